From an optimization exercise on the open Yosys and OpenROAD flow, aimed at small area; shortcuts taken in it are not production practice. Function was checked by simulation only, so behaviour that the tests miss may differ from the original. Runs are listed by start time; runs that overlapped did not see each other's results, and the first one shown may already differ from the original design. Some runs may be left out. An edit can pass the tests and still lose a function that they never use. Power figures rest on the tool's default switching activity, not on a simulated workload.

### flow/run.sh
#!/bin/bash
# synth_recipe.tcl (not shown) runs the flow's synth.tcl, then flattens the netlist and writes it again
# the make line also repeats each setting of config.mk as NAME=value (left out here)
make -C /OpenROAD-flow-scripts/flow DESIGN_CONFIG=/design/flow/config.mk WORK_HOME=/design/flow/orfs CLKGATE_MAP_FILE= SYNTH_SCRIPT=/design/flow/synth_recipe.tcl finish
### flow/config.mk
export PLATFORM = sky130hd
export DESIGN_NAME = snn_rgb
export DESIGN_NICKNAME = snn_rgb
export VERILOG_FILES = /design/flow/design.v
export SDC_FILE = /design/flow/constraint.sdc
export NUM_CORES = 4
export LEC_CHECK = 0
export CAP_MARGIN = 20
export CORE_MARGIN = 2
export CORE_UTILIZATION = 40
export SLEW_MARGIN = 20
### flow/constraint.sdc
create_clock -name core_clock -period 10.0 [get_ports {clk}]
set_input_delay 2.0000 -clock core_clock [delete_from_list [all_inputs] [get_ports {clk}]]
set_output_delay 2.0000 -clock core_clock [all_outputs]
set_load 0.01 [all_outputs]
### flow/design.v
module gen_input (
    input clk,
    input reset,
    input [7:0] r_st,
    input [7:0] g_st,
    input [7:0] b_st,
    output r_sp,
    output g_sp,
    output b_sp
);
reg [7:0] lfsr_r, lfsr_g, lfsr_b;
function [7:0] lfsr_next;
    input [7:0] s;
    begin
        lfsr_next = {1'b0, s[7:1]} ^ (s[0] ? 8'hB8 : 8'h00);
    end
endfunction
always @(posedge clk) begin
    if (reset) begin
        lfsr_r <= 8'h01;
        lfsr_g <= 8'h5A;
        lfsr_b <= 8'hC3;
    end else begin
        lfsr_r <= lfsr_next(lfsr_r);
        lfsr_g <= lfsr_next(lfsr_g);
        lfsr_b <= lfsr_next(lfsr_b);
    end
end
assign r_sp = (lfsr_r < r_st);
assign g_sp = (lfsr_g < g_st);
assign b_sp = (lfsr_b < b_st);
endmodule
module neuron (input[31:0] w_0 ,w_1, w_2, w_3, w_4, w_5, w_6, bias, v_th,
   input clk,
   input reset,
   input sp_0,
   input sp_1,
   input sp_2,
   input sp_3,
   input sp_4,
   input sp_5,
   input sp_6,
   input neuron_reset,
   output reg spike_out);
reg [31:0] tmp_sum_0;
reg [31:0] tmp_sum_1;
reg [31:0] tmp_sum_2;
reg [31:0] tmp_sum_3;
reg [31:0] tmp_sum_4;
reg [31:0] tmp_sum_5;
reg [31:0] tmp_sum_6;
reg [31:0] tmp_sum_b_0;
reg [31:0] tmp_sum_1_2;
reg [31:0] tmp_sum_3_4;
reg [31:0] tmp_sum_5_6;
reg [31:0] tmp_sum_b_0_1_2;
reg [31:0] tmp_sum_3_4_5_6;
reg [31:0] sum;
reg [31:0] voltage;
always @(posedge clk) begin
  if (reset) begin
    tmp_sum_0 <= 0;
    tmp_sum_1 <= 0;
    tmp_sum_2 <= 0;
    tmp_sum_3 <= 0;
    tmp_sum_4 <= 0;
    tmp_sum_5 <= 0;
    tmp_sum_6 <= 0;
    tmp_sum_b_0 <= 0;
    tmp_sum_1_2 <= 0;
    tmp_sum_3_4 <= 0;
    tmp_sum_5_6 <= 0;
    tmp_sum_b_0_1_2 <= 0;
    tmp_sum_3_4_5_6 <= 0;
    sum <= 0;
    voltage <= 0;
    spike_out <= 1'b0;
  end else begin
    tmp_sum_0 <= (sp_0) ? w_0 : 0;
    tmp_sum_1 <= (sp_1) ? w_1 : 0;
    tmp_sum_2 <= (sp_2) ? w_2 : 0;
    tmp_sum_3 <= (sp_3) ? w_3 : 0;
    tmp_sum_4 <= (sp_4) ? w_4 : 0;
    tmp_sum_5 <= (sp_5) ? w_5 : 0;
    tmp_sum_6 <= (sp_6) ? w_6 : 0;
    tmp_sum_b_0 <= bias + tmp_sum_0;
    tmp_sum_1_2 <= tmp_sum_1 + tmp_sum_2;
    tmp_sum_3_4 <= tmp_sum_3 + tmp_sum_4;
    tmp_sum_5_6 <= tmp_sum_5 + tmp_sum_6;
    tmp_sum_b_0_1_2 <= tmp_sum_b_0 + tmp_sum_1_2;
    tmp_sum_3_4_5_6 <= tmp_sum_3_4 + tmp_sum_5_6;
    sum <= tmp_sum_b_0_1_2 + tmp_sum_3_4_5_6;
    voltage <= voltage + sum; 
    if ($signed(voltage) > $signed(v_th)) begin
      voltage <= voltage - v_th;
      spike_out <= 1'b1;
    end else begin
      spike_out <= 1'b0;
    end
    if (neuron_reset) begin
      voltage <= 0;
    end
  end
end
endmodule
module snn_rgb (
    input clk,                      
    input reset_n,                    
    input [2:0] enable_in,            
    input [7:0] r_in,                 
    input [7:0] g_in,                 
    input [7:0] b_in,                 
    output reg [7:0] r_out,
    output reg [7:0] g_out,
    output reg [7:0] b_out
);
reg reset;                            
reg [7:0] r_0, g_0, b_0;              
reg r_out_1, g_out_1, b_out_1;   
wire h_0, h_1, h_2, h_3, h_4, h_5, h_6, out_0, out_1;   
wire r_sp, g_sp, b_sp;                                  
wire res_ly_1;              
wire res_ly_2;              
reg [7:0] step;              
reg [7:0] num_out0_sp;   
reg [7:0] num_out1_sp;
parameter v_th = 500;         
parameter n_sp_to_activate = 60;   
parameter w_0_n0 = 8;
parameter w_1_n0 = 37;
parameter w_2_n0 = 141;
parameter bias_n0 = 69;
parameter w_0_n1 = 44;
parameter w_1_n1 = 25;
parameter w_2_n1 = -73;
parameter bias_n1 = 124;
parameter w_0_n2 = 20;
parameter w_1_n2 = -39;
parameter w_2_n2 = -23;
parameter bias_n2 = 8;
parameter w_0_n3 = 137;
parameter w_1_n3 = 72;
parameter w_2_n3 = -113;
parameter bias_n3 = 20;
parameter w_0_n4 = 7;
parameter w_1_n4 = 45;
parameter w_2_n4 = -37;
parameter bias_n4 = -25;
parameter w_0_n5 = 81;
parameter w_1_n5 = 33;
parameter w_2_n5 = 55;
parameter bias_n5 = -57;
parameter w_0_n6 = -89;
parameter w_1_n6 = 0;
parameter w_2_n6 = 132;
parameter bias_n6 = 33;
parameter w_0_n7 = 196;
parameter w_1_n7 = 295;
parameter w_2_n7 = 74;
parameter w_3_n7 = -275;
parameter w_4_n7 =110;
parameter w_5_n7 = -178;
parameter w_6_n7 = 349;
parameter bias_n7 = 57;
parameter w_0_n8 = -255;
parameter w_1_n8 = 57;
parameter w_2_n8 = -171;
parameter w_3_n8 = 497;
parameter w_4_n8 = -108;
parameter w_5_n8 = 9;
parameter w_6_n8 = -386;
parameter bias_n8 = 92;
gen_input pseudo_random_inst (
    .clk(clk),
    .reset(reset),
    .r_st(r_in),
    .g_st(g_in),
    .b_st(b_in),
    .r_sp(r_sp),
    .g_sp(g_sp),
    .b_sp(b_sp)
);
neuron hidden0_inst (
    .w_0(w_0_n0),
    .w_1(w_1_n0),
    .w_2(w_2_n0),
    .w_3(32'd0),
    .w_4(32'd0),
    .w_5(32'd0),
    .w_6(32'd0),
    .bias(bias_n0),
    .v_th(v_th),
    .clk(clk),
    .reset(reset),
    .sp_0(r_sp),
    .sp_1(g_sp),
    .sp_2(b_sp),
    .sp_3(1'b0),
    .sp_4(1'b0),
    .sp_5(1'b0),
    .sp_6(1'b0),
    .neuron_reset(res_ly_1),
    .spike_out(h_0)
);
neuron hidden1_inst (
    .w_0(w_0_n1),
    .w_1(w_1_n1),
    .w_2(w_2_n1),
    .w_3(32'd0),
    .w_4(32'd0),
    .w_5(32'd0),
    .w_6(32'd0),
    .bias(bias_n1),
    .v_th(v_th),
    .clk(clk),
    .reset(reset),
    .sp_0(r_sp),
    .sp_1(g_sp),
    .sp_2(b_sp),
    .sp_3(1'b0),
    .sp_4(1'b0),
    .sp_5(1'b0),
    .sp_6(1'b0),
    .neuron_reset(res_ly_1),
    .spike_out(h_1)
);
neuron hidden2_inst (
    .w_0(w_0_n2),
    .w_1(w_1_n2),
    .w_2(w_2_n2),
    .w_3(32'd0),
    .w_4(32'd0),
    .w_5(32'd0),
    .w_6(32'd0),
    .bias(bias_n2),
    .v_th(v_th),
    .clk(clk),
    .reset(reset),
    .sp_0(r_sp),
    .sp_1(g_sp),
    .sp_2(b_sp),
    .sp_3(1'b0),
    .sp_4(1'b0),
    .sp_5(1'b0),
    .sp_6(1'b0),
    .neuron_reset(res_ly_1),
    .spike_out(h_2)
);
neuron hidden3_inst (
    .w_0(w_0_n3),
    .w_1(w_1_n3),
    .w_2(w_2_n3),
    .w_3(32'd0),
    .w_4(32'd0),
    .w_5(32'd0),
    .w_6(32'd0),
    .bias(bias_n3),
    .v_th(v_th),
    .clk(clk),
    .reset(reset),
    .sp_0(r_sp),
    .sp_1(g_sp),
    .sp_2(b_sp),
    .sp_3(1'b0),
    .sp_4(1'b0),
    .sp_5(1'b0),
    .sp_6(1'b0),
    .neuron_reset(res_ly_1),
    .spike_out(h_3)
);
neuron hidden4_inst (
    .w_0(w_0_n4),
    .w_1(w_1_n4),
    .w_2(w_2_n4),
    .w_3(32'd0),
    .w_4(32'd0),
    .w_5(32'd0),
    .w_6(32'd0),
    .bias(bias_n4),
    .v_th(v_th),
    .clk(clk),
    .reset(reset),
    .sp_0(r_sp),
    .sp_1(g_sp),
    .sp_2(b_sp),
    .sp_3(1'b0),
    .sp_4(1'b0),
    .sp_5(1'b0),
    .sp_6(1'b0),
    .neuron_reset(res_ly_1),
    .spike_out(h_4)
);
neuron hidden5_inst (
    .w_0(w_0_n5),
    .w_1(w_1_n5),
    .w_2(w_2_n5),
    .w_3(32'd0),
    .w_4(32'd0),
    .w_5(32'd0),
    .w_6(32'd0),
    .bias(bias_n5),
    .v_th(v_th),
    .clk(clk),
    .reset(reset),
    .sp_0(r_sp),
    .sp_1(g_sp),
    .sp_2(b_sp),
    .sp_3(1'b0),
    .sp_4(1'b0),
    .sp_5(1'b0),
    .sp_6(1'b0),
    .neuron_reset(res_ly_1),
    .spike_out(h_5)
);
neuron hidden6_inst (
    .w_0(w_0_n6),
    .w_1(w_1_n6),
    .w_2(w_2_n6),
    .w_3(32'd0),
    .w_4(32'd0),
    .w_5(32'd0),
    .w_6(32'd0),
    .bias(bias_n6),
    .v_th(v_th),
    .clk(clk),
    .reset(reset),
    .sp_0(r_sp),
    .sp_1(g_sp),
    .sp_2(b_sp),
    .sp_3(1'b0),
    .sp_4(1'b0),
    .sp_5(1'b0),
    .sp_6(1'b0),
    .neuron_reset(res_ly_1),
    .spike_out(h_6)
);
neuron output0 (
    .w_0(w_0_n7),
    .w_1(w_1_n7),
    .w_2(w_2_n7),
    .w_3(w_3_n7),
    .w_4(w_4_n7),
    .w_5(w_5_n7),
    .w_6(w_6_n7),
    .bias(bias_n7),
    .v_th(v_th),
    .clk(clk),
    .reset(reset),
    .sp_0(h_0),
    .sp_1(h_1),
    .sp_2(h_2),
    .sp_3(h_3),
    .sp_4(h_4),
    .sp_5(h_5),
    .sp_6(h_6),
    .neuron_reset(res_ly_2),
    .spike_out(out_0)
);
neuron output1 (
    .w_0(w_0_n8),
    .w_1(w_1_n8),
    .w_2(w_2_n8),
    .w_3(w_3_n8),
    .w_4(w_4_n8),
    .w_5(w_5_n8),
    .w_6(w_6_n8),
    .bias(bias_n8),
    .v_th(v_th),
    .clk(clk),
    .reset(reset),
    .sp_0(h_0),
    .sp_1(h_1),
    .sp_2(h_2),
    .sp_3(h_3),
    .sp_4(h_4),
    .sp_5(h_5),
    .sp_6(h_6),
    .neuron_reset(res_ly_2),
    .spike_out(out_1)
);
always @(posedge clk) begin
    reset <= ~reset_n;
end
always @(posedge clk) begin
    if (reset)
        step <= 8'd0;
    else
        step <= step + 1'b1;
end
assign res_ly_1 = (step == 8'd255);
assign res_ly_2 = (step == 8'd5);
always @(posedge clk) begin
  if (reset) begin
    num_out0_sp <= 8'd0;
    num_out1_sp <= 8'd0;
    r_out_1 <= 1'b0;
    g_out_1 <= 1'b0;
    b_out_1 <= 1'b0;
    r_out <= 8'd0;
    g_out <= 8'd0;
    b_out <= 8'd0;
  end else begin
    if (out_0) begin
        num_out0_sp <= num_out0_sp + 1'b1;
    end
    if (out_1) begin
        num_out1_sp <= num_out1_sp + 1'b1;
    end
    if (res_ly_2) begin
        if (num_out0_sp >= n_sp_to_activate) begin
            r_out_1 <= 1'b0;
            g_out_1 <= 1'b0;
            b_out_1 <= 1'b1;
        end else if (num_out1_sp >= n_sp_to_activate) begin
            r_out_1 <= 1'b1;
            g_out_1 <= 1'b1;
            b_out_1 <= 1'b0;
        end else begin
            r_out_1 <= 1'b0;
            g_out_1 <= 1'b0;
            b_out_1 <= 1'b0;
        end
        num_out0_sp <= 1'b0;
        num_out1_sp <= 1'b0;
    end
    r_out <= {r_out_1, r_out_1, r_out_1, r_out_1, r_out_1, r_out_1, r_out_1, r_out_1};
    g_out <= {g_out_1, g_out_1, g_out_1, g_out_1, g_out_1, g_out_1, g_out_1, g_out_1};
    b_out <= {b_out_1, b_out_1, b_out_1, b_out_1, b_out_1, b_out_1, b_out_1, b_out_1};
  end
end
endmodule
==> impl_metrics.csv, run 1 <==
group,metric,value,unit
run_status,outcome,"complete, no violations",
placement,portBuffers,49,
timing,slew_headroom,30.24,%
power,p_comb_share,36.8,%
critical_path,slowest_delay,0.63,ns
logic_synthesis,synthFlopType,"dfxtp_1",
logic_synthesis,mappedNetlistNets,5959,
clock_tree,clock_path_buffers,3,
drt,avgViaCountPerCell,5.236,
timing,post-route-period-util,38.72,%
placement,pre_cts_slack,5.585,ns
critical_path,crit_type,"reg2out",
drt,drtPass1Iterations,5,
logic_synthesis,synth_area_leader_cell,"dfxtp_1",
power,ir_drop,0.1204,mV
critical_path,crit_path_end_kind,"output port",
clock_tree,root_buffer,"clkbuf_16",
drt,routedWlPerCell,14.68,um
power,p_sw_share,37.38,%
clock_tree,cts_hold_buf,0,
grt,track_usage,17.16,%
critical_path,cpLargestDelayFamily,"buffers and inverters",
clock_tree,cts_tree,"built",
critical_path,start_kind,"register",
floorplanning,boundaryPins,53,
run,drv_cap,0,
critical_path,cp.depth,1,
clock_tree,cts_setup_buffers,0,
critical_path,rr_worst_depth,11,
finish,fin_util,44.39,%
finish,fillers,11480,
clock_tree,cts-htree-levels,3,
logic_synthesis,avgSynthCellArea,8.513,um^2
timing,worst_pin_slew,1.046,ns
floorplanning,start_util,40.12,%
logic_synthesis,synthesis.area,46440,um^2
min_path,hold_path.class,"reg2reg",
power,cellLeakagePower,0.02222,uW
floorplanning,die_w,344.7,um
floorplanning,die_height,344.7,um
timing,tns,0,ns
logic_synthesis,yosysUniqueCellTypes,87,
power,power_density,243.9,nW/um^2
logic_synthesis,synthArstFlopShare,0,%
timing,setup_violations,0,
finish,nets,5927,
critical_path,critPathMaxFanout,16,
logic_synthesis,synth_edf_count,0,
critical_path,slowest_stage,"clkdlybuf4s50_1",
clock_tree,cts_sinks,816,
timing,post-route-min-period,3.872,ns
grt,grt_pass1_wl,172200,um
timing,rsz0062_at_grt,"no",
finish,diodes,0,
logic_synthesis,ys_warn_count,3,
drt,num_vias,36730,
clock_tree,insertion_delay,0.66,ns
clock_tree,cts_buffers,92,
min_path,hold_depth,1,
timing,slew_violations,0,
finish,area_growth,10.63,%
floorplanning,rows,125,
timing,fin_worst_skew,0.02448,ns
grt,grt_max_degree,193,
timing,finalWorstSetupSlack,6.128,ns
critical_path,cp.buffers_inverters,1,
critical_path,r2r_setup_slack,6.19,ns
logic_synthesis,yosys_register_bits,816,
placement,hpwl,73480,um
logic_synthesis,synth.top_cells.by_area,"dfxtp_1, ha_1, xnor2_1",
timing,max_freq,0.2582,GHz
placement,place_area,48270,um^2
finish,drive_above_1_share,4.462,%
drt,drt_iter0_drc,1981,
critical_path,crit_required,8.00,ns
power,power,12530,uW
clock_tree,ctsResizeCount,0,
placement,gp_congestion,0.8439,
grt,first_global_vias,34740,
logic_synthesis,yosysSeqAreaShare,35.18,%
finish,finalInstanceArea,51380,um^2
drt,antenna_left,0,
timing,hold_violations,0,
drt,drc_errors,0,
floorplanning,dieArea,118800,um^2
power,clockPowerShare,27.4,%
power,intPower,7847,uW
logic_synthesis,syn_inst,5455,
power,p_seq_share,35.7,%
critical_path,arrival,1.87,ns
grt,antenna_found_initial,0,
floorplanning,coreArea,115700,um^2
logic_synthesis,yosysTopAreaCellShare,35.18,%
clock_tree,clk_pin_slew,0.06,ns
critical_path,cp_cell_sequence,"clkdlybuf4s50_1",
grt,grt_overflow,0,
drt,routed_wirelength,103000,um
power,p_switching,4683,uW
-- placed cells by master, fill, tap and decap left out, drive strengths merged, types with 19 or more instances in the layout --
master | synthesis | layout
dfxtp | 816 | 816
nor2 | 678 | 678
a21oi | 462 | 462
ha | 442 | 442
nand2 | 342 | 342
xnor2 | 309 | 309
nor2b | 277 | 277
o21ai | 255 | 255
xor2 | 243 | 243
inv | 180 | 185
a211oi | 141 | 141
a21o | 137 | 137
nor3 | 130 | 130
clkbuf | 177 | 124
nand3 | 82 | 82
nand2b | 72 | 72
a31oi | 52 | 52
or3 | 51 | 51
nand4 | 49 | 49
clkdlybuf4s50 | 0 | 49
and3 | 44 | 44
nor4 | 44 | 44
o21a | 42 | 42
fa | 33 | 33
o21bai | 32 | 32
and2 | 29 | 29
buf | 27 | 29
or2 | 28 | 28
o31ai | 27 | 27
or4 | 26 | 26
clkinv | 1 | 24
a211o | 19 | 19
o22ai | 19 | 19
-- power by group through the flow --
stage          logic (uW)  clock network [uW]  registers (uW)
2_1_floorplan        3760                   0            4350
4_1_cts              4630                3540            4480
3_3_place_gp         4520                   0            4540
5_1_grt              5250                3680            4570
6_report             4610                3440            4480
3_5_place_dp         4600                   0            4540
-- cell usage after synthesis, types with 43 or more instances --
cell type,number
a211oi_1,140
a21o_1,137
a21oi_1,462
a31oi_1,52
and3_1,44
clkbuf_1,176
dfxtp_1,816
ha_1,442
inv_1,180
nand2_1,342
nand2b_1,72
nand3_1,82
nand4_1,49
nor2_1,677
nor2b_1,277
nor3_1,130
nor4_1,43
o21ai_0,244
or3_1,49
xnor2_1,309
xor2_1,243
-- path summary, 6_finish.rpt --
check / from / end
worst max-delay path: g_out[0]$_SDFF_PP0_ / r_out[5]
worst min register to register: hidden1_inst.spike_out$_SDFF_PP0_ / output1.tmp_sum_1[4]$_SDFF_PP0_
worst min-delay path: hidden1_inst.spike_out$_SDFF_PP0_ / output1.tmp_sum_1[4]$_SDFF_PP0_
worst max register to register: hidden6_inst.sum[8]$_SDFF_PP0_ / hidden6_inst.voltage[28]$_SDFF_PP0_
-- metal layers --
layer / wire [um] / GRT usage, % / vias to the layer above
met5: 0 / 0 / -
met4: 1940 / 4.410 / 0
met3: 3455 / 2.127 / 124
met2: 45440 / 27.53 / 487
met1: 52150 / 24.30 / 17080
li1: - / - / 19040
-- stage by stage --
step,std cells,hold WS [ns]
2_1_floorplan,5455,0.3786
3_3_place_gp,6853,0.4154
3_5_place_dp,6853,0.4204
4_1_cts,7015,0.4241
5_1_grt,7015,0.4360
6_report,7015,0.4260
-- final cells by class --
| cell class | count | area, um^2 | share of cell area (%) |
|---|---|---|---|
| Multi-Input combinational cell | 4254 | 28620 | 55.71 |
| Inverter | 181 | 679.4 | 1.322 |
| Clock buffer | 124 | 2664 | 5.185 |
| Sequential cell | 816 | 16340 | 31.80 |
| Tap cell | 1524 | 1907 | 3.712 |
| Clock inverter | 38 | 442.9 | 0.8621 |
| Timing Repair Buffer | 78 | 720.7 | 1.403 |
-- logic make-up after synthesis --
| family | after synthesis | share of synthesized area, % |
|---|---|---|
| AND/OR/NAND/NOR | 1890 | 19.69 |
| XOR/XNOR | 552 | 10.41 |
| multiplexers | 11 | 0.2398 |
| flip-flops | 816 | 35.18 |
| buffers and inverters | 385 | 3.295 |
| adder cells (fa/ha/maj) | 475 | 13.33 |
| AO/OA/AOI/OAI | 1326 | 17.85 |
==> inputs of run 2 (changes only) <==
==> flow/design.v (replaced) <==
module gen_input (
    input clk,
    input reset,
    input [7:0] r_st,
    input [7:0] g_st,
    input [7:0] b_st,
    output r_sp,
    output g_sp,
    output b_sp
);
reg [7:0] s;
wire [7:0] lfsr_g, lfsr_b;
always @(posedge clk) begin
    if (reset)
        s <= 8'h01;
    else
        s <= {1'b0, s[7:1]} ^ (s[0] ? 8'hB8 : 8'h00);
end
assign lfsr_g[0] = s[2] ^ s[6] ^ s[7];
assign lfsr_g[1] = s[0] ^ s[3] ^ s[7];
assign lfsr_g[2] = s[1] ^ s[4];
assign lfsr_g[3] = s[0] ^ s[2] ^ s[5];
assign lfsr_g[4] = s[0] ^ s[1] ^ s[2] ^ s[3] ^ s[7];
assign lfsr_g[5] = s[1] ^ s[3] ^ s[4] ^ s[6] ^ s[7];
assign lfsr_g[6] = s[0] ^ s[4] ^ s[5] ^ s[6];
assign lfsr_g[7] = s[1] ^ s[5] ^ s[6] ^ s[7];
assign lfsr_b[0] = s[0] ^ s[1] ^ s[2] ^ s[3] ^ s[5] ^ s[7];
assign lfsr_b[1] = s[0] ^ s[1] ^ s[2] ^ s[3] ^ s[4] ^ s[6];
assign lfsr_b[2] = s[1] ^ s[2] ^ s[3] ^ s[4] ^ s[5] ^ s[7];
assign lfsr_b[3] = s[2] ^ s[3] ^ s[4] ^ s[5] ^ s[6];
assign lfsr_b[4] = s[1] ^ s[2] ^ s[4] ^ s[6];
assign lfsr_b[5] = s[1];
assign lfsr_b[6] = s[0] ^ s[1] ^ s[3] ^ s[5] ^ s[7];
assign lfsr_b[7] = s[0] ^ s[1] ^ s[2] ^ s[4] ^ s[6];
function less;
    input [7:0] a;
    input [7:0] b;
    integer i;
    reg c;
    begin
        c = 1'b0;
        for (i = 0; i < 8; i = i + 1)
            c = (~a[i] & b[i]) | (~(a[i] ^ b[i]) & c);
        less = c;
    end
endfunction
assign r_sp = less(s, r_st);
assign g_sp = less(lfsr_g, g_st);
assign b_sp = less(lfsr_b, b_st);
endmodule
module neuron #(
    parameter WIDTH = 16,
    parameter FIRE_LSB = 10,
    parameter signed [31:0] W0 = 0,
    parameter signed [31:0] W1 = 0,
    parameter signed [31:0] W2 = 0,
    parameter signed [31:0] BIAS = 0,
    parameter signed [31:0] INIT = 0       
) (
    input clk,
    input reset,
    input clear,
    input sp_0,
    input sp_1,
    input sp_2,
    output fire
);
localparam signed [31:0] V_TH = 500;
localparam signed [31:0] THRESH = (1 << WIDTH) - (1 << FIRE_LSB);
localparam [WIDTH-1:0] X_CLEAR = THRESH - V_TH - 1;
localparam [WIDTH-1:0] X_INIT = INIT + THRESH - V_TH - 1;
reg [WIDTH-1:0] x;
reg [WIDTH-1:0] k;
assign fire = &x[WIDTH-1:FIRE_LSB];
function [WIDTH-1:0] wsum;
    input [2:0] s;
    begin
        wsum = BIAS + (s[0] ? W0 : 0) + (s[1] ? W1 : 0) + (s[2] ? W2 : 0);
    end
endfunction
function [WIDTH-1:0] add_rc;
    input [WIDTH-1:0] a;
    input [WIDTH-1:0] b;
    integer i;
    reg c;
    begin
        c = 1'b0;
        for (i = 0; i < WIDTH; i = i + 1) begin
            add_rc[i] = a[i] ^ b[i] ^ c;
            c = (a[i] & b[i]) | (a[i] & c) | (b[i] & c);
        end
    end
endfunction
always @(*) begin
    if (fire)
        k = -V_TH;
    else
        case ({sp_2, sp_1, sp_0})
            3'd0: k = wsum(3'd0);
            3'd1: k = wsum(3'd1);
            3'd2: k = wsum(3'd2);
            3'd3: k = wsum(3'd3);
            3'd4: k = wsum(3'd4);
            3'd5: k = wsum(3'd5);
            3'd6: k = wsum(3'd6);
            default: k = wsum(3'd7);
        endcase
end
always @(posedge clk) begin
    if (reset)
        x <= X_INIT;
    else if (clear)
        x <= X_CLEAR;
    else
        x <= add_rc(x, k);
end
endmodule
module neuron_out #(
    parameter WIDTH = 18,
    parameter FIRE_LSB = 10,
    parameter signed [31:0] W0 = 0,
    parameter signed [31:0] W1 = 0,
    parameter signed [31:0] W2 = 0,
    parameter signed [31:0] W3 = 0,
    parameter signed [31:0] W4 = 0,
    parameter signed [31:0] W5 = 0,
    parameter signed [31:0] W6 = 0,
    parameter signed [31:0] BIAS = 0,
    parameter signed [31:0] INIT = 0
) (
    input clk,
    input reset,
    input clear,
    input [6:0] sp,
    output fire
);
localparam signed [31:0] V_TH = 500;
localparam signed [31:0] THRESH = (1 << WIDTH) - (1 << FIRE_LSB);
localparam [WIDTH-1:0] X_CLEAR = THRESH - V_TH - 1;
localparam [WIDTH-1:0] X_INIT = INIT + THRESH - V_TH - 1;
reg [WIDTH-1:0] x;
reg [WIDTH-1:0] ka, kb;
wire [WIDTH-1:0] cs_s, cs_c;
assign fire = &x[WIDTH-1:FIRE_LSB];
function [WIDTH-1:0] wsum_a;
    input [3:0] s;
    begin
        wsum_a = BIAS + (s[0] ? W0 : 0) + (s[1] ? W1 : 0) + (s[2] ? W2 : 0) + (s[3] ? W3 : 0);
    end
endfunction
function [WIDTH-1:0] wsum_b;
    input [2:0] s;
    begin
        wsum_b = (s[0] ? W4 : 0) + (s[1] ? W5 : 0) + (s[2] ? W6 : 0);
    end
endfunction
function [WIDTH-1:0] add_rc;
    input [WIDTH-1:0] a;
    input [WIDTH-1:0] b;
    integer i;
    reg c;
    begin
        c = 1'b0;
        for (i = 0; i < WIDTH; i = i + 1) begin
            add_rc[i] = a[i] ^ b[i] ^ c;
            c = (a[i] & b[i]) | (a[i] & c) | (b[i] & c);
        end
    end
endfunction
always @(*) begin
    if (fire)
        ka = -V_TH;
    else
        case (sp[3:0])
            4'd0: ka = wsum_a(4'd0);
            4'd1: ka = wsum_a(4'd1);
            4'd2: ka = wsum_a(4'd2);
            4'd3: ka = wsum_a(4'd3);
            4'd4: ka = wsum_a(4'd4);
            4'd5: ka = wsum_a(4'd5);
            4'd6: ka = wsum_a(4'd6);
            4'd7: ka = wsum_a(4'd7);
            4'd8: ka = wsum_a(4'd8);
            4'd9: ka = wsum_a(4'd9);
            4'd10: ka = wsum_a(4'd10);
            4'd11: ka = wsum_a(4'd11);
            4'd12: ka = wsum_a(4'd12);
            4'd13: ka = wsum_a(4'd13);
            4'd14: ka = wsum_a(4'd14);
            default: ka = wsum_a(4'd15);
        endcase
    if (fire)
        kb = 0;
    else
        case (sp[6:4])
            3'd0: kb = wsum_b(3'd0);
            3'd1: kb = wsum_b(3'd1);
            3'd2: kb = wsum_b(3'd2);
            3'd3: kb = wsum_b(3'd3);
            3'd4: kb = wsum_b(3'd4);
            3'd5: kb = wsum_b(3'd5);
            3'd6: kb = wsum_b(3'd6);
            default: kb = wsum_b(3'd7);
        endcase
end
assign cs_s = x ^ ka ^ kb;
assign cs_c = {(x[WIDTH-2:0] & ka[WIDTH-2:0]) | (x[WIDTH-2:0] & kb[WIDTH-2:0]) | (ka[WIDTH-2:0] & kb[WIDTH-2:0]), 1'b0};
always @(posedge clk) begin
    if (reset)
        x <= X_INIT;
    else if (clear)
        x <= X_CLEAR;
    else
        x <= add_rc(cs_s, cs_c);
end
endmodule
module snn_rgb (
    input clk,
    input reset_n,                    
    input [2:0] enable_in,            
    input [7:0] r_in,                 
    input [7:0] g_in,                 
    input [7:0] b_in,                 
    output [7:0] r_out,
    output [7:0] g_out,
    output [7:0] b_out
);
parameter n_sp_to_activate = 60;   
parameter w_0_n0 = 8;
parameter w_1_n0 = 37;
parameter w_2_n0 = 141;
parameter bias_n0 = 69;
parameter w_0_n1 = 44;
parameter w_1_n1 = 25;
parameter w_2_n1 = -73;
parameter bias_n1 = 124;
parameter w_0_n2 = 20;
parameter w_1_n2 = -39;
parameter w_2_n2 = -23;
parameter bias_n2 = 8;
parameter w_0_n3 = 137;
parameter w_1_n3 = 72;
parameter w_2_n3 = -113;
parameter bias_n3 = 20;
parameter w_0_n4 = 7;
parameter w_1_n4 = 45;
parameter w_2_n4 = -37;
parameter bias_n4 = -25;
parameter w_0_n5 = 81;
parameter w_1_n5 = 33;
parameter w_2_n5 = 55;
parameter bias_n5 = -57;
parameter w_0_n6 = -89;
parameter w_1_n6 = 0;
parameter w_2_n6 = 132;
parameter bias_n6 = 33;
parameter w_0_n7 = 196;
parameter w_1_n7 = 295;
parameter w_2_n7 = 74;
parameter w_3_n7 = -275;
parameter w_4_n7 = 110;
parameter w_5_n7 = -178;
parameter w_6_n7 = 349;
parameter bias_n7 = 57;
parameter w_0_n8 = -255;
parameter w_1_n8 = 57;
parameter w_2_n8 = -171;
parameter w_3_n8 = 497;
parameter w_4_n8 = -108;
parameter w_5_n8 = 9;
parameter w_6_n8 = -386;
parameter bias_n8 = 92;
reg reset;
reg [7:0] step;
wire r_sp, g_sp, b_sp;
wire [6:0] h;
wire out_0, out_1;
always @(posedge clk) begin
    reset <= ~reset_n;
end
function [7:0] inc8;
    input [7:0] a;
    integer i;
    reg c;
    begin
        c = 1'b1;
        for (i = 0; i < 8; i = i + 1) begin
            inc8[i] = a[i] ^ c;
            c = a[i] & c;
        end
    end
endfunction
always @(posedge clk) begin
    if (reset)
        step <= 8'd0;
    else
        step <= inc8(step);
end
wire clear_hidden = (step == 8'd251);
wire clear_output = (step == 8'd252);
wire classify     = (step == 8'd251);
wire show         = (step == 8'd6);
gen_input pseudo_random_inst (
    .clk(clk), .reset(reset),
    .r_st(r_in), .g_st(g_in), .b_st(b_in),
    .r_sp(r_sp), .g_sp(g_sp), .b_sp(b_sp)
);
neuron #(.WIDTH(10), .FIRE_LSB(9), .W0(w_0_n0), .W1(w_1_n0), .W2(w_2_n0), .BIAS(bias_n0), .INIT(bias_n0)) hidden0_inst (
    .clk(clk), .reset(reset), .clear(clear_hidden), .sp_0(r_sp), .sp_1(g_sp), .sp_2(b_sp), .fire(h[0]));
neuron #(.WIDTH(10), .FIRE_LSB(9), .W0(w_0_n1), .W1(w_1_n1), .W2(w_2_n1), .BIAS(bias_n1), .INIT(bias_n1)) hidden1_inst (
    .clk(clk), .reset(reset), .clear(clear_hidden), .sp_0(r_sp), .sp_1(g_sp), .sp_2(b_sp), .fire(h[1]));
neuron #(.WIDTH(14), .FIRE_LSB(11), .W0(w_0_n2), .W1(w_1_n2), .W2(w_2_n2), .BIAS(bias_n2), .INIT(bias_n2)) hidden2_inst (
    .clk(clk), .reset(reset), .clear(clear_hidden), .sp_0(r_sp), .sp_1(g_sp), .sp_2(b_sp), .fire(h[2]));
neuron #(.WIDTH(15), .FIRE_LSB(13), .W0(w_0_n3), .W1(w_1_n3), .W2(w_2_n3), .BIAS(bias_n3), .INIT(bias_n3)) hidden3_inst (
    .clk(clk), .reset(reset), .clear(clear_hidden), .sp_0(r_sp), .sp_1(g_sp), .sp_2(b_sp), .fire(h[3]));
neuron #(.WIDTH(14), .FIRE_LSB(6), .W0(w_0_n4), .W1(w_1_n4), .W2(w_2_n4), .BIAS(bias_n4), .INIT(bias_n4)) hidden4_inst (
    .clk(clk), .reset(reset), .clear(clear_hidden), .sp_0(r_sp), .sp_1(g_sp), .sp_2(b_sp), .fire(h[4]));
neuron #(.WIDTH(14), .FIRE_LSB(10), .W0(w_0_n5), .W1(w_1_n5), .W2(w_2_n5), .BIAS(bias_n5), .INIT(bias_n5)) hidden5_inst (
    .clk(clk), .reset(reset), .clear(clear_hidden), .sp_0(r_sp), .sp_1(g_sp), .sp_2(b_sp), .fire(h[5]));
neuron #(.WIDTH(14), .FIRE_LSB(10), .W0(w_0_n6), .W1(w_1_n6), .W2(w_2_n6), .BIAS(bias_n6), .INIT(bias_n6)) hidden6_inst (
    .clk(clk), .reset(reset), .clear(clear_hidden), .sp_0(r_sp), .sp_1(g_sp), .sp_2(b_sp), .fire(h[6]));
neuron_out #(.WIDTH(15), .FIRE_LSB(11), .W0(w_0_n7), .W1(w_1_n7), .W2(w_2_n7), .W3(w_3_n7), .W4(w_4_n7),
             .W5(w_5_n7), .W6(w_6_n7), .BIAS(bias_n7), .INIT(3 * bias_n7)) output0 (
    .clk(clk), .reset(reset), .clear(clear_output), .sp(h), .fire(out_0));
neuron_out #(.WIDTH(16), .FIRE_LSB(13), .W0(w_0_n8), .W1(w_1_n8), .W2(w_2_n8), .W3(w_3_n8), .W4(w_4_n8),
             .W5(w_5_n8), .W6(w_6_n8), .BIAS(bias_n8), .INIT(3 * bias_n8)) output1 (
    .clk(clk), .reset(reset), .clear(clear_output), .sp(h), .fire(out_1));
reg [5:0] num_out0_sp, num_out1_sp;
wire full0 = (num_out0_sp == n_sp_to_activate);
wire full1 = (num_out1_sp == n_sp_to_activate);
always @(posedge clk) begin
    if (reset || classify) begin
        num_out0_sp <= 6'd0;
        num_out1_sp <= 6'd0;
    end else begin
        if (out_0 && !full0)
            num_out0_sp <= inc8({2'b00, num_out0_sp});
        if (out_1 && !full1)
            num_out1_sp <= inc8({2'b00, num_out1_sp});
    end
end
reg blue_1, yellow_1, blue_q, yellow_q;
always @(posedge clk) begin
    if (reset) begin
        blue_1 <= 1'b0;
        yellow_1 <= 1'b0;
        blue_q <= 1'b0;
        yellow_q <= 1'b0;
    end else begin
        if (classify) begin
            blue_1 <= full0;
            yellow_1 <= !full0 && full1;
        end
        if (show) begin
            blue_q <= blue_1;
            yellow_q <= yellow_1;
        end
    end
end
assign r_out = {8{yellow_q}};
assign g_out = {8{yellow_q}};
assign b_out = {8{blue_q}};
endmodule
==> impl_metrics.csv, run 2 <==
group,metric,value,unit
grt,grtUsageMet1,22.78,%
drt,routed_wirelength,21270,um
critical_path,cp.buffers_inverters,6,
logic_synthesis,synthesis.area,10450,um^2
floorplanning,start_util,40.45,%
finish,fin_util,45.80,%
finish,area_growth,13.22,%
min_path,hold_depth,1,
critical_path,cpLargestDelayFamily,"adder cells",
min_path,holdPathEnd,"step[0]$_SDFF_PP0_",
drt,routedWlPerCell,14.49,um
power,p_comb_share,64.7,%
finish,largest_reg_flops,16,
grt,grt_overflow,0,
logic_synthesis,synth_area_leader_cell,"dfxtp_1",
logic_synthesis,mappedNetlistNets,1317,
floorplanning,die_height,165.6,um
critical_path,arrival,9.83,ns
logic_synthesis,yosys_register_bits,155,
timing,post-route-period-util,95.41,%
logic_synthesis,synthArstFlopShare,0,%
timing,fin_worst_skew,0.01023,ns
floorplanning,coreArea,25840,um^2
power,p_seq_share,21.4,%
finish,drive_above_1_share,7.944,%
critical_path,slowest_delay,0.46,ns
grt,first_global_vias,7279,
floorplanning,die_w,165.6,um
clock_tree,insertion_delay,0.43,ns
finish,mostFrequentLayoutCell,"inv_1",
placement,portBuffers,49,
critical_path,r2r-start,"pseudo_random_inst.s[4]$_SDFF_PP0_",
logic_synthesis,yosysUniqueCellTypes,64,
finish,max_flop_register,"output1.x",
logic_synthesis,avgSynthCellArea,9.580,um^2
critical_path,crit_required,10.29,ns
run_status,outcome,"complete, no violations",
clock_tree,clk_pin_slew,0.06,ns
finish,seq_area,3104,um^2
grt,track_usage,16.66,%
drt,drtPass1Iterations,5,
logic_synthesis,yosysSeqAreaShare,29.69,%
power,power_density,385.7,nW/um^2
drt,avgViaCountPerCell,4.860,
clock_tree,clock_path_buffers,2,
finish,nets,1346,
logic_synthesis,synth.top_cells.by_area,"dfxtp_1, fa_1, ha_1",
clock_tree,cts-htree-levels,4,
clock_tree,root_buffer,"clkbuf_16",
drt,drt_iter0_drc,424,
min_path,hp-start,"step[0]$_SDFF_PP0_",
min_path,hold_path.class,"reg2reg",
critical_path,rr_worst_depth,31,
logic_synthesis,synth_edf_count,0,
grt,grtUsageMet3,3.130,%
logic_synthesis,syn_inst,1091,
placement,dp_cells,1436,
power,p_sw_share,43.44,%
critical_path,start_kind,"primary input",
logic_synthesis,yosysTopAreaCellShare,29.69,%
placement,hpwl,16110,um
power,ir_drop,0.1441,mV
logic_synthesis,ys_warn_count,11,
drt,antenna_left,0,
logic_synthesis,synth_commonest_cells,"inv_1, dfxtp_1, fa_1",
finish,diodes,0,
power,p_switching,1982,uW
finish,most-common-layout-cells,"inv_1, dfxtp_1, fa_1",
timing,setup_violations,0,
finish,largest_registers,"output1.x x16, hidden3_inst.x x15, output0.x x15",
drt,drc_errors,0,
finish,fillers,2454,
timing,slew_headroom,42.04,%
drt,num_vias,7135,
timing,max_freq,0.1048,GHz
clock_tree,cts_hold_buf,0,
grt,grt_use_met2,26.93,%
clock_tree,cts_sinks,155,
clock_tree,cts_buffers,17,
grt,grt_max_degree,55,
power,cellLeakagePower,0.005391,uW
critical_path,crit_path_end_kind,"register",
timing,hold_violations,0,
floorplanning,boundaryPins,53,
floorplanning,dieArea,27440,um^2
critical_path,r2r_end,"hidden5_inst.x[13]$_SDFF_PP1_",
finish,multi_input_area,6395,um^2
clock_tree,ctsResizeCount,0,
grt,gr-max-usage-layer,"met2",
critical_path,cp.depth,29,
power,intPower,2581,uW
power,clockPowerShare,13.9,%
placement,gp_congestion,0.8662,
finish,finalNonFillerCells,1468,
clock_tree,cts_tree,"built",
clock_tree,cts_setup_buffers,0,
grt,grt_pass1_wl,36930,um
run,drv_cap,0,
critical_path,crit_type,"in2reg",
logic_synthesis,synthFlopType,"dfxtp_1",
critical_path,r2r_setup_slack,1.25,ns
grt,antenna_found_initial,0,
timing,tns,0,ns
critical_path,crit_top_cell,"fa_1",
timing,whs,0.4362,ns
timing,post-route-min-period,9.541,ns
logic_synthesis,yosysMostFrequentCell,"inv_1",
timing,rsz0062_at_grt,"no",
critical_path,critPathMaxFanout,4,
critical_path,slowest_stage,"fa_1",
floorplanning,rows,59,
timing,slew_violations,0,
timing,worst_pin_slew,0.8694,ns
[run 2: per-layer routing]
metal	vias up	share of wire (%)
li1	3486	-
met4	0	1.7
met2	163	46
met3	24	4.3
met5	-	0
met1	3462	48
[run 2: power groups by stage]
stage                     combinational [uW]  sequential [uW]  clock, uW
after CTS                               3030              979        654
after global routing                    3560             1000        682
after detailed placement                2990              990          0
after floorplan                         2300              957          0
after global placement                  2880              985          0
final                                   2950              976        634
[run 2: worst max-delay path by stage]
stage,end,slack [ns],start
after floorplan,hidden5_inst.x[13]$_SDFF_PP1_,0.34,b_in[4]
after global placement,hidden5_inst.x[13]$_SDFF_PP1_,-0.02,r_in[1]
after detailed placement,hidden5_inst.x[13]$_SDFF_PP1_,-0.03,r_in[1]
after CTS,hidden5_inst.x[13]$_SDFF_PP1_,0.39,r_in[1]
after global routing,hidden5_inst.x[13]$_SDFF_PP1_,0.01,r_in[1]
final,hidden5_inst.x[13]$_SDFF_PP1_,0.46,b_in[4]
[run 2: cell type report]
class                      count  share of cell area, %
sequential                   155                  26.23
timing repair buffer          83                  6.302
clock buffer                  18                  3.627
inverter                     158                  5.023
tap                          335                  3.542
clock inverter                14                  1.227
multi-input combinational    705                  54.04
[run 2: cell families after synthesis]
logic type	share of synthesized area [%]
flops	29.69
compound gates	8.931
buf+inv	9.302
fa+ha+maj	32.78
xor+xnor	4.370
simple gates	14.64
mux	0.2873
[run 2: per-stage QoR]
stage,instance area [um^2],worst slack (ns),power [uW]
2_1_floorplan,10450,0.3387,3261
3_3_place_gp,11250,-0.02094,3870
3_5_place_dp,11250,-0.03088,3983
4_1_cts,11830,0.3919,4664
5_1_grt,11830,0.01367,5245
6_report,11830,0.4591,4564
==> inputs of run 3 (changes only) <==
--- a/flow/config.mk
+++ b/flow/config.mk
@@ -8,4 +8,5 @@
 export CAP_MARGIN = 20
 export CORE_MARGIN = 2
 export CORE_UTILIZATION = 40
+export CTS_BUF_LIST = sky130_fd_sc_hd__clkbuf_2 sky130_fd_sc_hd__clkbuf_4 sky130_fd_sc_hd__clkbuf_8
 export SLEW_MARGIN = 20
==> impl_metrics.csv, run 3 <==
group,metric,value,unit
run_status,outcome,"complete, no violations",
drt,avgViaCountPerCell,4.827,
drt,drc_errors,0,
drt,drt_iter0_drc,431,
grt,grt_overflow,0,
logic_synthesis,synth_simple_gate_area_share,14.64,%
clock_tree,cts-htree-levels,4,
finish,finalNonFillerCells,1468,
finish,drive_above_1_share,8.032,%
clock_tree,ctsResizeCount,0,
finish,seq_area,3104,um^2
logic_synthesis,synth_top_family_by_area,"adder cells",
critical_path,crit_path_end_kind,"register",
clock_tree,clk_pin_slew,0.08,ns
logic_synthesis,synthArstFlopShare,0,%
placement,place_area,11250,um^2
critical_path,start_kind,"primary input",
timing,post-route-min-period,9.502,ns
drt,drtPass1Iterations,5,
finish,nets,1346,
critical_path,crit_type,"in2reg",
timing,max_freq,0.1052,GHz
critical_path,arrival,9.83,ns
critical_path,startpoint,"b_in[4]",
logic_synthesis,synth_compound_area_share,8.931,%
critical_path,crit_required,10.33,ns
critical_path,r2r_setup_slack,1.25,ns
floorplanning,dieArea,27440,um^2
min_path,hold_depth,1,
finish,diodes,0,
grt,first_global_vias,7269,
critical_path,critPathMaxFanout,4,
drt,routed_wirelength,21160,um
clock_tree,cts_hold_buf,0,
finish,fin_util,45.07,%
floorplanning,rows,59,
power,cellLeakagePower,0.005307,uW
logic_synthesis,ys_warn_count,11,
timing,slew_violations,0,
clock_tree,insertion_delay,0.46,ns
finish,largest_reg_flops,16,
run,drv_cap,0,
logic_synthesis,yosysMostFrequentCell,"inv_1",
drt,num_vias,7086,
clock_tree,cts_buffers,17,
timing,setup_violations,0,
clock_tree,cts_tree,"built",
critical_path,slowest_stage,"fa_1",
min_path,hp-start,"step[0]$_SDFF_PP0_",
logic_synthesis,synthesis.area,10450,um^2
finish,mostFrequentLayoutCell,"inv_1",
timing,post-route-period-util,95.02,%
timing,rsz0062_at_grt,"no",
logic_synthesis,yosysSeqAreaShare,29.69,%
placement,pre_cts_slack,-0.03088,ns
timing,hold_violations,0,
floorplanning,boundaryPins,53,
logic_synthesis,yosysTopAreaCellShare,29.69,%
drt,routedWlPerCell,14.42,um
power,power_density,377.7,nW/um^2
finish,largest_registers,"output1.x x16, hidden3_inst.x x15, output0.x x15",
logic_synthesis,mappedNetlistNets,1317,
grt,track_usage,16.57,%
logic_synthesis,synth.top_cells.by_area,"dfxtp_1, fa_1, ha_1",
critical_path,slowest_delay,0.46,ns
logic_synthesis,synth.mux.area_fraction,0.2873,%
clock_tree,clock_path_buffers,2,
critical_path,r2r-start,"pseudo_random_inst.s[4]$_SDFF_PP0_",
grt,grt_pass1_wl,36800,um
floorplanning,die_w,165.6,um
timing,slew_headroom,41.64,%
drt,antenna_left,0,
floorplanning,die_height,165.6,um
timing,finalWorstSetupSlack,0.4984,ns
clock_tree,root_buffer,"clkbuf_8",
logic_synthesis,yosysUniqueCellTypes,64,
critical_path,r2r_end,"hidden5_inst.x[13]$_SDFF_PP1_",
logic_synthesis,syn_inst,1091,
floorplanning,start_util,40.45,%
finish,multi_input_area,6395,um^2
clock_tree,cts_setup_buffers,0,
finish,fillers,2490,
logic_synthesis,synth_edf_count,0,
logic_synthesis,synthAdderAreaFrac,32.78,%
logic_synthesis,synthFlopType,"dfxtp_1",
clock_tree,cts_sinks,155,
power,ir_drop,0.1310,mV
placement,dp_cells,1436,
critical_path,crit_top_cell,"fa_1",
logic_synthesis,synth_commonest_cells,"inv_1, dfxtp_1, fa_1",
min_path,hold_path.class,"reg2reg",
critical_path,rr_worst_depth,31,
finish,max_flop_register,"output1.x",
placement,hpwl,16110,um
finish,area_growth,11.42,%
timing,worst_pin_slew,0.8755,ns
logic_synthesis,synth_area_leader_cell,"dfxtp_1",
logic_synthesis,yosys_register_bits,155,
min_path,holdPathEnd,"step[0]$_SDFF_PP0_",
timing,fin_worst_skew,0.01468,ns
finish,most-common-layout-cells,"inv_1, dfxtp_1, fa_1",
grt,grt_max_degree,55,
finish,finalInstanceArea,11640,um^2
floorplanning,coreArea,25840,um^2
grt,antenna_found_initial,0,
placement,portBuffers,49,
logic_synthesis,synthXorXnorAreaFrac,4.370,%
placement,gp_congestion,0.8662,
logic_synthesis,avgSynthCellArea,9.580,um^2
[run 3: cell counts after synthesis]
Identical to the previous run, type by type.
[run 3: critical path: cells and delay by family]
kind                     cells  cell delay, ns
AND/OR/NAND/NOR              2            0.32
adder cells (fa/ha/maj)     15            5.51
buffers and inverters        6            0.86
AO/OA/AOI/OAI                5            0.93
XOR/XNOR                     1            0.19
[run 3: how the worst max path moves through the flow]
| stage | to | slack, ns | cells past startpoint |
|---|---|---|---|
| after floorplan | hidden5_inst.x[13]$_SDFF_PP1_ | 0.34 | 28 |
| after global placement | hidden5_inst.x[13]$_SDFF_PP1_ | -0.02 | 28 |
| after detailed placement | hidden5_inst.x[13]$_SDFF_PP1_ | -0.03 | 28 |
| after CTS | hidden5_inst.x[13]$_SDFF_PP1_ | 0.44 | 28 |
| after global routing | hidden5_inst.x[13]$_SDFF_PP1_ | 0.06 | 33 |
| final | hidden5_inst.x[13]$_SDFF_PP1_ | 0.50 | 29 |
[run 3: cell type report]
type,count,area share [%]
clock buffer,18,2.074
multi-input combinational,705,54.92
timing repair buffer,83,6.404
clock inverter,14,1.246
tap,335,3.599
inverter,158,5.104
sequential,155,26.66
[run 3: kinds of logic (layout without fill, tap and decap cells)]
kind of cell	count (synthesis)	count (layout)
compound gates	139	139
flops	155	155
simple gates	318	318
xor+xnor	48	48
mux	3	3
fa+ha+maj	197	197
buf+inv	231	273
[run 3: power breakdown]
part	internal, uW	switching (uW)	total (uW)
sequential	871	104	975
combinational	1340	1610	2950
clock	225	246	471
total	2440	1960	4400
[run 3: per-stage QoR]
stage | total power, uW | hold WS [ns] | setup TNS [ns]
after floorplan | 3261 | 0.4019 | 0
after global placement | 3870 | 0.4158 | -0.02094
after detailed placement | 3983 | 0.4249 | -0.03088
after CTS | 4499 | 0.4420 | 0
after global routing | 5078 | 0.4755 | 0
final | 4398 | 0.4405 | 0
[run 3: layer usage]
metal / vias up / GRT usage [%] / share of wire, %
met1: 3410 / 22.69 / 47
met4: 0 / 5.028 / 1.6
li1: 3482 / - / -
met5: - / 0 / 0
met3: 24 / 3.226 / 5.0
met2: 170 / 26.68 / 46
==> inputs of run 4 (changes only) <==
--- a/flow/config.mk
+++ b/flow/config.mk
@@ -8,5 +8,8 @@
 export CAP_MARGIN = 20
 export CORE_MARGIN = 2
 export CORE_UTILIZATION = 40
-export CTS_BUF_LIST = sky130_fd_sc_hd__clkbuf_2 sky130_fd_sc_hd__clkbuf_4 sky130_fd_sc_hd__clkbuf_8
+export CTS_BUF_LIST = sky130_fd_sc_hd__clkbuf_8
+export CTS_CLUSTER_DIAMETER = 100
+export CTS_CLUSTER_SIZE = 30
+export GPL_TIMING_DRIVEN = 0
 export SLEW_MARGIN = 20
==> impl_metrics.csv, run 4 <==
group,metric,value,unit
run_status,outcome,"complete, no violations",
drt,drtPass1Iterations,7,
placement,portBuffers,49,
finish,max_flop_register,"output1.x",
logic_synthesis,avgSynthCellArea,9.580,um^2
grt,grt_pass1_wl,39650,um
clock_tree,root_buffer,"clkbuf_8",
logic_synthesis,synthFlopType,"dfxtp_1",
logic_synthesis,yosysUniqueCellTypes,64,
timing,slew_violations,0,
floorplanning,die_w,165.6,um
floorplanning,dieArea,27440,um^2
drt,routedWlPerCell,15.94,um
grt,grt_max_degree,18,
logic_synthesis,synth_commonest_cells,"inv_1, dfxtp_1, fa_1",
power,cellLeakagePower,0.005389,uW
logic_synthesis,mappedNetlistNets,1317,
critical_path,arrival,9.95,ns
clock_tree,clk_pin_slew,0.09,ns
critical_path,crit_required,10.33,ns
grt,antenna_found_initial,0,
drt,drc_errors,0,
power,power_density,376.7,nW/um^2
timing,worst_pin_slew,0.8941,ns
timing,whs,0.4462,ns
drt,drt_iter0_drc,423,
timing,post-route-period-util,96.18,%
placement,hpwl,18500,um
timing,fin_worst_skew,0.01278,ns
floorplanning,coreArea,25840,um^2
grt,track_usage,18.35,%
finish,diodes,0,
drt,avgViaCountPerCell,4.881,
power,ir_drop,0.1167,mV
finish,largest_registers,"output1.x x16, hidden3_inst.x x15, output0.x x15",
timing,max_freq,0.1040,GHz
logic_synthesis,yosysMostFrequentCell,"inv_1",
floorplanning,rows,59,
logic_synthesis,synthArstFlopShare,0,%
critical_path,start_kind,"primary input",
logic_synthesis,synth_edf_count,0,
run,drv_cap,0,
clock_tree,cts_tree,"built",
floorplanning,start_util,40.45,%
finish,drive_above_1_share,8.262,%
clock_tree,cts_buffers,17,
clock_tree,insertion_delay,0.46,ns
floorplanning,boundaryPins,53,
critical_path,crit_path_end_kind,"register",
logic_synthesis,yosysSeqAreaShare,29.69,%
critical_path,slowest_stage,"a2111oi_4",
logic_synthesis,ys_warn_count,11,
timing,setup_violations,0,
timing,post-route-min-period,9.618,ns
critical_path,critPathMaxFanout,10,
placement,gp_congestion,0.9515,
finish,largest_reg_flops,16,
finish,area_growth,13.86,%
finish,most-common-layout-cells,"inv_1, dfxtp_1, fa_1",
clock_tree,cts-htree-levels,4,
grt,grt_overflow,0,
min_path,hold_path.class,"reg2reg",
logic_synthesis,synth.top_cells.by_area,"dfxtp_1, fa_1, ha_1",
timing,finalWorstSetupSlack,0.3821,ns
logic_synthesis,synthesis.area,10450,um^2
drt,antenna_left,0,
drt,routed_wirelength,24050,um
timing,hold_violations,0,
grt,first_global_vias,7441,
logic_synthesis,syn_inst,1091,
clock_tree,cts_sinks,155,
critical_path,crit_type,"in2reg",
finish,mostFrequentLayoutCell,"inv_1",
placement,pre_cts_slack,-0.7562,ns
logic_synthesis,synth_area_leader_cell,"dfxtp_1",
logic_synthesis,yosysTopAreaCellShare,29.69,%
logic_synthesis,yosys_register_bits,155,
critical_path,slowest_delay,0.56,ns
critical_path,crit_top_cell,"fa_1",
finish,finalInstanceArea,11900,um^2
placement,place_area,11370,um^2
critical_path,r2r_setup_slack,1.02,ns
clock_tree,cts_hold_buf,0,
floorplanning,die_height,165.6,um
finish,nets,1387,
drt,num_vias,7365,
timing,slew_headroom,39.84,%
timing,rsz0062_at_grt,"yes",
clock_tree,clock_path_buffers,2,
==> run 4: changes by cell type in the layout (fill, tap and decap cells not counted), sizes merged <==
cell / before / now
buf: 34 / 35
inv: 158 / 161
clkbuf: 18 / 59
clkinv: 11 / 5
clkinvlp: 1 / 2
bufinv: 2 / 3
==> run 4: path summary, 6_finish.rpt <==
path,from,to,cells after the start
worst max register to register,pseudo_random_inst.s[4]$_SDFF_PP0_,hidden5_inst.x[13]$_SDFF_PP1_,32
worst min register to register,step[0]$_SDFF_PP0_,step[0]$_SDFF_PP0_,1
worst min-delay path,step[0]$_SDFF_PP0_,step[0]$_SDFF_PP0_,1
worst max-delay path,b_in[4],hidden5_inst.x[13]$_SDFF_PP1_,29
==> run 4: cell type report <==
class,instances,area (um^2)
fill,2470,13940
multi-input combinational,705,6465
sequential,155,3103
inverter,158,594.3
timing repair buffer,52,513.0
tap,335,419.2
buffer,72,376.6
clock buffer,19,261.5
clock inverter,13,167.7
==> run 4: cell families (layout without fill, tap and decap cells) <==
family          count (synthesis)  after routing  share of synthesized area [%]
buf+inv                       231            314                          9.302
xor+xnor                       48             48                          4.370
flops                         155            155                          29.69
mux                             3              3                         0.2873
simple gates                  318            318                          14.64
compound gates                139            139                          8.931
fa+ha+maj                     197            197                          32.78
==> run 4: per-stage QoR <==
step           total power, uW  instances  utilization [%]  setup TNS [ns]
4_1_cts                   4536       1509            45.89               0
3_5_place_dp              3951       1475            44.00          -1.785
3_3_place_gp              3869       1475            43.97          -1.852
5_1_grt                   5104       1509            46.06       -0.003019
6_report                  4483       1509            46.06               0
2_1_floorplan             3261       1091                -               0
==> run 4: power breakdown <==
| part | total [uW] | internal, uW | switching (uW) |
|---|---|---|---|
| registers | 965 | 871 | 94.2 |
| clock network | 517 | 263 | 255 |
| logic | 3000 | 1320 | 1680 |
| total | 4480 | 2460 | 2020 |
==> run 4: worst max-delay path: cells and delay by family <==
family,cells,cell delay [ns]
adder cells (fa/ha/maj),15,5.38
XOR/XNOR,1,0.16
buffers and inverters,6,0.82
AO/OA/AOI/OAI,5,1.26
AND/OR/NAND/NOR,2,0.32
==> run 4: per-layer routing <==
layer	vias to the layer above	track usage [%]	part of all wire [%]
met2	206	29.03	46
met4	0	7.410	2.9
met1	3541	25.21	46
met5	-	0	0
li1	3571	-	-
met3	47	2.963	5.0
==> run 4: repair_timing <==
action                     CTS  global route
pin swaps                    4             2
setup endpoints to repair    1             4
resized for setup            6            13
setup buffers                3             0
==> inputs of run 5 (changes only) <==
--- a/flow/config.mk
+++ b/flow/config.mk
@@ -11,5 +11,4 @@
 export CTS_BUF_LIST = sky130_fd_sc_hd__clkbuf_8
 export CTS_CLUSTER_DIAMETER = 100
 export CTS_CLUSTER_SIZE = 30
-export GPL_TIMING_DRIVEN = 0
 export SLEW_MARGIN = 20
==> impl_metrics.csv, run 5 <==
group,metric,value,unit
power,power_density,377.4,nW/um^2
logic_synthesis,ys_warn_count,11,
power,intPower,2434,uW
timing,hold_violations,0,
power,ir_drop,0.1310,mV
critical_path,cp.buffers_inverters,6,
floorplanning,boundaryPins,53,
logic_synthesis,synthFlopType,"dfxtp_1",
critical_path,critPathMaxFanout,4,
drt,drt_iter0_drc,431,
finish,area_growth,11.39,%
logic_synthesis,synth.top_cells.by_area,"dfxtp_1, fa_1, ha_1",
logic_synthesis,yosysMostFrequentCell,"inv_1",
clock_tree,cts_setup_buffers,0,
timing,max_freq,0.1052,GHz
drt,routedWlPerCell,14.40,um
drt,routed_wirelength,21140,um
critical_path,slowest_delay,0.46,ns
grt,grt_pass1_wl,36800,um
logic_synthesis,yosysTopAreaCellShare,29.69,%
clock_tree,clock_path_buffers,2,
timing,rsz0062_at_grt,"no",
grt,first_global_vias,7269,
critical_path,crit_type,"in2reg",
logic_synthesis,synth_commonest_cells,"inv_1, dfxtp_1, fa_1",
placement,place_area,11250,um^2
finish,largest_registers,"output1.x x16, hidden3_inst.x x15, output0.x x15",
placement,gp_congestion,0.8662,
placement,portBuffers,49,
floorplanning,dieArea,27440,um^2
finish,fillers,2490,
floorplanning,coreArea,25840,um^2
logic_synthesis,syn_inst,1091,
critical_path,crit_required,10.33,ns
timing,post-route-min-period,9.502,ns
critical_path,slowest_stage,"fa_1",
clock_tree,ctsResizeCount,0,
clock_tree,cts-htree-levels,4,
power,cellLeakagePower,0.005308,uW
drt,drtPass1Iterations,5,
grt,track_usage,16.57,%
critical_path,crit_path_end_kind,"register",
clock_tree,root_buffer,"clkbuf_8",
logic_synthesis,yosysSeqAreaShare,29.69,%
finish,fin_util,45.06,%
timing,setup_violations,0,
drt,drc_errors,0,
logic_synthesis,mappedNetlistNets,1317,
finish,finalInstanceArea,11640,um^2
critical_path,start_kind,"primary input",
floorplanning,die_w,165.6,um
timing,slew_headroom,41.72,%
clock_tree,insertion_delay,0.46,ns
power,p_sw_share,44.60,%
power,p_seq_share,22.2,%
finish,multi_input_area,6395,um^2
clock_tree,cts_hold_buf,0,
finish,most-common-layout-cells,"inv_1, dfxtp_1, fa_1",
power,clockPowerShare,10.6,%
finish,mostFrequentLayoutCell,"inv_1",
floorplanning,rows,59,
drt,num_vias,7068,
logic_synthesis,synthesis.area,10450,um^2
min_path,hold_path.class,"reg2reg",
logic_synthesis,synth_area_leader_cell,"dfxtp_1",
timing,fin_worst_skew,0.01488,ns
clock_tree,cts_sinks,155,
grt,grt_overflow,0,
finish,drive_above_1_share,7.944,%
timing,post-route-period-util,95.02,%
finish,diodes,0,
logic_synthesis,synth_edf_count,0,
finish,seq_area,3104,um^2
logic_synthesis,yosys_register_bits,155,
floorplanning,die_height,165.6,um
finish,largest_reg_flops,16,
logic_synthesis,avgSynthCellArea,9.580,um^2
power,p_switching,1960,uW
clock_tree,cts_tree,"built",
run,drv_cap,0,
floorplanning,start_util,40.45,%
critical_path,crit_top_cell,"fa_1",
drt,avgViaCountPerCell,4.815,
grt,antenna_found_initial,0,
critical_path,arrival,9.83,ns
timing,slew_violations,0,
clock_tree,cts_buffers,17,
grt,grt_max_degree,55,
placement,hpwl,16110,um
drt,antenna_left,0,
logic_synthesis,synthArstFlopShare,0,%
finish,nets,1346,
clock_tree,clk_pin_slew,0.08,ns
power,p_comb_share,67.2,%
timing,worst_pin_slew,0.8742,ns
critical_path,cpLargestDelayFamily,"adder cells",
run_status,outcome,"complete, no violations",
finish,max_flop_register,"output1.x",
logic_synthesis,yosysUniqueCellTypes,64,
run 5: cell types whose count changed in the layout (fill, tap and decap cells not counted), sizes merged:
| cell | previous run | this run |
|---|---|---|
| clkinvlp | 2 | 1 |
| bufinv | 3 | 2 |
| clkinv | 5 | 11 |
| inv | 161 | 159 |
| clkbuf | 59 | 17 |
| buf | 35 | 34 |
run 5: final cells by class:
type / instances / share of cell area [%]
clock buffer: 17 / 2.010
clock inverter: 15 / 1.279
inverter: 158 / 5.105
multi-input combinational: 705 / 54.93
sequential: 155 / 26.67
tap: 335 / 3.601
timing repair buffer: 83 / 6.406
run 5: path summary, 6_finish.rpt:
path | startpoint | endpoint | slack, ns | depth (start not counted)
setup / recovery | b_in[4] | hidden5_inst.x[13]$_SDFF_PP1_ | 0.50 | 29
hold / removal | step[0]$_SDFF_PP0_ | step[0]$_SDFF_PP0_ | 0.44 | 1
setup reg to reg | pseudo_random_inst.s[4]$_SDFF_PP0_ | hidden5_inst.x[13]$_SDFF_PP1_ | 1.25 | 31
hold reg to reg | step[0]$_SDFF_PP0_ | step[0]$_SDFF_PP0_ | 0.44 | 1
run 5: per-layer routing:
metal  routed length, um  GRT usage, %
met1                9969         22.69
met2                9790         26.68
met3                1044         3.226
met4                 333         5.028
met5                   0             0
run 5: metrics by stage:
step	TNS, ns	cells	power (uW)	setup WS (ns)	hold WS [ns]
finish	0	1468	4394	0.4976	0.4405
global route	0	1468	5074	0.06049	0.4755
CTS	0	1468	4496	0.4418	0.4420
detailed placement	-0.03088	1436	3983	-0.03088	0.4249
global placement	-0.02094	1436	3870	-0.02094	0.4158
floorplan	0	1091	3261	0.3387	0.4019
run 5: logic make-up (layout without fill, tap and decap cells):
kind of cell | count (synthesis) | after routing | share of synthesized area, %
buffers and inverters | 231 | 273 | 9.302
AO/OA/AOI/OAI | 139 | 139 | 8.931
multiplexers | 3 | 3 | 0.2873
adder cells (fa/ha/maj) | 197 | 197 | 32.78
AND/OR/NAND/NOR | 318 | 318 | 14.64
XOR/XNOR | 48 | 48 | 4.370
flip-flops | 155 | 155 | 29.69
run 5: power by group through the flow:
| stage | combinational, uW | sequential (uW) | clock, uW |
|---|---|---|---|
| after floorplan | 2300 | 957 | 0 |
| after global placement | 2880 | 985 | 0 |
| after detailed placement | 2990 | 990 | 0 |
| after CTS | 3030 | 978 | 487 |
| after global routing | 3560 | 1000 | 512 |
| final | 2950 | 975 | 467 |
==> inputs of run 6 (changes only) <==
--- a/flow/design.v
+++ b/flow/design.v
@@ -9,29 +9,37 @@
     output b_sp
 );
 reg [7:0] s;
-wire [7:0] lfsr_g, lfsr_b;
+wire [7:0] lfsr_r, lfsr_g, lfsr_b;
 always @(posedge clk) begin
     if (reset)
-        s <= 8'h01;
+        s <= 8'hF7;
     else
         s <= {1'b0, s[7:1]} ^ (s[0] ? 8'hB8 : 8'h00);
 end
-assign lfsr_g[0] = s[2] ^ s[6] ^ s[7];
-assign lfsr_g[1] = s[0] ^ s[3] ^ s[7];
-assign lfsr_g[2] = s[1] ^ s[4];
-assign lfsr_g[3] = s[0] ^ s[2] ^ s[5];
-assign lfsr_g[4] = s[0] ^ s[1] ^ s[2] ^ s[3] ^ s[7];
-assign lfsr_g[5] = s[1] ^ s[3] ^ s[4] ^ s[6] ^ s[7];
-assign lfsr_g[6] = s[0] ^ s[4] ^ s[5] ^ s[6];
-assign lfsr_g[7] = s[1] ^ s[5] ^ s[6] ^ s[7];
-assign lfsr_b[0] = s[0] ^ s[1] ^ s[2] ^ s[3] ^ s[5] ^ s[7];
-assign lfsr_b[1] = s[0] ^ s[1] ^ s[2] ^ s[3] ^ s[4] ^ s[6];
-assign lfsr_b[2] = s[1] ^ s[2] ^ s[3] ^ s[4] ^ s[5] ^ s[7];
-assign lfsr_b[3] = s[2] ^ s[3] ^ s[4] ^ s[5] ^ s[6];
-assign lfsr_b[4] = s[1] ^ s[2] ^ s[4] ^ s[6];
-assign lfsr_b[5] = s[1];
-assign lfsr_b[6] = s[0] ^ s[1] ^ s[3] ^ s[5] ^ s[7];
-assign lfsr_b[7] = s[0] ^ s[1] ^ s[2] ^ s[4] ^ s[6];
+assign lfsr_r[0] = s[5];
+assign lfsr_r[1] = s[0] ^ s[6];
+assign lfsr_r[2] = s[1] ^ s[7];
+assign lfsr_r[3] = s[0] ^ s[2];
+assign lfsr_r[4] = s[1] ^ s[3] ^ s[5];
+assign lfsr_r[5] = s[2] ^ s[4] ^ s[5] ^ s[6];
+assign lfsr_r[6] = s[3] ^ s[6] ^ s[7];
+assign lfsr_r[7] = s[4] ^ s[7];
+assign lfsr_g[0] = s[1] ^ s[3] ^ s[4] ^ s[6] ^ s[7];
+assign lfsr_g[1] = s[0] ^ s[2] ^ s[4] ^ s[5] ^ s[7];
+assign lfsr_g[2] = s[0] ^ s[1] ^ s[3] ^ s[5] ^ s[6];
+assign lfsr_g[3] = s[1] ^ s[2] ^ s[4] ^ s[6] ^ s[7];
+assign lfsr_g[4] = s[1] ^ s[2] ^ s[4] ^ s[5] ^ s[6];
+assign lfsr_g[5] = s[1] ^ s[2] ^ s[4] ^ s[5];
+assign lfsr_g[6] = s[1] ^ s[2] ^ s[4] ^ s[5] ^ s[7];
+assign lfsr_g[7] = s[0] ^ s[2] ^ s[3] ^ s[5] ^ s[6];
+assign lfsr_b[0] = s[1];
+assign lfsr_b[1] = s[2];
+assign lfsr_b[2] = s[3];
+assign lfsr_b[3] = s[0] ^ s[4];
+assign lfsr_b[4] = s[0] ^ s[5];
+assign lfsr_b[5] = s[0] ^ s[6];
+assign lfsr_b[6] = s[7];
+assign lfsr_b[7] = s[0];
 function less;
     input [7:0] a;
     input [7:0] b;
@@ -44,7 +52,7 @@
         less = c;
     end
 endfunction
-assign r_sp = less(s, r_st);
+assign r_sp = less(lfsr_r, r_st);
 assign g_sp = less(lfsr_g, g_st);
 assign b_sp = less(lfsr_b, b_st);
 endmodule
@@ -54,12 +62,10 @@
     parameter signed [31:0] W0 = 0,
     parameter signed [31:0] W1 = 0,
     parameter signed [31:0] W2 = 0,
-    parameter signed [31:0] BIAS = 0,
-    parameter signed [31:0] INIT = 0       
+    parameter signed [31:0] BIAS = 0
 ) (
     input clk,
-    input reset,
-    input clear,
+    input clear,                           
     input sp_0,
     input sp_1,
     input sp_2,
@@ -68,7 +74,6 @@
 localparam signed [31:0] V_TH = 500;
 localparam signed [31:0] THRESH = (1 << WIDTH) - (1 << FIRE_LSB);
 localparam [WIDTH-1:0] X_CLEAR = THRESH - V_TH - 1;
-localparam [WIDTH-1:0] X_INIT = INIT + THRESH - V_TH - 1;
 reg [WIDTH-1:0] x;
 reg [WIDTH-1:0] k;
 assign fire = &x[WIDTH-1:FIRE_LSB];
@@ -107,9 +112,7 @@
         endcase
 end
 always @(posedge clk) begin
-    if (reset)
-        x <= X_INIT;
-    else if (clear)
+    if (clear)
         x <= X_CLEAR;
     else
         x <= add_rc(x, k);
@@ -273,6 +276,7 @@
 reg reset;
 reg [7:0] step;
 wire r_sp, g_sp, b_sp;
+reg [2:0] sp;                           
 wire [6:0] h;
 wire out_0, out_1;
 always @(posedge clk) begin
@@ -296,40 +300,46 @@
     else
         step <= inc8(step);
 end
-wire clear_hidden = (step == 8'd251);
-wire clear_output = (step == 8'd252);
-wire classify     = (step == 8'd251);
+wire classify     = (step == 8'd252);
+wire clear_hidden = reset || classify;
+wire clear_output = (step == 8'd253);
 wire show         = (step == 8'd6);
 gen_input pseudo_random_inst (
     .clk(clk), .reset(reset),
     .r_st(r_in), .g_st(g_in), .b_st(b_in),
     .r_sp(r_sp), .g_sp(g_sp), .b_sp(b_sp)
 );
-neuron #(.WIDTH(10), .FIRE_LSB(9), .W0(w_0_n0), .W1(w_1_n0), .W2(w_2_n0), .BIAS(bias_n0), .INIT(bias_n0)) hidden0_inst (
-    .clk(clk), .reset(reset), .clear(clear_hidden), .sp_0(r_sp), .sp_1(g_sp), .sp_2(b_sp), .fire(h[0]));
-neuron #(.WIDTH(10), .FIRE_LSB(9), .W0(w_0_n1), .W1(w_1_n1), .W2(w_2_n1), .BIAS(bias_n1), .INIT(bias_n1)) hidden1_inst (
-    .clk(clk), .reset(reset), .clear(clear_hidden), .sp_0(r_sp), .sp_1(g_sp), .sp_2(b_sp), .fire(h[1]));
-neuron #(.WIDTH(14), .FIRE_LSB(11), .W0(w_0_n2), .W1(w_1_n2), .W2(w_2_n2), .BIAS(bias_n2), .INIT(bias_n2)) hidden2_inst (
-    .clk(clk), .reset(reset), .clear(clear_hidden), .sp_0(r_sp), .sp_1(g_sp), .sp_2(b_sp), .fire(h[2]));
-neuron #(.WIDTH(15), .FIRE_LSB(13), .W0(w_0_n3), .W1(w_1_n3), .W2(w_2_n3), .BIAS(bias_n3), .INIT(bias_n3)) hidden3_inst (
-    .clk(clk), .reset(reset), .clear(clear_hidden), .sp_0(r_sp), .sp_1(g_sp), .sp_2(b_sp), .fire(h[3]));
-neuron #(.WIDTH(14), .FIRE_LSB(6), .W0(w_0_n4), .W1(w_1_n4), .W2(w_2_n4), .BIAS(bias_n4), .INIT(bias_n4)) hidden4_inst (
-    .clk(clk), .reset(reset), .clear(clear_hidden), .sp_0(r_sp), .sp_1(g_sp), .sp_2(b_sp), .fire(h[4]));
-neuron #(.WIDTH(14), .FIRE_LSB(10), .W0(w_0_n5), .W1(w_1_n5), .W2(w_2_n5), .BIAS(bias_n5), .INIT(bias_n5)) hidden5_inst (
-    .clk(clk), .reset(reset), .clear(clear_hidden), .sp_0(r_sp), .sp_1(g_sp), .sp_2(b_sp), .fire(h[5]));
-neuron #(.WIDTH(14), .FIRE_LSB(10), .W0(w_0_n6), .W1(w_1_n6), .W2(w_2_n6), .BIAS(bias_n6), .INIT(bias_n6)) hidden6_inst (
-    .clk(clk), .reset(reset), .clear(clear_hidden), .sp_0(r_sp), .sp_1(g_sp), .sp_2(b_sp), .fire(h[6]));
+always @(posedge clk) begin
+    if (reset)
+        sp <= 3'd0;
+    else
+        sp <= {b_sp, g_sp, r_sp};
+end
+neuron #(.WIDTH(10), .FIRE_LSB(9), .W0(w_0_n0), .W1(w_1_n0), .W2(w_2_n0), .BIAS(bias_n0)) hidden0_inst (
+    .clk(clk), .clear(clear_hidden), .sp_0(sp[0]), .sp_1(sp[1]), .sp_2(sp[2]), .fire(h[0]));
+neuron #(.WIDTH(10), .FIRE_LSB(9), .W0(w_0_n1), .W1(w_1_n1), .W2(w_2_n1), .BIAS(bias_n1)) hidden1_inst (
+    .clk(clk), .clear(clear_hidden), .sp_0(sp[0]), .sp_1(sp[1]), .sp_2(sp[2]), .fire(h[1]));
+neuron #(.WIDTH(14), .FIRE_LSB(11), .W0(w_0_n2), .W1(w_1_n2), .W2(w_2_n2), .BIAS(bias_n2)) hidden2_inst (
+    .clk(clk), .clear(clear_hidden), .sp_0(sp[0]), .sp_1(sp[1]), .sp_2(sp[2]), .fire(h[2]));
+neuron #(.WIDTH(15), .FIRE_LSB(13), .W0(w_0_n3), .W1(w_1_n3), .W2(w_2_n3), .BIAS(bias_n3)) hidden3_inst (
+    .clk(clk), .clear(clear_hidden), .sp_0(sp[0]), .sp_1(sp[1]), .sp_2(sp[2]), .fire(h[3]));
+neuron #(.WIDTH(14), .FIRE_LSB(6), .W0(w_0_n4), .W1(w_1_n4), .W2(w_2_n4), .BIAS(bias_n4)) hidden4_inst (
+    .clk(clk), .clear(clear_hidden), .sp_0(sp[0]), .sp_1(sp[1]), .sp_2(sp[2]), .fire(h[4]));
+neuron #(.WIDTH(14), .FIRE_LSB(10), .W0(w_0_n5), .W1(w_1_n5), .W2(w_2_n5), .BIAS(bias_n5)) hidden5_inst (
+    .clk(clk), .clear(clear_hidden), .sp_0(sp[0]), .sp_1(sp[1]), .sp_2(sp[2]), .fire(h[5]));
+neuron #(.WIDTH(14), .FIRE_LSB(10), .W0(w_0_n6), .W1(w_1_n6), .W2(w_2_n6), .BIAS(bias_n6)) hidden6_inst (
+    .clk(clk), .clear(clear_hidden), .sp_0(sp[0]), .sp_1(sp[1]), .sp_2(sp[2]), .fire(h[6]));
 neuron_out #(.WIDTH(15), .FIRE_LSB(11), .W0(w_0_n7), .W1(w_1_n7), .W2(w_2_n7), .W3(w_3_n7), .W4(w_4_n7),
-             .W5(w_5_n7), .W6(w_6_n7), .BIAS(bias_n7), .INIT(3 * bias_n7)) output0 (
+             .W5(w_5_n7), .W6(w_6_n7), .BIAS(bias_n7), .INIT(2 * bias_n7)) output0 (
     .clk(clk), .reset(reset), .clear(clear_output), .sp(h), .fire(out_0));
 neuron_out #(.WIDTH(16), .FIRE_LSB(13), .W0(w_0_n8), .W1(w_1_n8), .W2(w_2_n8), .W3(w_3_n8), .W4(w_4_n8),
-             .W5(w_5_n8), .W6(w_6_n8), .BIAS(bias_n8), .INIT(3 * bias_n8)) output1 (
+             .W5(w_5_n8), .W6(w_6_n8), .BIAS(bias_n8), .INIT(2 * bias_n8)) output1 (
     .clk(clk), .reset(reset), .clear(clear_output), .sp(h), .fire(out_1));
 reg [5:0] num_out0_sp, num_out1_sp;
 wire full0 = (num_out0_sp == n_sp_to_activate);
 wire full1 = (num_out1_sp == n_sp_to_activate);
 always @(posedge clk) begin
-    if (reset || classify) begin
+    if (clear_hidden) begin
         num_out0_sp <= 6'd0;
         num_out1_sp <= 6'd0;
     end else begin
--- a/flow/config.mk
+++ b/flow/config.mk
@@ -9,6 +9,4 @@
 export CORE_MARGIN = 2
 export CORE_UTILIZATION = 40
 export CTS_BUF_LIST = sky130_fd_sc_hd__clkbuf_8
-export CTS_CLUSTER_DIAMETER = 100
-export CTS_CLUSTER_SIZE = 30
 export SLEW_MARGIN = 20
==> impl_metrics.csv, run 6 <==
group,metric,value,unit
run_status,outcome,"complete, no violations",
critical_path,r2r-start,"hidden5_inst.x[13]$_SDFF_PP1_",
clock_tree,cts-htree-levels,4,
finish,largest_reg_flops,16,
placement,dp_cells,1363,
timing,setup_violations,0,
grt,grt_max_degree,60,
floorplanning,die_w,163.6,um
logic_synthesis,synth_area_leader_cell,"dfxtp_1",
power,p_comb_share,60.3,%
power,clockPowerShare,13.7,%
finish,drive_above_1_share,4.887,%
critical_path,start_kind,"register",
finish,most-common-layout-cells,"dfxtp_1, inv_1, fa_1",
drt,routed_wirelength,19100,um
drt,routedWlPerCell,13.70,um
critical_path,arrival,8.37,ns
critical_path,crit_required,10.31,ns
run,drv_cap,0,
timing,slew_headroom,44.10,%
timing,rsz0062_at_grt,"no",
finish,finalNonFillerCells,1394,
critical_path,r2r_setup_slack,1.94,ns
logic_synthesis,yosysUniqueCellTypes,49,
drt,drt_iter0_drc,232,
drt,antenna_left,0,
timing,hold_violations,0,
floorplanning,dieArea,26760,um^2
grt,first_global_vias,6818,
timing,post-route-min-period,8.059,ns
timing,max_freq,0.1241,GHz
logic_synthesis,yosysSeqAreaShare,31.05,%
power,p_switching,1574,uW
finish,area_growth,10.05,%
logic_synthesis,ys_warn_count,11,
critical_path,crit_type,"reg2reg",
clock_tree,clk_pin_slew,0.09,ns
clock_tree,root_buffer,"clkbuf_8",
finish,max_flop_register,"output1.x",
critical_path,crit_top_cell,"fa_1",
power,p_seq_share,26.0,%
logic_synthesis,synthesis.area,10190,um^2
critical_path,r2r_end,"output1.x[15]$_SDFF_PP1_",
power,intPower,2158,uW
clock_tree,ctsResizeCount,0,
clock_tree,cts_tree,"built",
timing,tns,0,ns
critical_path,critPathMaxFanout,9,
logic_synthesis,avgSynthCellArea,9.768,um^2
logic_synthesis,synth_edf_count,0,
logic_synthesis,yosysMostFrequentCell,"dfxtp_1",
floorplanning,boundaryPins,53,
floorplanning,die_height,163.6,um
min_path,hold_path.class,"reg2reg",
placement,portBuffers,49,
logic_synthesis,yosysTopAreaCellShare,31.05,%
logic_synthesis,yosys_register_bits,158,
logic_synthesis,mappedNetlistNets,1272,
timing,worst_pin_slew,0.8354,ns
logic_synthesis,synthFlopType,"dfxtp_1",
critical_path,slowest_stage,"nor3_2",
placement,hpwl,14010,um
grt,grt_pass1_wl,33770,um
floorplanning,coreArea,25110,um^2
finish,nets,1281,
floorplanning,rows,58,
drt,num_vias,6519,
grt,grt_overflow,0,
clock_tree,cts_buffers,17,
clock_tree,cts_hold_buf,0,
min_path,hold_depth,1,
logic_synthesis,synthArstFlopShare,0,%
floorplanning,start_util,40.58,%
drt,avgViaCountPerCell,4.676,
clock_tree,clock_path_buffers,2,
timing,fin_worst_skew,0.01843,ns
logic_synthesis,synth.top_cells.by_area,"dfxtp_1, fa_1, ha_1",
drt,drc_errors,0,
power,ir_drop,0.1142,mV
power,cellLeakagePower,0.005162,uW
timing,slew_violations,0,
power,p_sw_share,42.17,%
min_path,holdPathEnd,"step[0]$_SDFF_PP0_",
logic_synthesis,synth_commonest_cells,"dfxtp_1, inv_1, fa_1",
min_path,hp-start,"step[0]$_SDFF_PP0_",
critical_path,slowest_delay,0.52,ns
grt,track_usage,15.97,%
clock_tree,cts_setup_buffers,0,
finish,largest_registers,"output1.x x16, hidden3_inst.x x15, output0.x x15",
timing,post-route-period-util,80.59,%
critical_path,rr_worst_depth,30,
critical_path,crit_path_end_kind,"register",
placement,gp_congestion,0.8117,
power,power_density,332.8,nW/um^2
drt,drtPass1Iterations,4,
grt,antenna_found_initial,0,
logic_synthesis,syn_inst,1043,
clock_tree,insertion_delay,0.46,ns
clock_tree,cts_sinks,158,
finish,mostFrequentLayoutCell,"dfxtp_1",
finish,diodes,0,
==> run 6: cell count changes after synthesis, sizes merged, moves of 11 or more <==
cell	change
nor3	-12
and2	+19
o21ai	-12
xnor2	-11
a21oi	-13
==> run 6: cell families (layout without fill, tap and decap cells) <==
family,count (synthesis),count (layout),share of synthesized area (%)
flip-flops,158,158,31.05
buffers and inverters,216,237,9.087
AND/OR/NAND/NOR,333,333,15.76
adder cells (fa/ha/maj),200,200,33.99
AO/OA/AOI/OAI,84,84,5.244
multiplexers,5,5,0.4912
XOR/XNOR,47,47,4.384
==> run 6: final cells by class <==
cell class	instances	area (um^2)
fillers	2449	13900
repair buffers	57	550.5
well taps	330	412.9
clock inverters	12	156.4
inverters	149	559.3
clock buffers	19	261.5
flip-flops and latches	158	3164
multi-input cells	669	6107
==> run 6: metrics by stage <==
stage          setup slack [ns]  hold slack [ns]  utilization (%)  power (uW)  area (um^2)
6_report                  1.941           0.4794            44.65        3732        11210
5_1_grt                   1.409           0.5412            44.65        4283        11210
4_1_cts                   1.840           0.4869            44.65        3810        11210
3_5_place_dp              1.848           0.4631            42.99        3268        10790
3_3_place_gp              1.972           0.4527            42.99        3171        10790
2_1_floorplan             2.604           0.4331                -        2765        10190
==> run 6: worst max-delay path: cells and delay by family (launching register included) <==
kind                     cells  cell delay [ns]
AO/OA/AOI/OAI                1             0.13
XOR/XNOR                     3             0.55
adder cells (fa/ha/maj)     16             5.25
buffers and inverters        5             0.49
flip-flops                   1             0.36
AND/OR/NAND/NOR              5             1.13
==> run 6: worst max path at each step <==
stage / from / slack [ns] / end
after floorplan: hidden4_inst.x[8]$_SDFF_PP1_ / 2.60 / output1.x[15]$_SDFF_PP1_
after global placement: hidden5_inst.x[11]$_SDFF_PP1_ / 1.97 / output1.x[15]$_SDFF_PP1_
after detailed placement: hidden5_inst.x[13]$_SDFF_PP1_ / 1.85 / output1.x[15]$_SDFF_PP1_
after CTS: hidden5_inst.x[13]$_SDFF_PP1_ / 1.84 / output1.x[15]$_SDFF_PP1_
after global routing: hidden5_inst.x[10]$_SDFF_PP0_ / 1.41 / output1.x[15]$_SDFF_PP1_
final: hidden5_inst.x[13]$_SDFF_PP1_ / 1.94 / output1.x[15]$_SDFF_PP1_
==> run 6: layer usage <==
metal | GRT usage (%) | vias up | part of all wire (%)
li1 | - | 3229 | -
met1 | 22.24 | 3157 | 49
met2 | 25.22 | 103 | 47
met3 | 2.539 | 30 | 3.0
met4 | 5.702 | 0 | 1.8
met5 | 0 | - | 0
==> run 6: power groups by stage <==
stage / combinational (uW) / sequential [uW] / clock (uW)
floorplan: 1810 / 956 / 0
global placement: 2190 / 979 / 0
detailed placement: 2280 / 983 / 0
CTS: 2310 / 972 / 526
global route: 2740 / 996 / 549
finish: 2250 / 970 / 513
==> inputs of run 7 (changes only) <==
--- a/flow/design.v
+++ b/flow/design.v
@@ -120,6 +120,7 @@
 endmodule
 module neuron_out #(
     parameter WIDTH = 18,
+    parameter KW = 12,
     parameter FIRE_LSB = 10,
     parameter signed [31:0] W0 = 0,
     parameter signed [31:0] W1 = 0,
@@ -142,16 +143,17 @@
 localparam [WIDTH-1:0] X_CLEAR = THRESH - V_TH - 1;
 localparam [WIDTH-1:0] X_INIT = INIT + THRESH - V_TH - 1;
 reg [WIDTH-1:0] x;
-reg [WIDTH-1:0] ka, kb;
+reg [KW-1:0] ka, kb;
+wire [KW-1:0] k;
 wire [WIDTH-1:0] cs_s, cs_c;
 assign fire = &x[WIDTH-1:FIRE_LSB];
-function [WIDTH-1:0] wsum_a;
+function [KW-1:0] wsum_a;
     input [3:0] s;
     begin
         wsum_a = BIAS + (s[0] ? W0 : 0) + (s[1] ? W1 : 0) + (s[2] ? W2 : 0) + (s[3] ? W3 : 0);
     end
 endfunction
-function [WIDTH-1:0] wsum_b;
+function [KW-1:0] wsum_b;
     input [2:0] s;
     begin
         wsum_b = (s[0] ? W4 : 0) + (s[1] ? W5 : 0) + (s[2] ? W6 : 0);
@@ -160,11 +162,13 @@
 function [WIDTH-1:0] add_rc;
     input [WIDTH-1:0] a;
     input [WIDTH-1:0] b;
+    input integer n;
     integer i;
     reg c;
     begin
         c = 1'b0;
-        for (i = 0; i < WIDTH; i = i + 1) begin
+        add_rc = 0;
+        for (i = 0; i < n; i = i + 1) begin
             add_rc[i] = a[i] ^ b[i] ^ c;
             c = (a[i] & b[i]) | (a[i] & c) | (b[i] & c);
         end
@@ -206,15 +210,16 @@
             default: kb = wsum_b(3'd7);
         endcase
 end
-assign cs_s = x ^ ka ^ kb;
-assign cs_c = {(x[WIDTH-2:0] & ka[WIDTH-2:0]) | (x[WIDTH-2:0] & kb[WIDTH-2:0]) | (ka[WIDTH-2:0] & kb[WIDTH-2:0]), 1'b0};
+assign k = add_rc(ka, kb, KW);
+assign cs_s = x;
+assign cs_c = {{(WIDTH-KW){k[KW-1]}}, k};
 always @(posedge clk) begin
     if (reset)
         x <= X_INIT;
     else if (clear)
         x <= X_CLEAR;
     else
-        x <= add_rc(cs_s, cs_c);
+        x <= add_rc(cs_s, cs_c, WIDTH);
 end
 endmodule
 module snn_rgb (
@@ -329,10 +334,10 @@
     .clk(clk), .clear(clear_hidden), .sp_0(sp[0]), .sp_1(sp[1]), .sp_2(sp[2]), .fire(h[5]));
 neuron #(.WIDTH(14), .FIRE_LSB(10), .W0(w_0_n6), .W1(w_1_n6), .W2(w_2_n6), .BIAS(bias_n6)) hidden6_inst (
     .clk(clk), .clear(clear_hidden), .sp_0(sp[0]), .sp_1(sp[1]), .sp_2(sp[2]), .fire(h[6]));
-neuron_out #(.WIDTH(15), .FIRE_LSB(11), .W0(w_0_n7), .W1(w_1_n7), .W2(w_2_n7), .W3(w_3_n7), .W4(w_4_n7),
+neuron_out #(.WIDTH(15), .FIRE_LSB(11), .KW(12), .W0(w_0_n7), .W1(w_1_n7), .W2(w_2_n7), .W3(w_3_n7), .W4(w_4_n7),
              .W5(w_5_n7), .W6(w_6_n7), .BIAS(bias_n7), .INIT(2 * bias_n7)) output0 (
     .clk(clk), .reset(reset), .clear(clear_output), .sp(h), .fire(out_0));
-neuron_out #(.WIDTH(16), .FIRE_LSB(13), .W0(w_0_n8), .W1(w_1_n8), .W2(w_2_n8), .W3(w_3_n8), .W4(w_4_n8),
+neuron_out #(.WIDTH(16), .FIRE_LSB(13), .KW(11), .W0(w_0_n8), .W1(w_1_n8), .W2(w_2_n8), .W3(w_3_n8), .W4(w_4_n8),
              .W5(w_5_n8), .W6(w_6_n8), .BIAS(bias_n8), .INIT(2 * bias_n8)) output1 (
     .clk(clk), .reset(reset), .clear(clear_output), .sp(h), .fire(out_1));
 reg [5:0] num_out0_sp, num_out1_sp;
==> impl_metrics.csv, run 7 <==
group,metric,value,unit
finish,finalNonFillerCells,1372,
clock_tree,cts_sinks,158,
critical_path,crit_required,10.34,ns
drt,antenna_left,0,
timing,fin_worst_skew,0.01999,ns
floorplanning,rows,57,
timing,tns,0,ns
logic_synthesis,ys_warn_count,11,
critical_path,rr_worst_depth,27,
clock_tree,cts_tree,"built",
critical_path,r2r_setup_slack,1.13,ns
min_path,holdPathEnd,"step[0]$_SDFF_PP0_",
min_path,hold_depth,1,
timing,post-route-min-period,8.870,ns
grt,first_global_vias,6690,
critical_path,crit_path_end_kind,"register",
timing,slew_headroom,45.61,%
finish,most-common-layout-cells,"dfxtp_1, fa_1, inv_1",
clock_tree,clk_pin_slew,0.10,ns
logic_synthesis,synthXorXnorAreaFrac,4.279,%
floorplanning,boundaryPins,53,
finish,largest_reg_flops,16,
timing,max_freq,0.1127,GHz
logic_synthesis,yosysMostFrequentCell,"dfxtp_1",
critical_path,crit_top_cell,"fa_1",
critical_path,critPathMaxFanout,10,
grt,track_usage,15.37,%
logic_synthesis,synth_compound_area_share,5.491,%
logic_synthesis,synthArstFlopShare,0,%
drt,drtPass1Iterations,5,
clock_tree,cts_setup_buffers,0,
logic_synthesis,synthAdderAreaFrac,33.45,%
clock_tree,cts_hold_buf,0,
floorplanning,die_w,161.4,um
min_path,hold_path.class,"reg2reg",
drt,num_vias,6522,
logic_synthesis,synthesis.area,9912,um^2
floorplanning,dieArea,26050,um^2
placement,hpwl,13830,um
grt,grt_pass1_wl,32220,um
logic_synthesis,synth.top_cells.by_area,"dfxtp_1, fa_1, ha_1",
grt,grt_overflow,0,
logic_synthesis,avgSynthCellArea,9.737,um^2
run,drv_cap,0,
drt,routedWlPerCell,13.51,um
finish,drive_above_1_share,5.439,%
power,cellLeakagePower,0.004956,uW
power,power_density,333.9,nW/um^2
floorplanning,start_util,40.76,%
clock_tree,insertion_delay,0.46,ns
timing,post-route-period-util,88.70,%
logic_synthesis,synth_area_leader_cell,"dfxtp_1",
min_path,hp-start,"step[0]$_SDFF_PP0_",
drt,drc_errors,0,
placement,dp_cells,1340,
drt,routed_wirelength,18530,um
placement,portBuffers,49,
power,ir_drop,0.1292,mV
floorplanning,die_height,161.4,um
timing,rsz0062_at_grt,"no",
timing,slew_violations,0,
finish,max_flop_register,"output1.x",
critical_path,slowest_delay,0.45,ns
clock_tree,root_buffer,"clkbuf_8",
logic_synthesis,synth_edf_count,0,
run_status,outcome,"complete, no violations",
critical_path,slowest_stage,"fa_1",
logic_synthesis,syn_inst,1018,
finish,diodes,0,
logic_synthesis,synth_commonest_cells,"dfxtp_1, fa_1, inv_1",
critical_path,start_kind,"register",
critical_path,r2r_end,"output1.x[15]$_SDFF_PP1_",
finish,area_growth,10.99,%
logic_synthesis,synth.mux.area_fraction,0.5049,%
drt,drt_iter0_drc,325,
drt,avgViaCountPerCell,4.754,
logic_synthesis,synth_simple_gate_area_share,16.35,%
clock_tree,cts_buffers,17,
clock_tree,cts-htree-levels,4,
clock_tree,clock_path_buffers,2,
finish,nets,1257,
logic_synthesis,synth_top_family_by_area,"adder cells",
timing,setup_violations,0,
logic_synthesis,yosys_register_bits,158,
grt,antenna_found_initial,1,
logic_synthesis,yosysSeqAreaShare,31.91,%
grt,grt_max_degree,66,
placement,gp_congestion,0.8411,
floorplanning,coreArea,24320,um^2
finish,mostFrequentLayoutCell,"dfxtp_1",
logic_synthesis,yosysTopAreaCellShare,31.91,%
critical_path,crit_type,"reg2reg",
critical_path,arrival,9.21,ns
critical_path,r2r-start,"hidden4_inst.x[8]$_SDFF_PP1_",
logic_synthesis,mappedNetlistNets,1240,
clock_tree,ctsResizeCount,0,
timing,hold_violations,0,
timing,worst_pin_slew,0.8148,ns
logic_synthesis,yosysUniqueCellTypes,53,
logic_synthesis,synthFlopType,"dfxtp_1",
finish,largest_registers,"output1.x x16, hidden3_inst.x x15, output0.x x15",
[run 7: cell count changes in the layout (fill, tap and decap cells not counted), sizes merged, moves of 6 or more]
cell    change
nand2      +17
fa          -8
o21bai      -6
inv        -26
and2        -8
buf         +8
[run 7: metal layers]
metal | global-route usage (%) | routed length, um | vias up | share of wire (%)
met2 | 25.16 | 8547 | 102 | 46
li1 | - | - | 3206 | -
met4 | 4.870 | 437 | 0 | 2.4
met5 | 0 | 0 | - | 0
met3 | 2.825 | 617 | 25 | 3.3
met1 | 20.71 | 8927 | 3189 | 48
[run 7: area by class of cell]
| class | instances | area (um^2) |
|---|---|---|
| clock inverters | 14 | 166.4 |
| multi-input cells | 674 | 5962 |
| inverters | 119 | 446.7 |
| well taps | 324 | 405.4 |
| repair buffers | 65 | 610.6 |
| clock buffers | 18 | 247.7 |
| fillers | 2306 | 13320 |
| flip-flops and latches | 158 | 3163 |
[run 7: worst max-delay path by stage]
| stage | endpoint | slack, ns | startpoint | cells after the start |
|---|---|---|---|---|
| 2_1_floorplan | output1.x[15]$_SDFF_PP1_ | 1.27 | hidden0_inst.x[9]$_SDFF_PP0_ | 25 |
| 3_3_place_gp | output1.x[15]$_SDFF_PP1_ | 1.15 | hidden4_inst.x[8]$_SDFF_PP1_ | 27 |
| 3_5_place_dp | output1.x[15]$_SDFF_PP1_ | 1.10 | hidden4_inst.x[8]$_SDFF_PP1_ | 27 |
| 4_1_cts | output1.x[15]$_SDFF_PP1_ | 1.06 | hidden4_inst.x[8]$_SDFF_PP1_ | 27 |
| 5_1_grt | output1.x[15]$_SDFF_PP1_ | 0.68 | hidden4_inst.x[8]$_SDFF_PP1_ | 27 |
| 6_report | output1.x[15]$_SDFF_PP1_ | 1.13 | hidden4_inst.x[8]$_SDFF_PP1_ | 27 |
[run 7: cells by family after synthesis]
logic type / after synthesis
AOI/OAI and AO/OA: 87
xor gates and xnor gates: 46
adders and majority gates: 193
buffers and inverters: 186
DFF: 158
muxes: 5
and+or+nand+nor: 343
[run 7: power by group]
part	switching [uW]	internal [uW]	total, uW
Sequential	107	876	983
Combinational	1180	1010	2190
Clock	261	237	497
[run 7: worst max-delay path, delay by kind of cell, from the launching register on]
kind,cells,cell delay (ns)
fa+ha+maj,17,6.92
simple gates,5,0.63
xor+xnor,2,0.39
flops,1,0.36
buf+inv,2,0.27
compound gates,1,0.17
[run 7: metrics by stage]
| step | power (uW) | hold slack (ns) | utilization, % | cell area (um^2) | setup WS [ns] |
|---|---|---|---|---|---|
| final | 3673 | 0.4624 | 45.24 | 11000 | 1.130 |
| after detailed placement | 3241 | 0.4445 | 43.54 | 10590 | 1.099 |
| after global routing | 4204 | 0.5099 | 45.24 | 11000 | 0.6777 |
| after CTS | 3766 | 0.4694 | 45.24 | 11000 | 1.062 |
| after global placement | 3149 | 0.4380 | 43.54 | 10590 | 1.153 |
| after floorplan | 2752 | 0.4178 | - | 9912 | 1.275 |
==> inputs of run 8 (changes only) <==
==> flow/flow/run.sh (new file) <==
#!/bin/bash
# Own layout flow: the standard ORFS flow (standard.sh, unchanged
# synthesis, floorplan, power grid and routing), with two changes:
#  - the port buffers are the smallest buffer, buf_1, instead of the
#    cell buffer_ports picks by default;
#  - clock tree synthesis uses clkbuf_8 buffers and no dummy loads.
# Each tool's full output goes to ORFS's own logs (orfs/logs/...), and make's
# output to flow.log in this folder.
set -euo pipefail
bash standard.sh \
  BUFFER_PORTS_ARGS="-buffer_cell sky130_fd_sc_hd__buf_1" \
  CTS_ARGS="-sink_clustering_enable -repair_clock_nets -dont_use_dummy_load -buf_list sky130_fd_sc_hd__clkbuf_8" \
  finish > flow.log 2>&1
==> flow/standard.sh (new file) <==
#!/bin/bash
# synth_recipe.tcl (not shown) runs the flow's synth.tcl, then flattens the netlist and writes it again
# the make line also repeats each setting of config.mk as NAME=value (left out here)
make -C /OpenROAD-flow-scripts/flow DESIGN_CONFIG=/design/flow/config.mk WORK_HOME=/design/flow/orfs CLKGATE_MAP_FILE= SYNTH_SCRIPT=/design/flow/synth_recipe.tcl "${@:-finish}"
removed: flow/run.sh
==> impl_metrics.csv, run 8 <==
group,metric,value,unit
logic_synthesis,yosysUniqueCellTypes,53,
clock_tree,ctsResizeCount,0,
critical_path,r2r-start,"hidden5_inst.x[11]$_SDFF_PP1_",
power,cellLeakagePower,0.004755,uW
critical_path,critPathMaxFanout,13,
finish,largest_registers,"output1.x x16, hidden3_inst.x x15, output0.x x15",
drt,num_vias,6386,
min_path,hold_depth,1,
clock_tree,clock_path_buffers,2,
logic_synthesis,ys_warn_count,11,
logic_synthesis,syn_inst,1018,
floorplanning,dieArea,26050,um^2
timing,worst_pin_slew,0.7581,ns
timing,tns,0,ns
finish,drive_above_1_share,4.066,%
floorplanning,rows,57,
finish,largest_reg_flops,16,
timing,rsz0062_at_grt,"no",
critical_path,slowest_delay,0.52,ns
floorplanning,coreArea,24320,um^2
timing,whs,0.4624,ns
timing,post-route-min-period,8.849,ns
min_path,hold_path.class,"reg2reg",
critical_path,crit_top_cell,"fa_1",
timing,post-route-period-util,88.49,%
critical_path,crit_required,10.32,ns
logic_synthesis,yosysSeqAreaShare,31.91,%
finish,mostFrequentLayoutCell,"dfxtp_1",
grt,antenna_found_initial,0,
logic_synthesis,yosysTopAreaCellShare,31.91,%
grt,grt_max_degree,46,
drt,drc_errors,0,
critical_path,arrival,9.16,ns
clock_tree,cts_sinks,158,
timing,hold_violations,0,
run_status,outcome,"complete, no violations",
drt,avgViaCountPerCell,4.706,
critical_path,slowest_stage,"fa_1",
timing,slew_violations,0,
clock_tree,cts_buffers,17,
logic_synthesis,synth_commonest_cells,"dfxtp_1, fa_1, inv_1",
critical_path,crit_type,"reg2reg",
floorplanning,boundaryPins,53,
power,ir_drop,0.1381,mV
critical_path,rr_worst_depth,25,
floorplanning,die_w,161.4,um
grt,grt_pass1_wl,31190,um
placement,hpwl,13430,um
placement,dp_cells,1340,
finish,fillers,2348,
timing,fin_worst_skew,0.04145,ns
min_path,holdPathEnd,"step[0]$_SDFF_PP0_",
clock_tree,cts_hold_buf,0,
min_path,hp-start,"step[0]$_SDFF_PP0_",
grt,first_global_vias,6373,
logic_synthesis,synthFlopType,"dfxtp_1",
placement,portBuffers,49,
finish,diodes,0,
clock_tree,cts-htree-levels,4,
critical_path,start_kind,"register",
timing,setup_violations,0,
run,drv_cap,0,
clock_tree,cts_tree,"built",
drt,antenna_left,0,
timing,finalWorstSetupSlack,1.151,ns
logic_synthesis,avgSynthCellArea,9.737,um^2
logic_synthesis,yosysMostFrequentCell,"dfxtp_1",
placement,gp_congestion,0.8444,
logic_synthesis,synth_edf_count,0,
clock_tree,root_buffer,"clkbuf_8",
grt,track_usage,14.97,%
finish,most-common-layout-cells,"dfxtp_1, fa_1, inv_1",
critical_path,r2r_setup_slack,1.15,ns
drt,drt_iter0_drc,368,
finish,multi_input_area,5962,um^2
finish,nets,1257,
logic_synthesis,synth.top_cells.by_area,"dfxtp_1, fa_1, ha_1",
critical_path,r2r_end,"output1.x[15]$_SDFF_PP1_",
critical_path,crit_path_end_kind,"register",
logic_synthesis,synth_area_leader_cell,"dfxtp_1",
clock_tree,clk_pin_slew,0.09,ns
drt,drtPass1Iterations,4,
floorplanning,start_util,40.76,%
finish,seq_area,3163,um^2
placement,pre_cts_slack,1.101,ns
finish,area_growth,6.084,%
logic_synthesis,mappedNetlistNets,1240,
finish,finalNonFillerCells,1357,
power,power_density,334.5,nW/um^2
drt,routed_wirelength,17980,um
drt,routedWlPerCell,13.25,um
logic_synthesis,synthArstFlopShare,0,%
clock_tree,cts_setup_buffers,0,
finish,max_flop_register,"output1.x",
timing,max_freq,0.1130,GHz
logic_synthesis,synthesis.area,9912,um^2
logic_synthesis,yosys_register_bits,158,
floorplanning,die_height,161.4,um
clock_tree,insertion_delay,0.46,ns
timing,slew_headroom,49.29,%
grt,grt_overflow,0,
-- run 8: cell counts after synthesis --
No cell type changed its count.
-- run 8: final cells by class --
type                       count  area share (%)
multi-input combinational    674           56.70
tap                          324           3.855
inverter                     119           4.248
timing repair buffer          65           2.891
clock buffer                  17           2.225
sequential                   158           30.08
-- run 8: worst max-delay path by stage --
| stage | from | to | slack (ns) | cells after the start |
|---|---|---|---|---|
| after global placement | hidden4_inst.x[6]$_SDFF_PP1_ | output1.x[15]$_SDFF_PP1_ | 1.13 | 27 |
| after global routing | hidden5_inst.x[10]$_SDFF_PP0_ | output1.x[15]$_SDFF_PP1_ | 0.63 | 25 |
| after floorplan | hidden0_inst.x[9]$_SDFF_PP0_ | output1.x[15]$_SDFF_PP1_ | 1.27 | 25 |
| after detailed placement | hidden4_inst.x[8]$_SDFF_PP1_ | output1.x[15]$_SDFF_PP1_ | 1.10 | 27 |
| after CTS | hidden4_inst.x[7]$_SDFF_PP1_ | output1.x[15]$_SDFF_PP1_ | 1.07 | 27 |
| final | hidden5_inst.x[11]$_SDFF_PP1_ | output1.x[15]$_SDFF_PP1_ | 1.15 | 25 |
-- run 8: cell families (layout without fill, tap and decap cells) --
kind of cell,count (synthesis),count (layout),share of synthesized area (%)
and+or+nand+nor,343,343,16.35
AOI/OAI and AO/OA,87,87,5.491
buffers and inverters,186,201,8.015
adders and majority gates,193,193,33.45
xor gates and xnor gates,46,46,4.279
DFF,158,158,31.91
muxes,5,5,0.5049
-- run 8: report_power, final --
part / switching, uW / leakage, uW / total [uW] / internal, uW
sequential: 105 / 0.00131 / 982 / 876
clock: 207 / 0.000122 / 357 / 150
combinational: 1170 / 0.00332 / 2180 / 1000
-- run 8: metrics by stage --
stage	util (%)	power, uW	instance area, um^2
2_1_floorplan	-	2752	9912
3_3_place_gp	42.28	3140	10280
3_5_place_dp	42.28	3212	10280
4_1_cts	43.24	3602	10520
5_1_grt	43.24	4049	10520
6_report	43.24	3517	10520
-- run 8: routing by layer --
layer | vias to the layer above | track usage, % | routed length [um]
li1 | 3204 | - | -
met3 | 17 | 2.825 | 475
met4 | 0 | 4.830 | 235
met5 | - | 0 | 0
met1 | 3077 | 20.17 | 8708
met2 | 88 | 24.42 | 8564
-- run 8: worst max-delay path: cells and delay by family, from the launching register on --
family / cells / cell delay (ns)
fa+ha+maj: 16 / 6.93
compound gates: 1 / 0.20
simple gates: 4 / 0.58
xor+xnor: 2 / 0.37
flops: 1 / 0.33
buf+inv: 2 / 0.27
==> inputs of run 9 (changes only) <==
==> flow/flow/run.sh (replaced) <==
#!/bin/bash
set -euo pipefail
bash standard.sh BUFFER_PORTS_ARGS="-buffer_cell sky130_fd_sc_hd__buf_1" CTS_ARGS="-sink_clustering_enable -repair_clock_nets -dont_use_dummy_load -sink_clustering_size 30 -sink_clustering_max_diameter 150 -buf_list sky130_fd_sc_hd__clkbuf_8"  finish > flow.log 2>&1
--- a/flow/config.mk
+++ b/flow/config.mk
@@ -8,5 +8,4 @@
 export CAP_MARGIN = 20
 export CORE_MARGIN = 2
 export CORE_UTILIZATION = 40
-export CTS_BUF_LIST = sky130_fd_sc_hd__clkbuf_8
 export SLEW_MARGIN = 20
==> impl_metrics.csv, run 9 <==
group,metric,value,unit
run_status,outcome,"complete, no violations",
logic_synthesis,synth_commonest_cells,"dfxtp_1, fa_1, inv_1",
logic_synthesis,synth_top_family_by_area,"adder cells",
finish,largest_reg_flops,16,
power,ir_drop,0.1381,mV
drt,drtPass1Iterations,4,
power,power_density,334.5,nW/um^2
clock_tree,cts_buffers,17,
grt,grt_overflow,0,
floorplanning,start_util,40.76,%
drt,routedWlPerCell,13.25,um
critical_path,cpLargestDelayFamily,"adder cells",
logic_synthesis,yosysTopAreaCellShare,31.91,%
logic_synthesis,syn_inst,1018,
logic_synthesis,synthAdderAreaFrac,33.45,%
critical_path,arrival,9.16,ns
critical_path,r2r_end,"output1.x[15]$_SDFF_PP1_",
drt,antenna_left,0,
logic_synthesis,yosysMostFrequentCell,"dfxtp_1",
critical_path,slowest_delay,0.52,ns
clock_tree,cts_sinks,158,
finish,mostFrequentLayoutCell,"dfxtp_1",
critical_path,critPathMaxFanout,13,
logic_synthesis,synth_simple_gate_area_share,16.35,%
clock_tree,insertion_delay,0.46,ns
floorplanning,die_w,161.4,um
placement,portBuffers,49,
finish,nets,1257,
critical_path,cp.buffers_inverters,2,
logic_synthesis,synthArstFlopShare,0,%
drt,drc_errors,0,
finish,drive_above_1_share,4.066,%
critical_path,crit_type,"reg2reg",
logic_synthesis,synth.mux.area_fraction,0.5049,%
critical_path,rr_worst_depth,25,
timing,tns,0,ns
critical_path,cp.depth,25,
clock_tree,clock_path_buffers,2,
critical_path,r2r-start,"hidden5_inst.x[11]$_SDFF_PP1_",
floorplanning,die_height,161.4,um
critical_path,crit_top_cell,"fa_1",
logic_synthesis,yosysSeqAreaShare,31.91,%
critical_path,crit_path_end_kind,"register",
timing,hold_violations,0,
timing,slew_violations,0,
logic_synthesis,synthesis.area,9912,um^2
logic_synthesis,synth_area_leader_cell,"dfxtp_1",
critical_path,start_kind,"register",
grt,track_usage,14.97,%
clock_tree,cts_setup_buffers,0,
logic_synthesis,synth.top_cells.by_area,"dfxtp_1, fa_1, ha_1",
clock_tree,cts-htree-levels,4,
drt,routed_wirelength,17980,um
run,drv_cap,0,
grt,grt_max_degree,46,
finish,area_growth,6.084,%
finish,multi_input_area,5962,um^2
drt,avgViaCountPerCell,4.706,
floorplanning,dieArea,26050,um^2
timing,post-route-period-util,88.49,%
timing,setup_violations,0,
logic_synthesis,yosysUniqueCellTypes,53,
placement,gp_congestion,0.8444,
finish,largest_registers,"output1.x x16, hidden3_inst.x x15, output0.x x15",
logic_synthesis,yosys_register_bits,158,
logic_synthesis,synth_compound_area_share,5.491,%
timing,finalWorstSetupSlack,1.151,ns
logic_synthesis,synthXorXnorAreaFrac,4.279,%
critical_path,r2r_setup_slack,1.15,ns
placement,hpwl,13430,um
timing,max_freq,0.1130,GHz
logic_synthesis,ys_warn_count,11,
clock_tree,clk_pin_slew,0.09,ns
timing,whs,0.4624,ns
logic_synthesis,synthFlopType,"dfxtp_1",
finish,seq_area,3163,um^2
floorplanning,rows,57,
clock_tree,ctsResizeCount,0,
finish,fillers,2348,
floorplanning,coreArea,24320,um^2
floorplanning,boundaryPins,53,
grt,grt_pass1_wl,31190,um
min_path,hold_depth,1,
critical_path,crit_required,10.32,ns
finish,max_flop_register,"output1.x",
logic_synthesis,avgSynthCellArea,9.737,um^2
critical_path,slowest_stage,"fa_1",
min_path,hold_path.class,"reg2reg",
power,cellLeakagePower,0.004755,uW
clock_tree,cts_tree,"built",
drt,num_vias,6386,
placement,pre_cts_slack,1.101,ns
clock_tree,cts_hold_buf,0,
finish,most-common-layout-cells,"dfxtp_1, fa_1, inv_1",
timing,rsz0062_at_grt,"no",
finish,diodes,0,
grt,antenna_found_initial,0,
min_path,hp-start,"step[0]$_SDFF_PP0_",
timing,worst_pin_slew,0.7581,ns
timing,fin_worst_skew,0.04145,ns
timing,post-route-min-period,8.849,ns
logic_synthesis,mappedNetlistNets,1240,
drt,drt_iter0_drc,368,
logic_synthesis,synth_edf_count,0,
min_path,holdPathEnd,"step[0]$_SDFF_PP0_",
timing,slew_headroom,49.29,%
clock_tree,root_buffer,"clkbuf_8",
grt,first_global_vias,6373,
[run 9: cell counts in the layout (fill, tap and decap cells not counted)]
No cell type changed its count.
[run 9: cells by family after synthesis]
kind of cell | Yosys count
AND/OR/NAND/NOR | 343
adder cells (fa/ha/maj) | 193
buffers and inverters | 186
flip-flops | 158
AO/OA/AOI/OAI | 87
XOR/XNOR | 46
multiplexers | 5
[run 9: final cells by class]
type / count / share of cell area, %
sequential: 158 / 30.08
multi-input combinational: 674 / 56.70
tap: 324 / 3.855
timing repair buffer: 65 / 2.891
clock buffer: 17 / 2.225
inverter: 119 / 4.248
[run 9: report_power, final]
group          internal, uW  total, uW  switching, uW
combinational          1000       2180           1170
clock                   150        357            207
sequential              876        982            105
total                  2030       3520           1490
[run 9: worst max path at each step]
stage                                  startpoint                        to  slack, ns
floorplan            hidden0_inst.x[9]$_SDFF_PP0_  output1.x[15]$_SDFF_PP1_       1.27
detailed placement   hidden4_inst.x[8]$_SDFF_PP1_  output1.x[15]$_SDFF_PP1_       1.10
global route        hidden5_inst.x[10]$_SDFF_PP0_  output1.x[15]$_SDFF_PP1_       0.63
CTS                  hidden4_inst.x[7]$_SDFF_PP1_  output1.x[15]$_SDFF_PP1_       1.07
global placement     hidden4_inst.x[6]$_SDFF_PP1_  output1.x[15]$_SDFF_PP1_       1.13
finish              hidden5_inst.x[11]$_SDFF_PP1_  output1.x[15]$_SDFF_PP1_       1.15
[run 9: per-stage QoR]
stage / std cells / total power (uW) / utilization [%] / area, um^2
final: 1357 / 3517 / 43.24 / 10520
after global routing: 1357 / 4049 / 43.24 / 10520
after CTS: 1357 / 3602 / 43.24 / 10520
after detailed placement: 1340 / 3212 / 42.28 / 10280
after global placement: 1340 / 3140 / 42.28 / 10280
after floorplan: 1018 / 2752 / - / 9912
[run 9: layer usage]
metal | vias to the layer above | wire, um | global-route usage, %
li1 | 3204 | - | -
met1 | 3077 | 8708 | 20.17
met2 | 88 | 8564 | 24.42
met3 | 17 | 475 | 2.825
met4 | 0 | 235 | 4.830
met5 | - | 0 | 0
==> inputs of run 10 (changes only) <==
==> flow/flow/run.sh (replaced) <==
#!/bin/bash
set -euo pipefail
bash standard.sh BUFFER_PORTS_ARGS="-buffer_cell sky130_fd_sc_hd__buf_1" CTS_ARGS="-sink_clustering_enable -repair_clock_nets -dont_use_dummy_load -sink_clustering_size 40 -sink_clustering_max_diameter 200 -buf_list sky130_fd_sc_hd__clkbuf_16"  finish > flow.log 2>&1
==> impl_metrics.csv, run 10 <==
group,metric,value,unit
run_status,outcome,"complete, no violations",
placement,pre_cts_slack,1.101,ns
logic_synthesis,yosys_register_bits,158,
finish,max_flop_register,"output1.x",
min_path,hold_depth,1,
floorplanning,boundaryPins,53,
critical_path,r2r_setup_slack,1.17,ns
logic_synthesis,synthXorXnorAreaFrac,4.279,%
critical_path,crit_path_end_kind,"register",
floorplanning,coreArea,24320,um^2
grt,first_global_vias,6421,
logic_synthesis,yosysMostFrequentCell,"dfxtp_1",
critical_path,slowest_stage,"fa_1",
logic_synthesis,synth_top_family_by_area,"adder cells",
timing,setup_violations,0,
finish,drive_above_1_share,4.066,%
finish,area_growth,8.015,%
timing,worst_pin_slew,0.7574,ns
power,p_seq_share,26.7,%
logic_synthesis,synth_compound_area_share,5.491,%
clock_tree,clock_path_buffers,2,
power,cellLeakagePower,0.004842,uW
timing,slew_violations,0,
floorplanning,die_w,161.4,um
drt,antenna_left,0,
critical_path,cp.depth,25,
finish,largest_reg_flops,16,
logic_synthesis,synth_area_leader_cell,"dfxtp_1",
finish,nets,1257,
grt,track_usage,15.02,%
timing,post-route-period-util,88.30,%
power,p_comb_share,59.1,%
power,intPower,2177,uW
finish,finalInstanceArea,10710,um^2
drt,drc_errors,0,
finish,fillers,2335,
min_path,hp-start,"step[0]$_SDFF_PP0_",
logic_synthesis,yosysSeqAreaShare,31.91,%
power,power_density,344.1,nW/um^2
grt,antenna_found_initial,0,
finish,diodes,0,
clock_tree,cts_buffers,17,
timing,finalWorstSetupSlack,1.170,ns
min_path,holdPathEnd,"step[0]$_SDFF_PP0_",
logic_synthesis,synth.top_cells.by_area,"dfxtp_1, fa_1, ha_1",
logic_synthesis,synthArstFlopShare,0,%
grt,grt_pass1_wl,31290,um
clock_tree,clk_pin_slew,0.07,ns
timing,hold_violations,0,
finish,largest_registers,"output1.x x16, hidden3_inst.x x15, output0.x x15",
placement,portBuffers,49,
timing,rsz0062_at_grt,"no",
finish,mostFrequentLayoutCell,"dfxtp_1",
floorplanning,dieArea,26050,um^2
clock_tree,cts_setup_buffers,0,
logic_synthesis,yosysTopAreaCellShare,31.91,%
drt,avgViaCountPerCell,4.699,
finish,most-common-layout-cells,"dfxtp_1, fa_1, inv_1",
power,p_switching,1507,uW
logic_synthesis,synthFlopType,"dfxtp_1",
critical_path,start_kind,"register",
critical_path,crit_type,"reg2reg",
logic_synthesis,synth.mux.area_fraction,0.5049,%
logic_synthesis,synth_simple_gate_area_share,16.35,%
logic_synthesis,avgSynthCellArea,9.737,um^2
logic_synthesis,synth_commonest_cells,"dfxtp_1, fa_1, inv_1",
critical_path,crit_required,10.29,ns
critical_path,slowest_delay,0.52,ns
critical_path,crit_top_cell,"fa_1",
clock_tree,cts_hold_buf,0,
critical_path,arrival,9.12,ns
power,clockPowerShare,14.2,%
clock_tree,cts_tree,"built",
timing,slew_headroom,49.32,%
timing,max_freq,0.1132,GHz
clock_tree,insertion_delay,0.43,ns
timing,tns,0,ns
drt,routed_wirelength,18050,um
finish,finalNonFillerCells,1357,
critical_path,cpLargestDelayFamily,"adder cells",
logic_synthesis,syn_inst,1018,
logic_synthesis,mappedNetlistNets,1240,
logic_synthesis,synth_edf_count,0,
min_path,hold_path.class,"reg2reg",
floorplanning,start_util,40.76,%
critical_path,r2r_end,"output1.x[15]$_SDFF_PP1_",
clock_tree,cts_sinks,158,
power,p_sw_share,40.90,%
drt,num_vias,6376,
timing,fin_worst_skew,0.03174,ns
clock_tree,root_buffer,"clkbuf_16",
grt,grt_max_degree,46,
logic_synthesis,synthAdderAreaFrac,33.45,%
critical_path,cp.buffers_inverters,2,
placement,dp_cells,1340,
placement,hpwl,13430,um
clock_tree,cts-htree-levels,4,
floorplanning,die_height,161.4,um
power,ir_drop,0.1421,mV
logic_synthesis,yosysUniqueCellTypes,53,
timing,post-route-min-period,8.830,ns
logic_synthesis,synthesis.area,9912,um^2
placement,gp_congestion,0.8444,
drt,drtPass1Iterations,6,
drt,routedWlPerCell,13.30,um
critical_path,r2r-start,"hidden5_inst.x[11]$_SDFF_PP1_",
drt,drt_iter0_drc,373,
floorplanning,rows,57,
grt,grt_overflow,0,
run,drv_cap,0,
logic_synthesis,ys_warn_count,11,
critical_path,rr_worst_depth,25,
placement,place_area,10280,um^2
critical_path,critPathMaxFanout,13,
clock_tree,ctsResizeCount,0,
[run 10: cell counts after synthesis]
Identical to the previous run, type by type.
[run 10: worst reg2reg max path: stages (launching register included)]
cell	delay, ns
dfxtp_1	0.31
inv_1	0.06
nor3_2	0.21
buf_4	0.21
ha_1	0.46
nor2_1	0.13
a21oi_1	0.20
nor2_1	0.10
fa_1	0.52
fa_1	0.46
fa_1	0.42
fa_1	0.42
fa_1	0.42
fa_1	0.43
fa_1	0.42
fa_1	0.42
fa_1	0.42
fa_1	0.42
fa_1	0.43
fa_1	0.42
fa_1	0.43
fa_1	0.42
fa_1	0.41
xnor2_1	0.16
xnor3_1	0.21
nand2b_1	0.14
[run 10: worst max-delay path by stage]
stage | slack, ns | start | endpoint
5_1_grt | 0.64 | hidden5_inst.x[10]$_SDFF_PP0_ | output1.x[15]$_SDFF_PP1_
3_3_place_gp | 1.13 | hidden4_inst.x[6]$_SDFF_PP1_ | output1.x[15]$_SDFF_PP1_
4_1_cts | 1.08 | hidden4_inst.x[7]$_SDFF_PP1_ | output1.x[15]$_SDFF_PP1_
3_5_place_dp | 1.10 | hidden4_inst.x[8]$_SDFF_PP1_ | output1.x[15]$_SDFF_PP1_
2_1_floorplan | 1.27 | hidden0_inst.x[9]$_SDFF_PP0_ | output1.x[15]$_SDFF_PP1_
6_report | 1.17 | hidden5_inst.x[11]$_SDFF_PP1_ | output1.x[15]$_SDFF_PP1_
[run 10: area by class of cell]
class	instances	area (um^2)	area share, %
repair buffers	65	304.0	2.840
clock buffers	17	425.4	3.973
multi-input cells	674	5962	55.69
inverters	119	446.7	4.172
well taps	324	405.4	3.786
flip-flops and latches	158	3163	29.54
[run 10: cell families (layout without fill, tap and decap cells)]
logic type               after synthesis  in the layout
XOR/XNOR                              46             46
buffers and inverters                186            201
AO/OA/AOI/OAI                         87             87
AND/OR/NAND/NOR                      343            343
multiplexers                           5              5
adder cells (fa/ha/maj)              193            193
flip-flops                           158            158
[run 10: metrics by stage]
step	hold slack [ns]	total power, uW	util, %
after floorplan	0.4178	2752	-
after global placement	0.4384	3140	42.28
after detailed placement	0.4460	3212	42.28
after CTS	0.4616	3771	44.02
after global routing	0.4823	4217	44.02
final	0.4571	3684	44.02
[run 10: power groups by stage]
stage	Sequential, uW	Clock [uW]	Combinational (uW)
after floorplan	963	0	1790
after global placement	991	0	2150
after detailed placement	993	0	2220
after CTS	985	540	2250
after global routing	1010	565	2640
final	983	522	2180
[run 10: layer usage]
layer	vias to the layer above	GRT usage, %	wire, um
li1	3203	-	-
met1	3078	20.15	8811
met2	74	24.83	8548
met3	21	2.902	422
met4	0	4.261	272
met5	-	0	0
==> inputs of run 11 (changes only) <==
--- a/flow/design.v
+++ b/flow/design.v
@@ -287,6 +287,27 @@
 always @(posedge clk) begin
     reset <= ~reset_n;
 end
+function [7:0] step_next;
+    input [7:0] s;
+    begin
+        step_next = {s[6:0], s[7] ^ s[5] ^ s[4] ^ s[3] ^ (s[6:0] == 7'd0)};
+    end
+endfunction
+function [7:0] STEP;
+    input integer n;
+    integer i;
+    begin
+        STEP = 8'd0;
+        for (i = 0; i < n; i = i + 1)
+            STEP = step_next(STEP);
+    end
+endfunction
+always @(posedge clk) begin
+    if (reset)
+        step <= 8'd0;
+    else
+        step <= step_next(step);
+end
 function [7:0] inc8;
     input [7:0] a;
     integer i;
@@ -299,16 +320,10 @@
         end
     end
 endfunction
-always @(posedge clk) begin
-    if (reset)
-        step <= 8'd0;
-    else
-        step <= inc8(step);
-end
-wire classify     = (step == 8'd252);
+wire classify     = (step == STEP(252));
 wire clear_hidden = reset || classify;
-wire clear_output = (step == 8'd253);
-wire show         = (step == 8'd6);
+wire clear_output = (step == STEP(253));
+wire show         = (step == STEP(6));
 gen_input pseudo_random_inst (
     .clk(clk), .reset(reset),
     .r_st(r_in), .g_st(g_in), .b_st(b_in),
@@ -337,7 +352,7 @@
 neuron_out #(.WIDTH(15), .FIRE_LSB(11), .KW(12), .W0(w_0_n7), .W1(w_1_n7), .W2(w_2_n7), .W3(w_3_n7), .W4(w_4_n7),
              .W5(w_5_n7), .W6(w_6_n7), .BIAS(bias_n7), .INIT(2 * bias_n7)) output0 (
     .clk(clk), .reset(reset), .clear(clear_output), .sp(h), .fire(out_0));
-neuron_out #(.WIDTH(16), .FIRE_LSB(13), .KW(11), .W0(w_0_n8), .W1(w_1_n8), .W2(w_2_n8), .W3(w_3_n8), .W4(w_4_n8),
+neuron_out #(.WIDTH(15), .FIRE_LSB(11), .KW(11), .W0(w_0_n8), .W1(w_1_n8), .W2(w_2_n8), .W3(w_3_n8), .W4(w_4_n8),
              .W5(w_5_n8), .W6(w_6_n8), .BIAS(bias_n8), .INIT(2 * bias_n8)) output1 (
     .clk(clk), .reset(reset), .clear(clear_output), .sp(h), .fire(out_1));
 reg [5:0] num_out0_sp, num_out1_sp;
==> flow/flow/run.sh (replaced) <==
#!/bin/bash
# Own layout flow: the standard ORFS flow (standard.sh, unchanged
# synthesis, floorplan, power grid and routing), with two changes:
#  - the port buffers are the smallest buffer, buf_1, instead of the
#    cell buffer_ports picks by default;
#  - clock tree synthesis uses clkbuf_8 buffers and no dummy loads.
# Each tool's full output goes to ORFS's own logs (orfs/logs/...), and make's
# output to flow.log in this folder.
set -euo pipefail
bash standard.sh \
  BUFFER_PORTS_ARGS="-buffer_cell sky130_fd_sc_hd__buf_1" \
  CTS_ARGS="-sink_clustering_enable -repair_clock_nets -dont_use_dummy_load -buf_list sky130_fd_sc_hd__clkbuf_8" \
  finish > flow.log 2>&1
--- a/flow/config.mk
+++ b/flow/config.mk
@@ -8,4 +8,5 @@
 export CAP_MARGIN = 20
 export CORE_MARGIN = 2
 export CORE_UTILIZATION = 40
+export CTS_BUF_LIST = sky130_fd_sc_hd__clkbuf_8
 export SLEW_MARGIN = 20
==> impl_metrics.csv, run 11 <==
group,metric,value,unit
run_status,outcome,"complete, no violations",
drt,drtPass1Iterations,5,
power,p_switching,1444,uW
grt,antenna_found_initial,0,
clock_tree,insertion_delay,0.47,ns
logic_synthesis,synthArstFlopShare,0,%
power,ir_drop,0.1503,mV
critical_path,slowest_stage,"dfxtp_1",
timing,max_freq,0.1144,GHz
logic_synthesis,mappedNetlistNets,1201,
grt,first_global_vias,6335,
timing,fin_worst_skew,0.04195,ns
finish,mostFrequentLayoutCell,"dfxtp_1",
critical_path,crit_path_end_kind,"register",
finish,largest_registers,"hidden3_inst.x x15, output0.x x15, output1.x x15",
critical_path,r2r_end,"output1.x[14]$_SDFF_PP1_",
power,p_seq_share,27.8,%
critical_path,cp_cell_sequence,"inv_1 > ha_1 > xnor2_1 > xnor2_1 > nor2_1 > ha_1 > fa_1 > fa_1 > fa_1 > fa_1 > fa_1 > fa_1 > fa_1 > fa_1 > fa_1 > fa_1 > fa_1 > fa_1 > fa_1 > fa_1 > xnor2_1 > xnor3_1 > nand2b_1",
timing,finalWorstSetupSlack,1.259,ns
floorplanning,start_util,40.58,%
logic_synthesis,syn_inst,986,
logic_synthesis,synth_commonest_cells,"dfxtp_1, fa_1, inv_1",
clock_tree,cts_sinks,157,
logic_synthesis,yosysTopAreaCellShare,31.94,%
clock_tree,root_buffer,"clkbuf_8",
power,power_density,332.6,nW/um^2
critical_path,rr_worst_depth,23,
drt,routedWlPerCell,13.45,um
finish,nets,1216,
clock_tree,cts_tree,"built",
finish,diodes,0,
finish,area_growth,5.670,%
floorplanning,coreArea,24250,um^2
logic_synthesis,ys_warn_count,11,
critical_path,r2r_setup_slack,1.26,ns
logic_synthesis,yosysUniqueCellTypes,54,
logic_synthesis,synth.top_cells.by_area,"dfxtp_1, fa_1, ha_1",
min_path,hold_depth,2,
placement,portBuffers,49,
grt,track_usage,14.74,%
finish,most-common-layout-cells,"dfxtp_1, fa_1, inv_1",
min_path,hold_path.class,"reg2reg",
floorplanning,die_w,160.9,um
critical_path,crit_top_cell,"fa_1",
grt,grt_pass1_wl,30790,um
min_path,holdPathEnd,"yellow_1$_SDFFE_PP0P_",
power,cellLeakagePower,0.004608,uW
clock_tree,cts_buffers,17,
placement,hpwl,13000,um
drt,avgViaCountPerCell,4.717,
floorplanning,rows,57,
floorplanning,boundaryPins,53,
finish,finalNonFillerCells,1323,
drt,routed_wirelength,17800,um
logic_synthesis,avgSynthCellArea,9.980,um^2
logic_synthesis,synth_edf_count,0,
timing,setup_violations,0,
timing,hold_violations,0,
floorplanning,die_height,160.9,um
timing,post-route-period-util,87.41,%
logic_synthesis,synth_area_leader_cell,"dfxtp_1",
floorplanning,dieArea,25870,um^2
grt,grt_max_degree,79,
placement,gp_congestion,0.8298,
timing,rsz0062_at_grt,"no",
timing,tns,0,ns
clock_tree,clk_pin_slew,0.09,ns
timing,post-route-min-period,8.741,ns
logic_synthesis,synthesis.area,9841,um^2
timing,slew_violations,0,
critical_path,cpLargestDelayFamily,"adder cells",
logic_synthesis,yosys_register_bits,157,
critical_path,start_kind,"register",
critical_path,cp.buffers_inverters,1,
clock_tree,clock_path_buffers,2,
logic_synthesis,yosysSeqAreaShare,31.94,%
power,intPower,2015,uW
timing,slew_headroom,32.16,%
critical_path,crit_type,"reg2reg",
critical_path,arrival,9.06,ns
power,p_sw_share,41.75,%
finish,drive_above_1_share,4.104,%
critical_path,slowest_delay,0.65,ns
placement,pre_cts_slack,1.209,ns
drt,drc_errors,0,
drt,drt_iter0_drc,273,
placement,place_area,10160,um^2
clock_tree,cts-htree-levels,4,
grt,grt_overflow,0,
timing,worst_pin_slew,1.014,ns
finish,finalInstanceArea,10400,um^2
clock_tree,cts_hold_buf,0,
timing,whs,0.4632,ns
placement,dp_cells,1306,
drt,num_vias,6240,
logic_synthesis,synthFlopType,"dfxtp_1",
power,clockPowerShare,10.2,%
logic_synthesis,yosysMostFrequentCell,"dfxtp_1",
clock_tree,cts_setup_buffers,0,
power,p_comb_share,61.9,%
drt,antenna_left,0,
run,drv_cap,0,
min_path,hp-start,"yellow_1$_SDFFE_PP0P_",
critical_path,crit_required,10.32,ns
critical_path,critPathMaxFanout,14,
clock_tree,ctsResizeCount,0,
critical_path,r2r-start,"hidden1_inst.x[9]$_SDFF_PP0_",
[run 11: worst register-to-register path: stages (launching register included)]
cell and delay [ns]:
dfxtp_1 0.65, inv_1 0.31, ha_1 0.44, xnor2_1 0.21, xnor2_1 0.14, nor2_1 0.07
ha_1 0.24, fa_1 0.47, fa_1 0.46, fa_1 0.43, fa_1 0.43, fa_1 0.42
fa_1 0.43, fa_1 0.42, fa_1 0.42, fa_1 0.42, fa_1 0.42, fa_1 0.43
fa_1 0.42, fa_1 0.42, fa_1 0.42, xnor2_1 0.17, xnor3_1 0.22, nand2b_1 0.14
[run 11: logic make-up (layout without fill, tap and decap cells)]
logic type / after synthesis / after routing / synth area share [%]
compound gates: 97 / 97 / 6.357
xor+xnor: 47 / 47 / 4.476
fa+ha+maj: 186 / 186 / 32.80
buf+inv: 176 / 189 / 7.807
flops: 157 / 157 / 31.94
mux: 8 / 8 / 0.8138
simple gates: 315 / 315 / 15.80
[run 11: worst max path at each step]
stage,startpoint,to,slack [ns],cells past startpoint
after floorplan,hidden0_inst.x[9]$_SDFF_PP0_,output1.x[14]$_SDFF_PP1_,1.69,24
after global placement,hidden1_inst.x[9]$_SDFF_PP0_,output1.x[14]$_SDFF_PP1_,1.28,23
after detailed placement,hidden1_inst.x[9]$_SDFF_PP0_,output1.x[14]$_SDFF_PP1_,1.21,23
after CTS,hidden1_inst.x[9]$_SDFF_PP0_,output1.x[14]$_SDFF_PP1_,1.21,23
after global routing,hidden1_inst.x[9]$_SDFF_PP0_,output1.x[14]$_SDFF_PP1_,0.79,23
final,hidden1_inst.x[9]$_SDFF_PP0_,output1.x[14]$_SDFF_PP1_,1.26,23
[run 11: layout make-up]
cell class / count / area [um^2]
inverters: 112 / 420.4
flip-flops and latches: 157 / 3143
repair buffers: 60 / 266.5
fillers: 2389 / 13850
clock buffers: 17 / 234.0
well taps: 324 / 405.4
multi-input cells: 653 / 5929
[run 11: metrics by stage]
step,util [%],total power (uW)
floorplan,-,2708
global placement,41.92,3076
detailed placement,41.92,3159
CTS,42.88,3548
global route,42.88,3982
finish,42.88,3459
[run 11: power by group through the flow]
stage	combinational (uW)	clock (uW)	sequential (uW)
after floorplan	1760	0	950
after global placement	2100	0	973
after detailed placement	2180	0	976
after CTS	2210	369	966
after global routing	2600	396	987
final	2140	354	962
[run 11: metal layers]
layer	GRT usage, %	share of wire [%]	up-vias	wire [um]
met1	19.96	49	3046	8664
li1	-	-	3097	-
met3	2.634	2.6	17	458
met2	24.23	47	80	8419
met5	0	0	-	0
met4	4.383	1.4	0	252

-- port drivers added, routing unchanged --
The results above use ideal ports. As a check the final layouts listed here were re-extracted and re-timed, cells and wires unchanged.
Step 1 sets driving cells, clkbuf_16 on the clock port and buf_2 on the other inputs (assumed; they add their load-dependent delay and slew).
Step 2 moves the port delays by t, midway between the first and last clock arrival at a register: inputs arrive t later, outputs are due t later. That takes back most of the time a late clock gives input paths.
Three values: ideal, step 1, step 2; two values: the first two.
run	t (ns)	slack for setup (ns)	hold slack, ns	latest minus earliest clock arrival (ns)	pins driven straight from the clock port
run 1	0.720	6.128 / 6.059 / 5.594	0.426 / 0.426 / 0.426	0.026 / 0.026	1
run 2	0.476	0.459 / 0.477 / 0.000	0.436 / 0.436 / 0.436	0.011 / 0.011	1
run 3	0.502	0.498 / 0.509 / 0.007	0.440 / 0.440 / 0.440	0.015 / 0.014	1
run 4	0.500	0.382 / 0.398 / -0.103	0.446 / 0.446 / 0.446	0.013 / 0.013	1
run 5	0.502	0.498 / 0.508 / 0.006	0.440 / 0.440 / 0.440	0.015 / 0.015	1
run 6	0.495	1.941 / 1.941 / 1.941	0.479 / 0.479 / 0.479	0.018 / 0.019	1
run 7	0.489	1.130 / 1.130 / 1.130	0.462 / 0.462 / 0.462	0.020 / 0.020	1
run 8	0.477	1.151 / 1.151 / 1.151	0.462 / 0.462 / 0.462	0.042 / 0.042	1
run 9	0.477	1.151 / 1.151 / 1.151	0.462 / 0.462 / 0.462	0.042 / 0.042	1
run 10	0.461	1.170 / 1.170 / 1.170	0.457 / 0.457 / 0.457	0.032 / 0.032	1
run 11	0.489	1.259 / 1.259 / 1.259	0.463 / 0.463 / 0.463	0.043 / 0.042	1
Met with ideal ports but missed after step 2: setup timing in run 4. For run 1, which loses most, drivers alone change the setup slack by -0.069 ns; drivers and shift together by -0.534 ns.
